What follows belongs to an exercise in optimizing a design on an open flow for small area and a short achievable clock period; a production flow would make more cautious choices.
At most, simulation tests tie the RTL to the original design; equivalence was not proved.
Order is by start time. A run may have started before the one above it ended, and the first run may already hold edits.
Not every run is shown, and edits may drop behaviour that the tests do not exercise.
The RTL of run 1 was laid out without a check of its function.
Power figures rest on the tool's default switching activity, not on a simulated workload.

--- design/flow/config.mk ---
export PLATFORM = sky130hd
export DESIGN_NAME = ucsbece154b_victim_cache
export DESIGN_NICKNAME = ucsbece154b_victim_cache
export VERILOG_FILES = /design/flow/design.v
export SDC_FILE = /design/flow/constraint.sdc
export NUM_CORES = 4
export LEC_CHECK = 0
export CAP_MARGIN = 20
export CORE_MARGIN = 2
export CORE_UTILIZATION = 40
export SLEW_MARGIN = 20
--- design/flow/constraint.sdc ---
create_clock -name core_clock -period 28.0 [get_ports {clk_i}]
set_input_delay 5.6000 -clock core_clock [delete_from_list [all_inputs] [get_ports {clk_i}]]
set_output_delay 5.6000 -clock core_clock [all_outputs]
set_load 0.01 [all_outputs]
--- design/flow/design.v ---
module ucsbece154b_victim_cache #(
    parameter int unsigned ADDR_WIDTH = 56,
    parameter int unsigned LINE_WIDTH = 128,
    parameter int unsigned NR_ENTRIES = 8
) (
    input   logic                   clk_i,
    input   logic                   rst_ni,
    input   logic                   flush_i,
    input   logic                   en_i,
    input   logic [ADDR_WIDTH-1:0]  raddr_i,
    output  logic [LINE_WIDTH-1:0]  rdata_o,
    output  logic                   hit_o,
    input   logic                   we_i,
    input   logic [ADDR_WIDTH-1:0]  waddr_i,
    input   logic [LINE_WIDTH-1:0]  wdata_i
);
localparam OFFSET_WIDTH = LINE_WIDTH/32;  
localparam TAG_SIZE = ADDR_WIDTH - LINE_WIDTH/32;  
logic [TAG_SIZE-1:0] rtag, wtag;
assign rtag = raddr_i[OFFSET_WIDTH +: TAG_SIZE];  
assign wtag = waddr_i[OFFSET_WIDTH +: TAG_SIZE];
/*verilator lint_off UNUSED*/
wire unused = (|raddr_i[OFFSET_WIDTH-1:0])|(|waddr_i[OFFSET_WIDTH-1:0]);
/*verilator lint_on UNUSED*/
typedef logic [$clog2(NR_ENTRIES)-1:0] way_index_t;
logic [NR_ENTRIES-1:0][LINE_WIDTH-1:0] data_d, data_q;
logic [NR_ENTRIES-1:0][TAG_SIZE-1:0] tag_d, tag_q;
way_index_t [NR_ENTRIES-1:0] lrup_d, lrup_q;  
way_index_t [NR_ENTRIES-1:0] mrup_d, mrup_q;  
logic [NR_ENTRIES-1:0] valid_d, valid_q;
way_index_t lru_d, lru_q, mru_d, mru_q;
function automatic void lru_bump(input way_index_t way);
    if (way != mru_d) begin
        if (way == lru_d) lru_d = mrup_d[way];
        else mrup_d[lrup_d[way]] = mrup_d[way];
        lrup_d[mrup_d[way]] = lrup_d[way];
        lrup_d[way] = mru_d;
        mrup_d[mru_d] = way;
        mru_d = way;
    end
endfunction
always_comb begin
    rdata_o = 'x;
    hit_o = 1'b0;
    lru_d = lru_q;
    mru_d = mru_q;
    data_d = data_q;
    tag_d = tag_q;
    lrup_d = lrup_q;
    mrup_d = mrup_q;
    valid_d = valid_q;
    for (int i = 0; i < NR_ENTRIES; i++) begin
        if (!hit_o && en_i && valid_d[i] && (rtag==tag_d[i])) begin
            hit_o = '1;
            rdata_o = data_d[i];
            lru_bump(way_index_t'(i));
        end
    end
    if (en_i && we_i) begin
        data_d[lru_d] = wdata_i;
        tag_d[lru_d] = wtag;
        valid_d[lru_d] = '1;
        lru_bump(lru_d);
    end
    if (!rst_ni || flush_i || !en_i) begin
        for (int i = 0; i < NR_ENTRIES; i++) begin
            valid_d[i] = 1'b0;
            lrup_d[i] = way_index_t'(i-1);
            mrup_d[i] = way_index_t'(i+1);
        end
        lru_d = '0;
        mru_d = way_index_t'(NR_ENTRIES-1);
    end
end
always_ff @(posedge clk_i) begin
    data_q <= data_d;
    tag_q <= tag_d;
    lrup_q <= lrup_d;
    mrup_q <= mrup_d;
    valid_q <= valid_d;
    lru_q <= lru_d;
    mru_q <= mru_d;
end
endmodule
--- design/flow/run.sh ---
#!/bin/bash
# synth_recipe.tcl (not shown) runs the flow's synth.tcl, then flattens the netlist and writes it again
# the make line also repeats each setting of config.mk as NAME=value (left out here)
make -C /OpenROAD-flow-scripts/flow DESIGN_CONFIG=/design/flow/config.mk WORK_HOME=/design/flow/orfs CLKGATE_MAP_FILE= SYNTH_SCRIPT=/design/flow/synth_recipe.tcl finish
==> results of run 1 <==
==> cells by family (layout without fill, tap and decap cells) <==
kind of cell             Yosys count  count (layout)  share of synthesized area
AO/OA/AOI/OAI                   3500            3500                      0.259
AND/OR/NAND/NOR                 3343            3343                      0.158
flip-flops                      1502            1502                      0.463
buffers and inverters           1097            2211                     0.0449
XOR/XNOR                         406             406                     0.0381
multiplexers                     203             203                     0.0232
adder cells (fa/ha/maj)          110             110                     0.0144
other                              0              11                          0
==> cells in the final DEF (no fill, tap or decap), types with 29 or more instances in the layout <==
cell,netlist,final
nand2b_1,63,62
inv_1,143,142
a32o_1,520,520
xnor2_1,274,270
o211ai_1,38,38
clkinv_1,4,40
a22o_1,603,603
o22ai_1,72,72
a211oi_1,39,39
xor2_1,118,117
clkinv_2,1,33
and3_1,47,46
nor4_1,94,88
o221ai_1,73,73
clkdlybuf4s50_1,0,362
nor2b_1,77,77
nand4_1,158,158
o21ai_1,25,29
edfxtp_1,1440,1440
nor2_1,763,753
buf_4,7,1197
nor3_1,153,146
and2_1,45,44
o21ai_0,956,952
buf_12,0,162
a21oi_1,625,617
nand3_1,293,289
mux2_2,49,49
a221o_1,43,43
mux2i_1,140,138
a22oi_1,123,123
nand2_1,1468,1461
clkbuf_16,0,175
ha_1,109,107
dfxtp_1,62,62
or3_1,32,32
clkbuf_1,627,31
a31oi_1,70,68
==> per-layer routing <==
metal,vias to the layer above,part of all wire
met5,-,0.00094
met3,978,0.12
met2,6268,0.41
met1,48100,0.41
li1,40800,-
met4,54,0.053
==> flip-flops by register name (all words and copies together) (netlist names) <==
name / count
mru_q: 3
valid_q: 8
mrup_q: 24
lrup_q: 24
tag_q: 416
data_q: 1024
lru_q: 3
==> per-stage QoR <==
stage,hold WS (ns),std cells,setup slack (ns),util,area (um^2)
after floorplan,0.437,10200,3.74,-,96100
after global placement,0.501,14100,2.66,0.473,113000
after detailed placement,0.509,14100,2.53,0.473,113000
after CTS,0.525,14400,3.33,0.497,118000
after global routing,0.556,14400,2.10,0.497,119000
final,0.525,14500,2.75,0.497,119000
==> path summary, 6_finish.rpt <==
| kind | from | endpoint | slack, ns | cells after the start |
|---|---|---|---|---|
| min reg2reg | valid_q[4]$_SDFFE_PP0P_ | valid_q[4]$_SDFFE_PP0P_ | 0.52 | 2 |
| max | raddr_i[44] | tag_q[167]$_DFFE_PP_ | 2.75 | 73 |
| min | valid_q[4]$_SDFFE_PP0P_ | valid_q[4]$_SDFFE_PP0P_ | 0.52 | 2 |
| max reg2reg | tag_q[38]$_DFFE_PP_ | tag_q[167]$_DFFE_PP_ | 7.89 | 68 |
==> power breakdown <==
| group | internal, mW | switching [mW] |
|---|---|---|
| sequential | 2.57 | 0.0668 |
| clock | 1.30 | 1.06 |
| combinational | 0.271 | 0.454 |
==> critical path, delay by kind of cell <==
kind | cells | cell delay (ns)
xor+xnor | 1 | 0.83
fa+ha+maj | 9 | 2.35
mux | 5 | 1.69
buf+inv | 16 | 3.11
simple gates | 19 | 5.40
compound gates | 23 | 6.92
==> area by class of cell <==
cell class	count	area (um^2)
clock inverters	116	1280
repair buffers	1727	15900
clock buffers	209	4540
multi-input cells	7562	47700
well taps	3167	3960
diodes	11	27.5
fillers	22300	120000
flip-flops and latches	1502	44500
inverters	159	622
==> results_dict.tcl, run 1 <==
set metrics [dict create \
    status "finished clean" \
    fp.dieH_um 494 \
    yosysTopAreaCell "edfxtp_1" \
    clockRootBuffer "clkbuf_16" \
    synth_warnings 1 \
    ir_drop_mv 0.0581 \
    worstPathArrival_ns 26.00 \
    top_usage_layer "met2" \
    crit_type "in -> reg" \
    synth.net_count 10500 \
    synth-async-reset-ratio 0 \
    syn_avg_cell_area_um2 9.46 \
    grt_usage 0.401 \
    crit_required_ns 28.74 \
    nNetsFinal 11500 \
    grt_max_degree 181 \
    max_cap_viol_count 0 \
    fin_crit_ns 25.25 \
    cts_made_buffers 175 \
    skew_ns 0.102 \
    grtUsageMet1 0.561 \
    seq_area_frac_synth 0.463 \
    dr.pass1.iters 8 \
    crit_top_cell "ha_1" \
    finalPower_mw 5.73 \
    endpoint_kind "register" \
    synth_flop_cell "edfxtp_1" \
    worstMarginPinSlew_ns 1.33 \
    io-pin-count 374 \
    drc 0 \
    core_um2 238000 \
    synthTopCellsByCount "1,468 x nand2_1, 1,440 x edfxtp_1, 956 x o21ai_0" \
    port_buffers 365 \
    grt_antenna_before_repair 51 \
    cp_slowest_cell "xnor2_1" \
    yosysMostFrequentCell "nand2_1" \
    clockBufferDepth 3 \
    grt_pass1_vias 88300 \
    cts_sinks 1502 \
    ys_seq_elements 1502 \
    synth_area_um2 96100 \
    setup_violations 0 \
    rsz0062_at_grt "no" \
    std_cell_rows 179 \
    vias_per_cell 6.65 \
    synth.distinct_cells 135 \
    synth-edff-count 1440 \
    slowest_delay_ns 0.83 \
    start_util 0.403 \
    wl_um 508000 \
    finalHoldViolCount 0 \
    grt_overflow 0 \
    post-dp-hpwl_um 380000 \
    ant_nets 0 \
    routed-via-count 96100 \
    h-tree-depth 4 \
    finalCritPeriodShare 0.902 \
    drt_iter0_drc 15500 \
    wire_per_inst_um 35.1 \
    die_w_um 494 \
    synth_area_leaders "edfxtp_1 45%, nand2_1 5.7%, a22o_1 5.5%, a32o_1 5.4%, o21ai_0 5.0%" \
    tns_ns 0 \
    maxClockFrequency_mhz 39.6 \
    maxSlewHeadroom 0.111 \
    clk_pin_slew_ns 0.06 \
    place.gp.congestion 1.10 \
    drive_above_1_share 0.166 \
    hp-class "reg -> reg" \
    grt_use_met2 0.571 \
    grtUsageMet3 0.114 \
    clock_latency_ns 0.91 \
    die_area_um2 244000 \
    p_leak_nw 44.4 \
    cts_tree "built" \
    postSynthCellCount 10200 \
    cp_max_fo 17 \
    post_cts_resized 0 \
    powerDensity_nw_per_um2 48.3 \
    syn2layout_area_growth_pct 23.4 \
    synth.top_cell.area_share 0.450 \
    cts_setup_buffers 0 \
    grt_pass1_wl_um 700000 \
    start_kind "input port" \
    drv_slew 0 \
    holdBufCountCts 0 \
]
==> inputs of run 2 (changes only) <==
==> design/flow/design.v (replaced) <==
module ucsbece154b_victim_cache #(
    parameter int unsigned ADDR_WIDTH = 56,
    parameter int unsigned LINE_WIDTH = 128,
    parameter int unsigned NR_ENTRIES = 8
) (
    input   logic                   clk_i,
    input   logic                   rst_ni,
    input   logic                   flush_i,
    input   logic                   en_i,
    input   logic [ADDR_WIDTH-1:0]  raddr_i,
    output  logic [LINE_WIDTH-1:0]  rdata_o,
    output  logic                   hit_o,
    input   logic                   we_i,
    input   logic [ADDR_WIDTH-1:0]  waddr_i,
    input   logic [LINE_WIDTH-1:0]  wdata_i
);
localparam int OFFSET_WIDTH = LINE_WIDTH/32;
localparam int TAG_SIZE = ADDR_WIDTH - OFFSET_WIDTH;
localparam int N = NR_ENTRIES;
logic [TAG_SIZE-1:0] rtag, wtag;
assign rtag = raddr_i[OFFSET_WIDTH +: TAG_SIZE];
assign wtag = waddr_i[OFFSET_WIDTH +: TAG_SIZE];
/*verilator lint_off UNUSED*/
wire unused = (|raddr_i[OFFSET_WIDTH-1:0])|(|waddr_i[OFFSET_WIDTH-1:0]);
/*verilator lint_on UNUSED*/
logic [N-1:0][LINE_WIDTH-1:0] data_q;
logic [N-1:0][TAG_SIZE-1:0]   tag_q;
logic [N-1:0]                 valid_q;
logic [N-1:0][N-1:0]          older_q;
logic [N-1:0] match, sel;
always_comb begin
    for (int i = 0; i < N; i++)
        match[i] = valid_q[i] && (tag_q[i] == rtag);
    for (int i = 0; i < N; i++) begin
        sel[i] = match[i];
        for (int j = 0; j < i; j++)
            if (match[j]) sel[i] = 1'b0;
    end
end
assign hit_o = en_i && (|match);
always_comb begin
    rdata_o = '0;
    for (int i = 0; i < N; i++)
        rdata_o = rdata_o | ({LINE_WIDTH{sel[i]}} & data_q[i]);
end
logic [N-1:0][N-1:0] older1, older2;
logic [N-1:0] victim;
logic clear;
assign clear = !rst_ni || flush_i || !en_i;
always_comb begin
    older1 = older_q;
    for (int i = 0; i < N; i++)
        for (int j = i+1; j < N; j++) begin
            if (sel[i]) older1[i][j] = 1'b0;
            if (sel[j]) older1[i][j] = 1'b1;
        end
    for (int i = 0; i < N; i++) begin
        victim[i] = 1'b1;
        for (int j = 0; j < N; j++) begin
            if (j > i && !older1[i][j]) victim[i] = 1'b0;
            if (j < i && older1[j][i]) victim[i] = 1'b0;
        end
    end
    older2 = older1;
    if (we_i)
        for (int i = 0; i < N; i++)
            for (int j = i+1; j < N; j++) begin
                if (victim[i]) older2[i][j] = 1'b0;
                if (victim[j]) older2[i][j] = 1'b1;
            end
end
always_ff @(posedge clk_i) begin
    if (clear) begin
        valid_q <= '0;
        for (int i = 0; i < N; i++)
            for (int j = 0; j < N; j++)
                older_q[i][j] <= 1'b1;
    end else begin
        for (int i = 0; i < N; i++)
            if (we_i && victim[i]) valid_q[i] <= 1'b1;
        older_q <= older2;
    end
end
always_ff @(posedge clk_i) begin
    for (int i = 0; i < N; i++)
        if (we_i && victim[i]) begin
            data_q[i] <= wdata_i;
            tag_q[i] <= wtag;
        end
end
endmodule
==> results_dict.tcl, run 2 <==
set metrics [dict create \
    ant_nets 0 \
    start_kind "input port" \
    synth.net_count 3568 \
    synth-async-reset-ratio 0 \
    routed-via-count 31600 \
    ir_drop_mv 0.0570 \
    powerDensity_nw_per_um2 68.6 \
    postSynthCellCount 3323 \
    cts_setup_buffers 0 \
    finalHoldViolCount 0 \
    reg_top3 "data_q (1024), tag_q (416), older_q (28)" \
    synth_area_leaders "edfxtp_1 77%, xnor2_1 4.8%, a21oi_1 2.4%, nand3_1 2.4%, a222oi_1 2.3%" \
    drive_above_1_share 0.0731 \
    h-tree-depth 4 \
    finalPower_mw 4.55 \
    grt_overflow 0 \
    multiInputGateArea_um2 11000 \
    endpoint_kind "primary output" \
    yosysMostFrequentCell "edfxtp_1" \
    fillers 11700 \
    synth_area_um2 55800 \
    final_cell_mix "1,440 x edfxtp_1, 365 x clkdlybuf4s50_1, 305 x xnor2_1, 271 x a21oi_1, 267 x nand3_1" \
    crit_required_ns 22.40 \
    io-pin-count 374 \
    yosysTopAreaCell "edfxtp_1" \
    std_cell_rows 137 \
    syn2layout_area_growth_pct 18.8 \
    synth-edff-count 1440 \
    clockBufferDepth 3 \
    holdBufCountCts 0 \
    core_um2 139000 \
    final_common_cell "edfxtp_1" \
    grt_max_degree 178 \
    largest_reg_flops 1024 \
    vias_per_cell 5.54 \
    cts_sinks 1476 \
    max_cap_viol_count 0 \
    drc 0 \
    crit_type "in -> out" \
    die_w_um 378 \
    seq_area_um2 44000 \
    grt_usage 0.209 \
    cp_max_fo 53 \
    rsz0062_at_grt "no" \
    fin_crit_ns 17.64 \
    cts_tree "built" \
    cts_made_buffers 155 \
    synth_warnings 1 \
    ys_seq_elements 1476 \
    port_buffers 365 \
    top_register "data_q" \
    place.gp.congestion 0.816 \
    clock_latency_ns 0.78 \
    post_cts_resized 0 \
    status "finished clean" \
    hp-class "reg -> reg" \
    die_area_um2 143000 \
    clk_pin_slew_ns 0.06 \
    skew_ns 0.0258 \
    worstPathArrival_ns 12.04 \
    start_util 0.401 \
    synth_flop_cell "edfxtp_1" \
    syn_avg_cell_area_um2 16.8 \
    setup_violations 0 \
    drt_iter0_drc 3383 \
    post-dp-hpwl_um 83700 \
    maxClockFrequency_mhz 56.7 \
    dr.pass1.iters 9 \
    p_leak_nw 20.4 \
    synth.distinct_cells 60 \
    tns_ns 0 \
    grt_pass1_vias 29900 \
    seq_area_frac_synth 0.788 \
    grt_pass1_wl_um 215000 \
    wire_per_inst_um 26.6 \
    synthTopCellsByCount "1,440 x edfxtp_1, 305 x xnor2_1, 271 x a21oi_1" \
    grt_antenna_before_repair 20 \
    fp.dieH_um 378 \
    synth.top_cell.area_share 0.775 \
    clockRootBuffer "clkbuf_16" \
    worstMarginPinSlew_ns 1.35 \
    finalCritPeriodShare 0.630 \
    maxSlewHeadroom 0.0988 \
    nNetsFinal 3936 \
    drv_slew 0 \
    wl_um 152000 \
]
-- run 2: cell types whose count changed after synthesis, moves of 74 or more --
cell | previous run | this run
nand2_1 | 1468 | 142
o21ai_0 | 956 | 18
nor2_1 | 763 | 13
a22o_1 | 603 | 0
a32o_1 | 520 | 0
clkbuf_1 | 627 | 135
a21oi_1 | 625 | 271
buf_1 | 202 | 12
mux2i_1 | 140 | 0
nor3_1 | 153 | 19
inv_1 | 143 | 12
a222oi_1 | 7 | 128
ha_1 | 109 | 0
nor2b_1 | 77 | 3
-- run 2: worst paths after layout --
check	from	to	slack [ns]	cells past startpoint
setup / recovery	raddr_i[20]	rdata_o[65]	10.36	14
hold / removal	valid_q[0]$_SDFFE_PP0P_	valid_q[0]$_SDFFE_PP0P_	0.48	1
setup reg to reg	tag_q[112]$_DFFE_PP_	data_q[635]$_DFFE_PP_	20.17	13
hold reg to reg	valid_q[0]$_SDFFE_PP0P_	valid_q[0]$_SDFFE_PP0P_	0.48	1
-- run 2: final cells by class --
| type | count | share of cell area |
|---|---|---|
| Antenna cell | 6 | 0.000226 |
| Clock buffer | 208 | 0.0628 |
| Multi-Input combinational cell | 1629 | 0.166 |
| Sequential cell | 1476 | 0.663 |
| Inverter | 13 | 0.00119 |
| Timing Repair Buffer | 416 | 0.0620 |
| Clock inverter | 73 | 0.00893 |
| Tap cell | 1876 | 0.0354 |
-- run 2: layer usage --
| layer | global-route usage | share of wire |
|---|---|---|
| met5 | 0 | 0.0012 |
| met4 | 0.0596 | 0.021 |
| met3 | 0.0477 | 0.084 |
| met2 | 0.323 | 0.46 |
| met1 | 0.297 | 0.43 |
-- run 2: kinds of logic after synthesis --
| logic type | count (synthesis) | share of synthesized area |
|---|---|---|
| AOI/OAI and AO/OA | 600 | 0.0741 |
| xor gates and xnor gates | 415 | 0.0651 |
| buffers and inverters | 218 | 0.0161 |
| DFF | 1476 | 0.788 |
| and+or+nand+nor | 614 | 0.0570 |
-- run 2: power by group --
| group | internal, mW | switching, mW | total (mW) |
|---|---|---|---|
| registers | 2.45 | 0.00683 | 2.46 |
| clock network | 1.09 | 0.840 | 1.93 |
| logic | 0.0550 | 0.0958 | 0.151 |
-- run 2: through the flow --
step	instances	hold WS, ns	util	instance area, um^2	setup WS, ns
6_report	5697	0.476	0.477	66300	10.36
5_1_grt	5692	0.486	0.477	66300	10.25
4_1_cts	5691	0.473	0.477	66300	10.45
3_5_place_dp	5410	0.460	0.443	61500	10.52
3_3_place_gp	5410	0.446	0.443	61500	10.50
2_1_floorplan	3323	0.426	-	55800	2.34
-- run 2: worst max-delay path, cell delays in order --
cell and delay [ns]:
clkdlybuf4s50_1 0.88, xor2_1 0.35, nor4_1 0.80, nand4_1 0.27
nor4_4 0.30, buf_4 0.62, buf_4 0.75, or3_1 0.45
nor3_4 0.08, buf_4 0.26, buf_4 0.39, a22oi_1 0.32
nand3_1 0.19, clkdlybuf4s50_1 0.53
==> inputs of run 3 (changes only) <==
--- a/design/flow/config.mk
+++ b/design/flow/config.mk
@@ -7,5 +7,6 @@
 export LEC_CHECK = 0
 export CAP_MARGIN = 20
 export CORE_MARGIN = 2
-export CORE_UTILIZATION = 40
+export CORE_UTILIZATION = 65
+export CTS_BUF_LIST = sky130_fd_sc_hd__clkbuf_4
 export SLEW_MARGIN = 20
==> results_dict.tcl, run 3 <==
set metrics [dict create \
    setup_violations 0 \
    cts_tree "built" \
    skew_ns 0.0889 \
    postSynthCellCount 3323 \
    cts_setup_buffers 0 \
    fin_crit_ns 17.55 \
    nNetsFinal 4147 \
    post_cts_resized 0 \
    hold_end "valid_q[0]$_SDFFE_PP0P_" \
    finalHoldViolCount 0 \
    routed-via-count 33500 \
    placed_area_um2 60600 \
    vias_per_cell 6.33 \
    fillers 5183 \
    ant_nets 0 \
    synth.net_count 3568 \
    h-tree-depth 5 \
    reg_top3 "data_q (1024), tag_q (416), older_q (28)" \
    endpoint_kind "primary output" \
    clkPwrFrac 0.390 \
    drc 0 \
    start_kind "input port" \
    clockRootBuffer "clkbuf_4" \
    wl_um 146000 \
    rsz0062_at_grt "no" \
    seq_area_frac_synth 0.788 \
    maxClockFrequency_mhz 57.0 \
    hold_path_depth 1 \
    p_leak_nw 20.7 \
    tns_ns 0 \
    drive_above_1_share 0.144 \
    std_cell_rows 107 \
    reg2reg_slack_ns 19.82 \
    powerDensity_nw_per_um2 66.0 \
    port_buffers 365 \
    grt_pass1_wl_um 212000 \
    synth_area_leaders "edfxtp_1 77%, xnor2_1 4.8%, a21oi_1 2.4%, nand3_1 2.4%, a222oi_1 2.3%" \
    drt_iter0_drc 3932 \
    slowest_delay_ns 0.88 \
    yosysMostFrequentCell "edfxtp_1" \
    crit_family "simple AND/OR/NAND/NOR gates" \
    top_register "data_q" \
    place.gp.congestion 0.889 \
    cp_max_fo 55 \
    worstMarginPinSlew_ns 1.16 \
    max_cap_viol_count 0 \
    clk_pin_slew_ns 0.06 \
    final_common_cell "edfxtp_1" \
    synth_area_um2 55800 \
    post-place-cells 4677 \
    drv_slew 0 \
    worstPathArrival_ns 11.95 \
    grt_antenna_before_repair 24 \
    cp_cell_sequence "clkdlybuf4s50_1 -> xnor2_1 -> nand4_1 -> nor4_1 -> nand4_1 -> nor4b_2 -> nor2b_4 -> buf_4 -> a222oi_1 -> nand3_1 -> clkdlybuf4s50_1" \
    grt_overflow 0 \
    status "finished clean" \
    crit_type "in -> out" \
    hp-start "valid_q[0]$_SDFFE_PP0P_" \
    grt_max_degree 138 \
    rr_startpoint "tag_q[176]$_DFFE_PP_" \
    syn_avg_cell_area_um2 16.8 \
    synthTopCellsByCount "1,440 x edfxtp_1, 305 x xnor2_1, 271 x a21oi_1" \
    finalCritPeriodShare 0.627 \
    ys_seq_elements 1476 \
    die_w_um 297 \
    grt_usage 0.330 \
    design_area_um2 64800 \
    p_int_mw 3.37 \
    seqPwrFrac 0.575 \
    syn2layout_area_growth_pct 16.2 \
    yosysTopAreaCell "edfxtp_1" \
    clockBufferDepth 4 \
    core_um2 85100 \
    synth.top_cell.area_share 0.775 \
    hp-class "reg -> reg" \
    holdBufCountCts 0 \
    swShare 0.212 \
    dr.pass1.iters 7 \
    cp_slowest_cell "nor2b_4" \
    r2r-end "data_q[337]$_DFFE_PP_" \
    start_util 0.656 \
    largest_reg_flops 1024 \
    rr_worst_depth 13 \
    grt_pass1_vias 33800 \
    cts_made_buffers 367 \
    io-pin-count 374 \
    synth-edff-count 1440 \
    synth_flop_cell "edfxtp_1" \
    fp.dieH_um 297 \
    post-dp-hpwl_um 79900 \
    synth.distinct_cells 60 \
    crit_required_ns 22.40 \
    ir_drop_mv 0.0495 \
    clock_latency_ns 1.21 \
    synth_warnings 1 \
    synth-async-reset-ratio 0 \
    maxSlewHeadroom 0.227 \
    die_area_um2 88200 \
    worstPathBufferInverterCount 3 \
    cts_sinks 1476 \
    comb_power_share 0.035 \
    final_cell_mix "1,440 x edfxtp_1, 504 x clkbuf_4, 365 x clkdlybuf4s50_1, 305 x xnor2_1, 271 x a21oi_1" \
    wire_per_inst_um 27.7 \
    switchingPower_mw 0.907 \
    instances_no_fill 5286 \
]
-- run 3: cell counts after synthesis --
No cell type changed its count.
-- run 3: worst max-delay path by stage --
stage,cells after the start,end,slack [ns],startpoint
floorplan,9,data_q[384]$_DFFE_PP_,2.34,raddr_i[18]
global placement,11,rdata_o[124],10.58,raddr_i[24]
detailed placement,11,rdata_o[124],10.57,raddr_i[24]
CTS,11,rdata_o[124],10.54,raddr_i[24]
global route,11,rdata_o[44],10.29,raddr_i[36]
finish,11,rdata_o[124],10.45,raddr_i[36]
-- run 3: power by group through the flow --
stage | combinational (mW) | clock, mW | sequential (mW)
after global placement | 0.142 | 0 | 2.51
after global routing | 0.155 | 1.80 | 2.46
after CTS | 0.147 | 1.70 | 2.46
final | 0.148 | 1.67 | 2.46
after detailed placement | 0.146 | 0 | 2.51
after floorplan | 0.0564 | 0 | 2.51
-- run 3: routing by layer --
metal  vias to the layer above  track usage  wire length, um
met4                        26        0.122             3970
met5                         -            0              162
met3                       281        0.100            17100
met2                      2046        0.530            71700
li1                      14500            -                -
met1                     16600        0.432            53500
-- run 3: layout make-up --
cell class	instances	area, um^2	share of cell area
multi-input combinational	1629	11000	0.170
sequential	1476	44000	0.678
antenna	8	20.0	0.000309
inverter	13	78.8	0.00122
tap	1144	1430	0.0221
clock inverter	97	483	0.00745
clock buffer	504	3780	0.0584
timing repair buffer	415	4070	0.0627
-- run 3: logic make-up (layout without fill, tap and decap cells) --
| family | after synthesis | count (layout) | synth area share |
|---|---|---|---|
| DFF | 1476 | 1476 | 0.788 |
| other | 0 | 8 | 0 |
| xor gates and xnor gates | 415 | 415 | 0.0651 |
| buffers and inverters | 218 | 1029 | 0.0161 |
| AOI/OAI and AO/OA | 600 | 600 | 0.0741 |
| and+or+nand+nor | 614 | 614 | 0.0570 |
-- run 3: through the flow --
stage / util / hold WS (ns) / setup slack, ns / total power, mW
2_1_floorplan: - / 0.426 / 2.34 / 2.57
3_3_place_gp: 0.711 / 0.449 / 10.58 / 2.65
3_5_place_dp: 0.711 / 0.453 / 10.57 / 2.65
4_1_cts: 0.761 / 0.469 / 10.54 / 4.30
5_1_grt: 0.762 / 0.478 / 10.29 / 4.42
6_report: 0.762 / 0.471 / 10.45 / 4.28
==> inputs of run 4 (changes only) <==
==> design/flow/flow/run.sh (new file) <==
#!/bin/bash
# Layout flow: the standard synthesis unchanged, then the standard ORFS steps with
# small port buffers and timing repair that aims past the bare constraint.
set -euo pipefail
bash standard.sh synth > synth_make.log 2>&1
bash standard.sh \
  "BUFFER_PORTS_ARGS=-buffer_cell sky130_fd_sc_hd__buf_2" \
  SETUP_SLACK_MARGIN=14 \
  finish > layout_make.log 2>&1
==> design/flow/standard.sh (new file) <==
#!/bin/bash
# synth_recipe.tcl (not shown) runs the flow's synth.tcl, then flattens the netlist and writes it again
# the make line also repeats each setting of config.mk as NAME=value (left out here)
make -C /OpenROAD-flow-scripts/flow DESIGN_CONFIG=/design/flow/config.mk WORK_HOME=/design/flow/orfs CLKGATE_MAP_FILE= SYNTH_SCRIPT=/design/flow/synth_recipe.tcl "${@:-finish}"
removed: design/flow/run.sh
==> results_dict.tcl, run 4 <==
set metrics [dict create \
    topRoutingLayerUsed "met5" \
    clk_pin_slew_ns 0.06 \
    cts_tree "built" \
    seq_area_um2 44000 \
    setup_violations 0 \
    setup_slack_ns 13.71 \
    rsz0062_at_grt "yes" \
    nNetsFinal 4251 \
    placed_area_um2 58700 \
    routed-via-count 35000 \
    whs_ns 0.470 \
    ys_seq_elements 1476 \
    finalCritPeriodShare 0.510 \
    grt_usage 0.354 \
    syn_avg_cell_area_um2 16.8 \
    grt_pass1_wl_um 224000 \
    top_register "data_q" \
    status "finished clean" \
    start_kind "input port" \
    skew_ns 0.0883 \
    synth-edff-count 1440 \
    holdBufCountCts 0 \
    worst-path-stages 15 \
    tns_ns 0 \
    dr.pass1.iters 9 \
    worstPathArrival_ns 8.69 \
    fin_util 0.778 \
    worstPathBufferInverterCount 7 \
    wl_met3_um 20900 \
    reg_top3 "data_q (1024), tag_q (416), older_q (28)" \
    p_leak_nw 22.5 \
    yosysMostFrequentCell "edfxtp_1" \
    final_cell_mix "1,440 x edfxtp_1, 533 x clkbuf_4, 301 x buf_2, 271 x a21oi_1, 266 x xnor2_1" \
    maxSlewHeadroom 0.229 \
    cp_cell_sequence "buf_6 -> xnor2_1 -> nand4_1 -> nor4_4 -> nand4_1 -> buf_6 -> buf_12 -> nand4_1 -> nor4_4 -> clkbuf_16 -> buf_12 -> clkbuf_16 -> a222oi_1 -> nand3_1 -> buf_2" \
    seq_area_frac_synth 0.788 \
    clockRootBuffer "clkbuf_4" \
    final_common_cell "edfxtp_1" \
    crit_type "in -> out" \
    multiInputGateArea_um2 12000 \
    wire_per_inst_um 30.3 \
    fillers 4946 \
    synth-async-reset-ratio 0 \
    hp-start "valid_q[2]$_SDFFE_PP0P_" \
    grt_antenna_before_repair 26 \
    synth.distinct_cells 60 \
    drt_iter0_drc 4842 \
    powerDensity_nw_per_um2 64.9 \
    reg2reg_slack_ns 21.81 \
    clockBufferDepth 4 \
    postSynthCellCount 3323 \
    vias_per_cell 6.49 \
    crit_top_cell "nand4_1" \
    cts_sinks 1476 \
    finalPower_mw 4.30 \
    synth_flop_cell "edfxtp_1" \
    hp-class "reg -> reg" \
    synth_warnings 1 \
    hold_end "valid_q[2]$_SDFFE_PP0P_" \
    crit_family "simple AND/OR/NAND/NOR gates" \
    synth.net_count 3568 \
    port_buffers 365 \
    start_util 0.656 \
    fin_crit_ns 14.29 \
    core_um2 85100 \
    grt_overflow 0 \
    ir_drop_mv 0.0521 \
    cts_made_buffers 373 \
    switchingPower_mw 0.920 \
    max_cap_viol_count 0 \
    h-tree-depth 5 \
    wl_um 164000 \
    fp.dieH_um 297 \
    pre_cts_ws_ns 11.72 \
    slowest_delay_ns 0.43 \
    synth_area_um2 55800 \
    std_cell_rows 107 \
    place.gp.congestion 0.875 \
    cp_slowest_cell "nor4_4" \
    grt_pass1_vias 33800 \
    endpoint_kind "primary output" \
    post-place-cells 4670 \
    die_area_um2 88200 \
    wl_met2_um 78300 \
    clkPwrFrac 0.394 \
    syn2layout_area_growth_pct 18.8 \
    drv_slew 0 \
    rr_worst_depth 15 \
    synthTopCellsByCount "1,440 x edfxtp_1, 305 x xnor2_1, 271 x a21oi_1" \
    finalHoldViolCount 0 \
    design_area_um2 66300 \
    r2r-end "data_q[886]$_DFFE_PP_" \
    post-dp-hpwl_um 80100 \
    p_int_mw 3.38 \
    grt_max_degree 122 \
    cp_max_fo 11 \
    maxClockFrequency_mhz 70.0 \
    drive_above_1_share 0.273 \
    largest_reg_flops 1024 \
    rr_startpoint "tag_q[96]$_DFFE_PP_" \
    yosysTopAreaCell "edfxtp_1" \
    comb_power_share 0.034 \
    drc 0 \
    wirelength_met1_um 58600 \
    hold_path_depth 1 \
    synth_area_leaders "edfxtp_1 77%, xnor2_1 4.8%, a21oi_1 2.4%, nand3_1 2.4%, a222oi_1 2.3%" \
    ant_nets 0 \
    worstMarginPinSlew_ns 1.16 \
    die_w_um 297 \
    instances_no_fill 5394 \
    synth.top_cell.area_share 0.775 \
    io-pin-count 374 \
    clock_latency_ns 1.24 \
    seqPwrFrac 0.572 \
    crit_required_ns 22.40 \
    swShare 0.214 \
]
## run 4: cell counts after synthesis
Identical to the previous run, type by type.
## run 4: power by group through the flow
stage                     Combinational [mW]  Clock, mW  Sequential [mW]
final                                  0.146       1.69             2.46
after floorplan                       0.0566          0             2.51
after CTS                              0.141       1.70             2.46
after global placement                 0.125          0             2.51
after global routing                   0.153       1.82             2.46
after detailed placement               0.129          0             2.51
## run 4: what timing repair did
item,4_1_cts,5_1_grt
cloned,23,18
setup endpoints to repair,129,128
resized for setup,263,62
pin swaps,121,170
buffers inserted,51,13
## run 4: cell type report
cell class | instances | share of cell area
sequential | 1476 | 0.663
multi-input combinational | 1633 | 0.181
timing repair buffer | 509 | 0.0677
clock buffer | 533 | 0.0604
tap | 1144 | 0.0216
clock inverter | 71 | 0.00483
inverter | 13 | 0.00119
antenna | 15 | 0.000566
## run 4: layer usage
metal	global-route usage	vias to the layer above
met1	0.481	17400
met4	0.135	26
li1	-	14800
met5	0	-
met2	0.553	2483
met3	0.0973	372
## run 4: worst max path at each step
stage	start	to	slack (ns)
global placement	raddr_i[36]	rdata_o[52]	11.68
CTS	raddr_i[31]	rdata_o[22]	13.94
finish	raddr_i[26]	rdata_o[117]	13.71
global route	raddr_i[9]	rdata_o[117]	13.67
floorplan	raddr_i[18]	data_q[384]$_DFFE_PP_	14.22
detailed placement	raddr_i[22]	rdata_o[62]	11.72
## run 4: logic make-up (layout without fill, tap and decap cells)
| logic type | after synthesis | in the layout | synth area share |
|---|---|---|---|
| AND/OR/NAND/NOR | 614 | 618 | 0.0570 |
| AO/OA/AOI/OAI | 600 | 600 | 0.0741 |
| other | 0 | 15 | 0 |
| XOR/XNOR | 415 | 415 | 0.0651 |
| flip-flops | 1476 | 1476 | 0.788 |
| buffers and inverters | 218 | 1126 | 0.0161 |
==> inputs of run 5 (changes only) <==
==> design/flow/flow/run.sh (replaced) <==
#!/bin/bash
# Layout flow: the standard synthesis unchanged, then the standard ORFS steps with
# small port buffers, a clock tree of clkbuf_16 leaf clusters without dummy loads,
# and timing repair that aims past the bare constraint.
set -euo pipefail
bash standard.sh synth > synth_make.log 2>&1
bash standard.sh \
  "BUFFER_PORTS_ARGS=-buffer_cell sky130_fd_sc_hd__buf_1" \
  "CTS_ARGS=-sink_clustering_enable -repair_clock_nets -dont_use_dummy_load -sink_clustering_size 20 -sink_clustering_max_diameter 60 -buf_list sky130_fd_sc_hd__clkbuf_16" \
  SETUP_SLACK_MARGIN=13.5 \
  finish > layout_make.log 2>&1
--- a/design/flow/config.mk
+++ b/design/flow/config.mk
@@ -8,5 +8,4 @@
 export CAP_MARGIN = 20
 export CORE_MARGIN = 2
 export CORE_UTILIZATION = 65
-export CTS_BUF_LIST = sky130_fd_sc_hd__clkbuf_4
 export SLEW_MARGIN = 20
==> results_dict.tcl, run 5 <==
set metrics [dict create \
    status "finished clean" \
    hp-class "reg -> reg" \
    endpoint_kind "primary output" \
    crit_type "in -> out" \
    yosys.area_share.simple 0.0570 \
    yosys.area_share.adder 0 \
    synth_top_family_by_area "compound AO/OA/AOI/OAI gates" \
    final_common_cell "edfxtp_1" \
    synth.net_count 3568 \
    post-dp-hpwl_um 80000 \
    clk_pin_slew_ns 0.08 \
    final_cell_mix "1,440 x edfxtp_1, 328 x buf_1, 290 x xnor2_1, 271 x a21oi_1, 266 x nand3_1" \
    place.gp.congestion 0.867 \
    vias_per_cell 6.67 \
    synth_area_um2 55800 \
    drc 0 \
    p_leak_nw 19.3 \
    fp.dieH_um 297 \
    synth_warnings 1 \
    finalHoldViolCount 0 \
    finalCritPeriodShare 0.517 \
    drt_iter0_drc 4601 \
    grt_usage 0.334 \
    fin_util 0.734 \
    r2r-end "data_q[792]$_DFFE_PP_" \
    dr.pass1.iters 8 \
    slowest_delay_ns 0.61 \
    rsz0062_at_grt "yes" \
    synth_xor_area_frac 0.0651 \
    postSynthCellCount 3323 \
    cts_tree "built" \
    core_um2 85100 \
    maxClockFrequency_mhz 69.1 \
    worstMarginPinSlew_ns 1.06 \
    synth_mux_area_frac 0 \
    cp_max_fo 40 \
    crit_required_ns 22.40 \
    grt_max_degree 137 \
    drv_slew 0 \
    nNetsFinal 3945 \
    worstPathBufferInverterCount 5 \
    clockBufferDepth 3 \
    synth.top_cell.area_share 0.775 \
    ir_drop_mv 0.0658 \
    setup_violations 0 \
    cp_slowest_cell "nor4_1" \
    wl_um 150000 \
    yosysMostFrequentCell "edfxtp_1" \
    syn_avg_cell_area_um2 16.8 \
    reg2reg_slack_ns 21.09 \
    rr_startpoint "tag_q[10]$_DFFE_PP_" \
    reg_top3 "data_q (1024), tag_q (416), older_q (28)" \
    start_util 0.656 \
    holdBufCountCts 0 \
    grt_pass1_vias 31400 \
    ant_nets 0 \
    seq_area_frac_synth 0.788 \
    maxSlewHeadroom 0.291 \
    synth_area_leaders "edfxtp_1 77%, xnor2_1 4.8%, a21oi_1 2.4%, nand3_1 2.4%, a222oi_1 2.3%" \
    hp-start "valid_q[0]$_SDFFE_PP0P_" \
    hold_end "valid_q[0]$_SDFFE_PP0P_" \
    h-tree-depth 3 \
    worstPathArrival_ns 8.88 \
    synth-compound-area-share 0.0741 \
    synth_flop_cell "edfxtp_1" \
    io-pin-count 374 \
    clockRootBuffer "clkbuf_16" \
    cp_cell_sequence "clkbuf_4 -> xnor2_1 -> o2111ai_1 -> nor4_1 -> nand4_1 -> buf_4 -> nor4_4 -> bufbuf_16 -> clkbuf_16 -> a222oi_1 -> nand3_1 -> buf_1" \
    synth-async-reset-ratio 0 \
    wire_per_inst_um 30.9 \
    crit_path_start "raddr_i[53]" \
    die_area_um2 88200 \
    max_cap_viol_count 0 \
    top_register "data_q" \
    ys_seq_elements 1476 \
    syn2layout_area_growth_pct 12.0 \
    grt_overflow 0 \
    clock_latency_ns 0.69 \
    powerDensity_nw_per_um2 61.8 \
    grt_antenna_before_repair 25 \
    fin_crit_ns 14.48 \
    largest_reg_flops 1024 \
    cts_sinks 1476 \
    die_w_um 297 \
    skew_ns 0.0777 \
    rr_worst_depth 14 \
    port_buffers 365 \
    cts_made_buffers 97 \
    grt_pass1_wl_um 214000 \
    crit_family "buffers and inverters" \
    yosysTopAreaCell "edfxtp_1" \
    tns_ns 0 \
    synth-edff-count 1440 \
    synthTopCellsByCount "1,440 x edfxtp_1, 305 x xnor2_1, 271 x a21oi_1" \
    std_cell_rows 107 \
    routed-via-count 32400 \
    synth.distinct_cells 60 \
    hold_path_depth 1 \
    start_kind "input port" \
    drive_above_1_share 0.0887 \
]
## run 5: worst register-to-register path, cell delays in order, from the launching register on
cell and delay, ns:
edfxtp_1 0.39, xnor2_1 0.26, nand4_1 0.23, nor4_4 0.31, buf_6 0.20, buf_4 0.14, buf_4 0.16, and4_2 0.66
or4b_2 0.27, nor2_1 0.06, o21bai_1 0.63, nand4_1 0.63, inv_8 0.85, buf_4 0.82, buf_4 0.85
## run 5: per-stage QoR
stage                     hold slack, ns  cell area, um^2  total power [mW]  instances  setup slack [ns]
after detailed placement           0.454            58400              2.63       4691             10.77
final                              0.473            62500              3.86       4859             13.52
after global routing               0.501            62500              3.95       4852             13.46
after floorplan                    0.426            55800              2.57       3323             14.22
after global placement             0.448            58400              2.63       4691             10.86
after CTS                          0.467            62000              3.87       4826             13.50
## run 5: where the power goes
group,leakage [nW],total (mW),switching (mW),internal [mW]
sequential,13.3,2.46,0.00757,2.45
clock,1.20,1.27,0.657,0.611
combinational,4.79,0.135,0.0974,0.0376
## run 5: cells by family after synthesis
group,count (synthesis)
buf+inv,218
xor+xnor,415
flops,1476
simple gates,614
compound gates,600
## run 5: how the worst max path moves through the flow
| stage | to | slack [ns] | depth (start not counted) |
|---|---|---|---|
| after global placement | rdata_o[121] | 10.86 | 12 |
| after CTS | rdata_o[82] | 13.50 | 13 |
| after global routing | rdata_o[83] | 13.46 | 12 |
| after floorplan | data_q[384]$_DFFE_PP_ | 14.22 | 9 |
| after detailed placement | rdata_o[121] | 10.77 | 12 |
| final | rdata_o[83] | 13.52 | 12 |
## run 5: repair_timing
action / in CTS / in global routing
pin swaps: 21 / 19
gates cloned: 11 / 7
buffers inserted: 27 / 9
endpoints found under the setup margin: 129 / 111
resized for setup: 171 / 43
## run 5: cell type report
cell class,instances,area [um^2]
inverter,13,78.8
timing repair buffer,479,2950
antenna,17,42.5
tap,1144,1430
clock buffer,97,2430
fill,5310,22700
multi-input combinational,1633,11600
sequential,1476,44000
## run 5: routing by layer
| metal | up-vias | part of all wire | global-route usage |
|---|---|---|---|
| li1 | 13800 | - | - |
| met1 | 16400 | 0.37 | 0.470 |
| met2 | 1933 | 0.49 | 0.532 |
| met3 | 278 | 0.11 | 0.0688 |
| met4 | 26 | 0.030 | 0.109 |
| met5 | - | 0.0011 | 0 |
==> inputs of run 6 (changes only) <==
--- a/design/flow/design.v
+++ b/design/flow/design.v
@@ -38,11 +38,9 @@
     end
 end
 assign hit_o = en_i && (|match);
-always_comb begin
-    rdata_o = '0;
-    for (int i = 0; i < N; i++)
-        rdata_o = rdata_o | ({LINE_WIDTH{sel[i]}} & data_q[i]);
-end
+ucsbece154b_victim_cache_rmux #(.W(LINE_WIDTH), .N(N)) u_rmux (
+    .sel_i(sel), .data_i(data_q), .data_o(rdata_o)
+);
 logic [N-1:0][N-1:0] older1, older2;
 logic [N-1:0] victim;
 logic clear;
@@ -89,3 +87,17 @@
         end
 end
 endmodule
+module ucsbece154b_victim_cache_rmux #(
+    parameter int W = 128,
+    parameter int N = 8
+) (
+    input  logic [N-1:0]        sel_i,
+    input  logic [N-1:0][W-1:0] data_i,
+    output logic [W-1:0]        data_o
+);
+always_comb begin
+    data_o = '0;
+    for (int i = 0; i < N; i++)
+        data_o = data_o | ({W{sel_i[i]}} & data_i[i]);
+end
+endmodule
--- a/design/flow/config.mk
+++ b/design/flow/config.mk
@@ -9,3 +9,5 @@
 export CORE_MARGIN = 2
 export CORE_UTILIZATION = 65
 export SLEW_MARGIN = 20
+export SYNTH_HIERARCHICAL = 1
+export SYNTH_MINIMUM_KEEP_SIZE = 0
==> results_dict.tcl, run 6 <==
set metrics [dict create \
    start_kind "input port" \
    final_common_cell "edfxtp_1" \
    clkPwrFrac 0.326 \
    worstMarginPinSlew_ns 1.07 \
    grt_antenna_before_repair 19 \
    synth_warnings 8 \
    synth-async-reset-ratio 0 \
    clock_latency_ns 0.68 \
    clk_pin_slew_ns 0.07 \
    crit_path_start "raddr_i[52]" \
    fin_crit_ns 14.49 \
    drv_slew 0 \
    grt_overflow 0 \
    die_w_um 297 \
    start_util 0.655 \
    holdBufCountCts 0 \
    slowest_delay_ns 0.46 \
    h-tree-depth 3 \
    cts_sinks 1476 \
    seqPwrFrac 0.640 \
    endpoint_kind "primary output" \
    clockRootBuffer "clkbuf_16" \
    cp_cell_sequence "buf_1 -> buf_8 -> buf_4 -> xnor2_1 -> nand4_1 -> nor4_4 -> and4_4 -> nor4_4 -> nand2_4 -> bufinv_16 -> clkbuf_16 -> a22oi_1 -> nand4_1 -> buf_1" \
    swShare 0.197 \
    worstPathArrival_ns 8.89 \
    fillers 5264 \
    wl_um 143000 \
    instances_no_fill 4566 \
    maxClockFrequency_mhz 69.0 \
    synth.top_cell.area_share 0.776 \
    grt_pass1_vias 29300 \
    ys_seq_elements 1476 \
    syn2layout_area_growth_pct 9.72 \
    post-place-cells 4412 \
    grt_max_degree 113 \
    synth_flop_cell "edfxtp_1" \
    io-pin-count 374 \
    p_int_mw 3.09 \
    seq_area_um2 44000 \
    synth_area_um2 55700 \
    drive_above_1_share 0.0837 \
    multiInputGateArea_um2 10600 \
    maxSlewHeadroom 0.285 \
    place.gp.congestion 0.869 \
    seq_area_frac_synth 0.789 \
    ant_nets 0 \
    synth.net_count 3269 \
    synth.distinct_cells 59 \
    finalCritPeriodShare 0.517 \
    cp_slowest_cell "nor4_4" \
    synth_area_leaders "edfxtp_1 78%, a22oi_1 6.9%, xnor2_1 5.8%, nand4_1 2.5%, buf_6 1.9%" \
    crit_family "simple AND/OR/NAND/NOR gates" \
    comb_power_share 0.034 \
    die_area_um2 88100 \
    drt_iter0_drc 3821 \
    syn_avg_cell_area_um2 18.4 \
    p_leak_nw 18.4 \
    whs_ns 0.471 \
    max_cap_viol_count 0 \
    crit_required_ns 22.40 \
    reg_top3 "data_q (1024), tag_q (416), older_q (28)" \
    final_cell_mix "1,440 x edfxtp_1, 512 x a22oi_1, 357 x xnor2_1, 333 x buf_1, 226 x nand4_1" \
    finalHoldViolCount 0 \
    drc 0 \
    crit_type "in -> out" \
    routed-via-count 30500 \
    clockBufferDepth 3 \
    nNetsFinal 3652 \
    dr.pass1.iters 6 \
    vias_per_cell 6.68 \
    hp-start "valid_q[3]$_SDFFE_PP0P_" \
    cts_made_buffers 95 \
    cp_max_fo 36 \
    yosysMostFrequentCell "edfxtp_1" \
    core_um2 85000 \
    post-dp-hpwl_um 76400 \
    ir_drop_mv 0.0567 \
    synthTopCellsByCount "1,440 x edfxtp_1, 513 x a22oi_1, 366 x xnor2_1" \
    port_buffers 365 \
    grt_usage 0.320 \
    grt_pass1_wl_um 203000 \
    cts_tree "built" \
    yosysTopAreaCell "edfxtp_1" \
    top_register "data_q" \
    switchingPower_mw 0.758 \
    rr_startpoint "tag_q[195]$_DFFE_PP_" \
    status "finished clean" \
    tns_ns 0 \
    fp.dieH_um 297 \
    setup_violations 0 \
    postSynthCellCount 3024 \
    worstPathBufferInverterCount 6 \
    rsz0062_at_grt "yes" \
    hp-class "reg -> reg" \
    std_cell_rows 107 \
    powerDensity_nw_per_um2 62.9 \
    largest_reg_flops 1024 \
    skew_ns 0.0735 \
    synth-edff-count 1440 \
    wire_per_inst_um 31.2 \
]
run 6: layout make-up:
| class | count | share of cell area |
|---|---|---|
| Multi-Input combinational cell | 1359 | 0.173 |
| Clock buffer | 95 | 0.0389 |
| Inverter | 18 | 0.00397 |
| Antenna cell | 17 | 0.000696 |
| Timing Repair inverter | 7 | 0.00100 |
| Timing Repair Buffer | 450 | 0.0395 |
| Sequential cell | 1476 | 0.719 |
| Tap cell | 1144 | 0.0234 |
run 6: kinds of logic (layout without fill, tap and decap cells):
group,after synthesis,in the layout,share of synthesized area
buffers and inverters,190,570,0.0275
AO/OA/AOI/OAI,590,590,0.0792
AND/OR/NAND/NOR,352,353,0.0389
other,0,17,0
flip-flops,1476,1476,0.789
XOR/XNOR,416,416,0.0654
run 6: path summary, 6_finish.rpt:
path / endpoint / slack (ns) / cells past startpoint
worst max-delay path: rdata_o[13] / 13.51 / 14
worst min-delay path: valid_q[3]$_SDFFE_PP0P_ / 0.47 / 1
worst max register to register: data_q[540]$_DFFE_PP_ / 21.72 / 12
worst min register to register: valid_q[3]$_SDFFE_PP0P_ / 0.47 / 1
run 6: timing repair:
item                                   CTS  global route
pin swaps                               15            10
cloned                                  12             2
buffers inserted                        14            14
setup endpoints to repair              128           116
endpoints found under the hold margin    0             0
resized for setup                      153            13
run 6: power by group through the flow:
stage	registers [mW]	clock network (mW)	logic, mW
3_3_place_gp	2.51	0	0.121
4_1_cts	2.46	1.27	0.129
6_report	2.46	1.25	0.131
2_1_floorplan	2.51	0	0.0573
5_1_grt	2.46	1.34	0.139
3_5_place_dp	2.51	0	0.125
run 6: metal layers:
metal	share of wire	routed length (um)	vias up	global-route usage
li1	-	-	12900	-
met1	0.39	55500	15700	0.462
met2	0.49	69200	1589	0.509
met3	0.097	13800	229	0.0544
met4	0.028	4040	16	0.0960
met5	0.00069	99	-	0
run 6: through the flow:
step                       util  worst slack [ns]  power [mW]  instance area [um^2]
final                     0.719             13.51        3.84                 61100
after global routing      0.719             13.46        3.94                 61100
after CTS                 0.716             13.51        3.86                 60900
after detailed placement  0.677             11.25        2.63                 57600
after global placement    0.677             11.22        2.63                 57600
after floorplan               -             14.07        2.57                 55700
==> inputs of run 7 (changes only) <==
==> design/flow/flow/run.sh (replaced) <==
#!/bin/bash
# Layout flow: the standard synthesis unchanged, then the standard ORFS steps with
# small port buffers, a clock tree of clkbuf_8 leaf clusters without dummy loads,
# and timing repair that aims past the bare constraint.
set -euo pipefail
bash standard.sh synth > synth_make.log 2>&1
bash standard.sh \
  "BUFFER_PORTS_ARGS=-buffer_cell sky130_fd_sc_hd__buf_1" \
  "CTS_ARGS=-sink_clustering_enable -repair_clock_nets -dont_use_dummy_load -sink_clustering_size 16 -sink_clustering_max_diameter 40 -buf_list sky130_fd_sc_hd__clkbuf_8" \
  SETUP_SLACK_MARGIN=13.5 \
  finish > layout_make.log 2>&1
==> results_dict.tcl, run 7 <==
set metrics [dict create \
    pre_cts_ws_ns 11.25 \
    finalCritPeriodShare 0.515 \
    synth_area_um2 55700 \
    wire_per_inst_um 31.0 \
    seq_area_frac_synth 0.789 \
    cts_tree "built" \
    yosysMostFrequentCell "edfxtp_1" \
    skew_ns 0.0942 \
    clock_latency_ns 0.84 \
    postSynthCellCount 3024 \
    worstPathArrival_ns 8.83 \
    synth_area_leaders "edfxtp_1 78%, a22oi_1 6.9%, xnor2_1 5.8%, nand4_1 2.5%, buf_6 1.9%" \
    hp-class "reg -> reg" \
    start_kind "input port" \
    place.gp.congestion 0.869 \
    crit_required_ns 22.40 \
    crit_type "in -> out" \
    top_register "data_q" \
    cts_made_buffers 154 \
    port_buffers 365 \
    routed-via-count 30700 \
    grt_overflow 0 \
    setup_slack_ns 13.57 \
    post-place-cells 4412 \
    drc 0 \
    powerDensity_nw_per_um2 61.3 \
    setup_violations 0 \
    start_util 0.655 \
    post-dp-hpwl_um 76400 \
    finalHoldViolCount 0 \
    instances_no_fill 4625 \
    core_um2 85000 \
    r2r-end "data_q[548]$_DFFE_PP_" \
    fp.dieH_um 297 \
    io-pin-count 374 \
    rsz0062_at_grt "no" \
    grt_pass1_wl_um 204000 \
    cp_max_fo 68 \
    fin_crit_ns 14.43 \
    hold_end "valid_q[3]$_SDFFE_PP0P_" \
    h-tree-depth 4 \
    grt_pass1_vias 29600 \
    drv_slew 0 \
    maxClockFrequency_mhz 69.3 \
    ant_nets 0 \
    status "finished clean" \
    holdBufCountCts 0 \
    drive_above_1_share 0.102 \
    worstMarginPinSlew_ns 1.08 \
    fillers 5286 \
    ir_drop_mv 0.0598 \
    clk_pin_slew_ns 0.05 \
    wl_um 143000 \
    grtUsageMet1 0.462 \
    finalPower_mw 3.73 \
    maxSlewHeadroom 0.281 \
    clockBufferDepth 3 \
    synth_flop_cell "edfxtp_1" \
    top_usage_layer "met2" \
    drt_iter0_drc 3763 \
    ys_seq_elements 1476 \
    clockRootBuffer "clkbuf_8" \
    rr_startpoint "tag_q[346]$_DFFE_PP_" \
    grt_antenna_before_repair 18 \
    vias_per_cell 6.63 \
    whs_ns 0.465 \
    syn2layout_area_growth_pct 9.32 \
    hp-start "valid_q[3]$_SDFFE_PP0P_" \
    reg_top3 "data_q (1024), tag_q (416), older_q (28)" \
    nNetsFinal 3715 \
    synth.top_cell.area_share 0.776 \
    endpoint_kind "primary output" \
    die_w_um 297 \
    max_cap_viol_count 0 \
    tns_ns 0 \
    grtUsageMet3 0.0554 \
    cts_sinks 1476 \
    yosysTopAreaCell "edfxtp_1" \
    synth_warnings 8 \
    reg2reg_slack_ns 21.71 \
    p_leak_nw 18.4 \
    hold_path_depth 1 \
    synth.distinct_cells 59 \
    dr.pass1.iters 5 \
    grt_use_met2 0.513 \
    synth-async-reset-ratio 0 \
    final_cell_mix "1,440 x edfxtp_1, 509 x a22oi_1, 357 x xnor2_1, 331 x buf_1, 226 x nand4_1" \
    largest_reg_flops 1024 \
    std_cell_rows 107 \
    grt_usage 0.322 \
    rr_worst_depth 13 \
    synth-edff-count 1440 \
    final_common_cell "edfxtp_1" \
    grt_max_degree 113 \
    syn_avg_cell_area_um2 18.4 \
    die_area_um2 88100 \
    synthTopCellsByCount "1,440 x edfxtp_1, 513 x a22oi_1, 366 x xnor2_1" \
    synth.net_count 3269 \
]
## run 7: changes by cell type in the layout (fill, tap and decap cells not counted), sizes merged
cell	before	now
buf	439	438
bufbuf	5	3
bufinv	3	2
clkbuf	101	167
diode	17	13
inv	21	22
## run 7: repair_timing
| item | 4_1_cts | 5_1_grt |
|---|---|---|
| setup endpoints to repair | 128 | 106 |
| pin swaps | 15 | 12 |
| cloned | 11 | 4 |
| setup buffers | 14 | 17 |
| gates resized for setup | 155 | 26 |
## run 7: critical path: stages
cell	delay [ns]
clkbuf_4	0.20
xnor2_2	0.22
nand4_1	0.18
or4_4	0.60
or4_4	0.55
nand4_1	0.16
buf_4	0.16
nor3_4	0.06
bufbuf_16	0.36
a22oi_1	0.25
nand4_1	0.19
buf_1	0.18
## run 7: worst max path at each step
stage / start / endpoint / slack (ns)
6_report: raddr_i[51] / rdata_o[35] / 13.57
5_1_grt: raddr_i[51] / rdata_o[10] / 13.47
4_1_cts: raddr_i[42] / rdata_o[12] / 13.50
3_5_place_dp: raddr_i[30] / rdata_o[73] / 11.25
3_3_place_gp: raddr_i[30] / rdata_o[73] / 11.22
2_1_floorplan: raddr_i[30] / data_q[384]$_DFFE_PP_ / 14.07
## run 7: cell families after synthesis
group / count (synthesis) / share of synthesized area
xor gates and xnor gates: 416 / 0.0654
DFF: 1476 / 0.789
AOI/OAI and AO/OA: 590 / 0.0792
and+or+nand+nor: 352 / 0.0389
buffers and inverters: 190 / 0.0275
## run 7: cell type report
class	count	area, um^2	area share
flip-flops and latches	1476	44000	0.722
multi-input cells	1359	10600	0.174
repair buffers	454	2450	0.0403
clock buffers	154	2120	0.0348
well taps	1144	1430	0.0235
inverters	18	233	0.00382
repair inverters	7	61.3	0.00101
diodes	13	32.5	0.000534
## run 7: metal layers
layer / vias to the layer above / part of all wire
met5: - / 0.00060
met4: 14 / 0.027
met3: 230 / 0.094
met2: 1667 / 0.49
met1: 15700 / 0.39
li1: 13000 / -
## run 7: power breakdown
part | leakage [nW] | switching (mW) | internal [mW] | total (mW)
clock | 1.11 | 0.652 | 0.488 | 1.14
combinational | 3.94 | 0.0943 | 0.0369 | 0.131
sequential | 13.3 | 0.00787 | 2.45 | 2.46
## run 7: metrics by stage
stage	cell area, um^2	utilization
6_report	60900	0.717
3_5_place_dp	57600	0.677
5_1_grt	60900	0.716
4_1_cts	60600	0.713
2_1_floorplan	55700	-
3_3_place_gp	57600	0.677
==> inputs of run 8 (changes only) <==
==> design/flow/flow/run.sh (replaced) <==
#!/bin/bash
# Layout flow: the standard synthesis unchanged, then the standard ORFS steps with
# small port buffers, a clock tree of small clkbuf_4 leaf clusters without dummy
# loads, and timing repair that aims past the bare constraint.
set -euo pipefail
bash standard.sh synth > synth_make.log 2>&1
bash standard.sh \
  "BUFFER_PORTS_ARGS=-buffer_cell sky130_fd_sc_hd__buf_1" \
  "CTS_ARGS=-sink_clustering_enable -repair_clock_nets -dont_use_dummy_load -sink_clustering_size 10 -sink_clustering_max_diameter 35 -buf_list sky130_fd_sc_hd__clkbuf_4" \
  SETUP_SLACK_MARGIN=13.75 \
  finish > layout_make.log 2>&1
==> results_dict.tcl, run 8 <==
set metrics [dict create \
    synth_area_leaders "edfxtp_1 78%, a22oi_1 6.9%, xnor2_1 5.8%, nand4_1 2.5%, buf_6 1.9%" \
    routed-via-count 31400 \
    io-pin-count 374 \
    crit_type "in -> out" \
    max_cap_viol_count 0 \
    wire_per_inst_um 32.1 \
    ant_nets 0 \
    worstMarginPinSlew_ns 1.09 \
    largest_reg_flops 1024 \
    cts_sinks 1476 \
    nNetsFinal 3790 \
    die_area_um2 88100 \
    hold_path_depth 1 \
    finalCritPeriodShare 0.509 \
    top_register "data_q" \
    core_um2 85000 \
    p_leak_nw 18.6 \
    grt_pass1_wl_um 209000 \
    wl_um 151000 \
    synth_area_um2 55700 \
    status "finished clean" \
    yosysMostFrequentCell "edfxtp_1" \
    finalHoldViolCount 0 \
    powerDensity_nw_per_um2 57.9 \
    grt_usage 0.331 \
    start_util 0.655 \
    grt_max_degree 113 \
    cp_max_fo 9 \
    cts_tree "built" \
    vias_per_cell 6.68 \
    synth.distinct_cells 59 \
    multiInputGateArea_um2 10900 \
    reg_top3 "data_q (1024), tag_q (416), older_q (28)" \
    synth_warnings 8 \
    post-dp-hpwl_um 76400 \
    fin_crit_ns 14.25 \
    fillers 5327 \
    endpoint_kind "primary output" \
    rsz0062_at_grt "yes" \
    setup_violations 0 \
    rr_worst_depth 15 \
    whs_ns 0.469 \
    worstPathArrival_ns 8.65 \
    maxClockFrequency_mhz 70.2 \
    syn2layout_area_growth_pct 9.79 \
    skew_ns 0.131 \
    ir_drop_mv 0.0411 \
    clockRootBuffer "clkbuf_4" \
    setup_slack_ns 13.75 \
    synth_flop_cell "edfxtp_1" \
    tns_ns 0 \
    place.gp.congestion 0.869 \
    seq_area_um2 44000 \
    clockBufferDepth 3 \
    yosysTopAreaCell "edfxtp_1" \
    die_w_um 297 \
    fin_util 0.720 \
    final_common_cell "edfxtp_1" \
    h-tree-depth 4 \
    syn_avg_cell_area_um2 18.4 \
    drv_slew 0 \
    clk_pin_slew_ns 0.06 \
    port_buffers 365 \
    grt_antenna_before_repair 18 \
    pre_cts_ws_ns 11.25 \
    synth-edff-count 1440 \
    drt_iter0_drc 3812 \
    grt_overflow 0 \
    hp-class "reg -> reg" \
    drive_above_1_share 0.139 \
    std_cell_rows 107 \
    finalPower_mw 3.54 \
    ys_seq_elements 1476 \
    drc 0 \
    synth-async-reset-ratio 0 \
    dr.pass1.iters 8 \
    clock_latency_ns 1.15 \
    fp.dieH_um 297 \
    seq_area_frac_synth 0.789 \
    cts_made_buffers 189 \
    grt_pass1_vias 30300 \
    crit_required_ns 22.40 \
    synth.top_cell.area_share 0.776 \
    synth.net_count 3269 \
    final_cell_mix "1,440 x edfxtp_1, 473 x a22oi_1, 356 x xnor2_1, 308 x buf_1, 226 x nand4_1" \
    postSynthCellCount 3024 \
    synthTopCellsByCount "1,440 x edfxtp_1, 513 x a22oi_1, 366 x xnor2_1" \
    start_kind "input port" \
    maxSlewHeadroom 0.272 \
]
run 8: cell counts after synthesis:
Identical to the previous run, type by type.
run 8: cell type report:
cell class / instances / area share
antenna: 18 / 0.000736
clock buffer: 189 / 0.0232
inverter: 18 / 0.00348
multi-input combinational: 1359 / 0.177
sequential: 1476 / 0.719
tap: 1144 / 0.0234
timing repair buffer: 491 / 0.0513
timing repair inverter: 10 / 0.00178
run 8: routing by layer:
| metal | track usage | wire [um] | vias to the layer above |
|---|---|---|---|
| met3 | 0.0614 | 15100 | 270 |
| met5 | 0 | 107 | - |
| met1 | 0.471 | 58300 | 16100 |
| met4 | 0.106 | 4510 | 16 |
| met2 | 0.528 | 72900 | 1758 |
| li1 | - | - | 13300 |
run 8: critical path, stage by stage:
cell     delay [ns]
buf_1          0.08
buf_6          0.15
xnor2_4        0.17
nand4_1        0.18
or4_4          0.59
or4_4          0.55
nand4_1        0.16
buf_4          0.16
nor3_4         0.05
buf_6          0.17
buf_16         0.19
a22oi_1        0.18
nand4_1        0.19
buf_2          0.19
run 8: cell families after synthesis:
group	count (synthesis)	share of synthesized area
buffers and inverters	190	0.0275
flip-flops	1476	0.789
XOR/XNOR	416	0.0654
AO/OA/AOI/OAI	590	0.0792
AND/OR/NAND/NOR	352	0.0389
run 8: path summary, 6_finish.rpt:
path                                                end  slack [ns]                     from
worst min-delay path            valid_q[3]$_SDFFE_PP0P_        0.47  valid_q[3]$_SDFFE_PP0P_
worst min register to register  valid_q[3]$_SDFFE_PP0P_        0.47  valid_q[3]$_SDFFE_PP0P_
worst max-delay path                        rdata_o[35]       13.75               raddr_i[7]
worst max register to register    data_q[561]$_DFFE_PP_       21.70      tag_q[55]$_DFFE_PP_
run 8: stage by stage:
| step | cells | cell area [um^2] |
|---|---|---|
| 2_1_floorplan | 3024 | 55700 |
| 3_3_place_gp | 4412 | 57600 |
| 3_5_place_dp | 4412 | 57600 |
| 4_1_cts | 4656 | 60400 |
| 5_1_grt | 4695 | 61100 |
| 6_report | 4705 | 61200 |
run 8: where the power goes:
| group | internal [mW] | switching (mW) | leakage, nW | total (mW) |
|---|---|---|---|---|
| clock | 0.309 | 0.643 | 0.870 | 0.952 |
| combinational | 0.0380 | 0.0949 | 4.39 | 0.133 |
| sequential | 2.45 | 0.00783 | 13.3 | 2.46 |
| total | 2.80 | 0.746 | 18.6 | 3.54 |
run 8: timing repair:
action                                  CTS  global route
hold buffers                              0             0
setup buffers                            33            15
endpoints found under the setup margin  129           128
endpoints found under the hold margin     0             0
pin swaps                                23            24
cloned                                   22            16
resized for setup                       205            83
==> inputs of run 9 (changes only) <==
--- a/design/flow/design.v
+++ b/design/flow/design.v
@@ -27,17 +27,21 @@
 logic [N-1:0][TAG_SIZE-1:0]   tag_q;
 logic [N-1:0]                 valid_q;
 logic [N-1:0][N-1:0]          older_q;
-logic [N-1:0] match, sel;
+logic [N-1:0] match_n, match, sel;
+for (genvar g = 0; g < N; g++) begin : g_cmp
+    ucsbece154b_victim_cache_cmp u_cmp (
+        .valid_i(valid_q[g]), .tag_i(tag_q[g]), .rtag_i(rtag), .match_no(match_n[g])
+    );
+end
+assign match = ~match_n;
 always_comb begin
-    for (int i = 0; i < N; i++)
-        match[i] = valid_q[i] && (tag_q[i] == rtag);
     for (int i = 0; i < N; i++) begin
         sel[i] = match[i];
         for (int j = 0; j < i; j++)
             if (match[j]) sel[i] = 1'b0;
     end
 end
-assign hit_o = en_i && (|match);
+assign hit_o = en_i && !(&match_n);
 ucsbece154b_victim_cache_rmux #(.W(LINE_WIDTH), .N(N)) u_rmux (
     .sel_i(sel), .data_i(data_q), .data_o(rdata_o)
 );
@@ -101,3 +105,39 @@
         data_o = data_o | ({W{sel_i[i]}} & data_i[i]);
 end
 endmodule
+module ucsbece154b_victim_cache_cmp (
+    input  logic        valid_i,
+    input  logic [51:0] tag_i,
+    input  logic [51:0] rtag_i,
+    output logic        match_no
+);
+logic [12:0] ne;
+logic [3:0]  eq;
+for (genvar g = 0; g < 13; g++) begin : g_eq
+    ucsbece154b_victim_cache_ne4 u_ne (.a_i(tag_i[4*g +: 4]), .b_i(rtag_i[4*g +: 4]), .ne_o(ne[g]));
+end
+for (genvar g = 0; g < 3; g++) begin : g_nor
+    ucsbece154b_victim_cache_nor4 u_nor (.a_i(ne[4*g +: 4]), .y_o(eq[g]));
+end
+assign eq[3] = valid_i && !ne[12];
+ucsbece154b_victim_cache_nand4 u_nand (.a_i(eq), .y_o(match_no));
+endmodule
+module ucsbece154b_victim_cache_ne4 (
+    input  logic [3:0] a_i,
+    input  logic [3:0] b_i,
+    output logic       ne_o
+);
+assign ne_o = !(&(a_i ~^ b_i));
+endmodule
+module ucsbece154b_victim_cache_nor4 (
+    input  logic [3:0] a_i,
+    output logic       y_o
+);
+assign y_o = !(|a_i);
+endmodule
+module ucsbece154b_victim_cache_nand4 (
+    input  logic [3:0] a_i,
+    output logic       y_o
+);
+assign y_o = !(&a_i);
+endmodule
==> results_dict.tcl, run 9 <==
set metrics [dict create \
    placed_area_um2 57700 \
    grt_usage 0.301 \
    cts_made_buffers 194 \
    seq_area_um2 44000 \
    die_w_um 297 \
    nNetsFinal 3734 \
    ir_drop_mv 0.0397 \
    routed-via-count 30200 \
    wl_um 134000 \
    whs_ns 0.474 \
    reg_top3 "data_q (1024), tag_q (416), older_q (28)" \
    setup_violations 0 \
    synth_top_family_by_area "compound AO/OA/AOI/OAI gates" \
    yosys.area_share.adder 0 \
    die_area_um2 88100 \
    synth.net_count 3225 \
    io-pin-count 374 \
    fillers 5420 \
    grt_antenna_before_repair 32 \
    synth-compound-area-share 0.0804 \
    clockBufferDepth 3 \
    h-tree-depth 4 \
    holdBufCountCts 0 \
    cp_slowest_cell "nor4_4" \
    critPathCapture "rdata_o[60]" \
    core_um2 85000 \
    grt_pass1_vias 31200 \
    crit_type "in -> out" \
    drc 0 \
    std_cell_rows 107 \
    synth_mux_area_frac 0 \
    start_util 0.656 \
    yosys.area_share.simple 0.0431 \
    endpoint_kind "primary output" \
    finalCritPeriodShare 0.507 \
    place.gp.congestion 0.812 \
    worst-path-stages 12 \
    wire_per_inst_um 28.7 \
    maxClockFrequency_mhz 70.4 \
    reg2reg_slack_ns 21.69 \
    status "finished clean" \
    skew_ns 0.108 \
    finalHoldViolCount 0 \
    grt_max_degree 124 \
    crit_required_ns 22.40 \
    crit_path_start "raddr_i[24]" \
    ant_nets 0 \
    tns_ns 0 \
    synthTopCellsByCount "1,440 x edfxtp_1, 514 x a22oi_1, 416 x xnor2_1" \
    maxSlewHeadroom 0.286 \
    synth.top_cell.area_share 0.776 \
    r2r-end "tag_q[203]$_DFFE_PP_" \
    grt_pass1_wl_um 195000 \
    seq_area_frac_synth 0.789 \
    start_kind "input port" \
    drv_slew 0 \
    syn_avg_cell_area_um2 18.7 \
    rsz0062_at_grt "no" \
    design_area_um2 60200 \
    syn2layout_area_growth_pct 8.00 \
    worstMarginPinSlew_ns 1.07 \
    largest_reg_flops 1024 \
    max_cap_viol_count 0 \
    rr_startpoint "tag_q[403]$_DFFE_PP_" \
    synth_warnings 8 \
    p_leak_nw 18.0 \
    clock_latency_ns 1.12 \
    yosysMostFrequentCell "edfxtp_1" \
    hp-class "reg -> reg" \
    crit_family "simple AND/OR/NAND/NOR gates" \
    fin_crit_ns 14.20 \
    synth.distinct_cells 65 \
    worstPathArrival_ns 8.60 \
    clk_pin_slew_ns 0.06 \
    crit_top_cell "nand4_1" \
    postSynthCellCount 2980 \
    slowest_delay_ns 0.35 \
    dr.pass1.iters 7 \
    final_cell_mix "1,440 x edfxtp_1, 514 x a22oi_1, 414 x xnor2_1, 308 x buf_1, 241 x nand4_1" \
    final_common_cell "edfxtp_1" \
    worstPathBufferInverterCount 4 \
    powerDensity_nw_per_um2 58.5 \
    clockRootBuffer "clkbuf_4" \
    grt_overflow 0 \
    yosysTopAreaCell "edfxtp_1" \
    port_buffers 365 \
    synth_xor_area_frac 0.0654 \
    top_register "data_q" \
    ys_seq_elements 1476 \
    synth-edff-count 1440 \
    post-dp-hpwl_um 69700 \
    synth_area_um2 55700 \
    drive_above_1_share 0.111 \
    synth_flop_cell "edfxtp_1" \
    cp_cell_sequence "buf_2 -> xnor2_1 -> nand4_1 -> nor4_4 -> nand4_1 -> buf_6 -> and3_2 -> and2_4 -> buf_16 -> a22oi_1 -> nand4_1 -> buf_2" \
    cts_tree "built" \
    vias_per_cell 6.51 \
    fp.dieH_um 297 \
    cts_sinks 1476 \
    cp_max_fo 25 \
    synth-async-reset-ratio 0 \
    multiInputGateArea_um2 10800 \
    drt_iter0_drc 2797 \
    synth_area_leaders "edfxtp_1 78%, a22oi_1 6.9%, xnor2_1 6.5%, nand4_1 2.7%, buf_6 1.8%" \
    rr_worst_depth 13 \
]
## run 9: cell count changes after synthesis, moves of 9 or more
| cell | previous run | this run |
|---|---|---|
| nor4_2 | 3 | 24 |
| buf_2 | 64 | 24 |
| xnor2_1 | 366 | 416 |
| nor3_1 | 14 | 4 |
| xor2_1 | 50 | 0 |
| nand4_1 | 226 | 241 |
| nand2_1 | 17 | 8 |
| nor4_1 | 35 | 2 |
## run 9: report_power, final
group / internal (mW) / switching [mW] / total, mW
registers: 2.45 / 0.00778 / 2.46
clock network: 0.317 / 0.632 / 0.949
logic: 0.0353 / 0.0779 / 0.113
## run 9: logic make-up after synthesis
| kind of cell | count (synthesis) |
|---|---|
| XOR/XNOR | 416 |
| AND/OR/NAND/NOR | 348 |
| AO/OA/AOI/OAI | 603 |
| buffers and inverters | 137 |
| flip-flops | 1476 |
## run 9: through the flow
| stage | setup WS (ns) | utilization | total power [mW] | std cells |
|---|---|---|---|---|
| floorplan | 14.11 | - | 2.56 | 2980 |
| global placement | 11.82 | 0.679 | 2.61 | 4399 |
| detailed placement | 11.79 | 0.679 | 2.62 | 4400 |
| CTS | 13.73 | 0.703 | 3.55 | 4613 |
| global route | 13.75 | 0.708 | 3.64 | 4644 |
| finish | 13.80 | 0.708 | 3.52 | 4647 |
## run 9: metal layers
metal | vias to the layer above | share of wire | global-route usage
met5 | - | 0.0012 | 0
met4 | 28 | 0.034 | 0.118
met3 | 305 | 0.090 | 0.0723
met2 | 1411 | 0.49 | 0.497
met1 | 15300 | 0.38 | 0.391
li1 | 13200 | - | -
## run 9: what timing repair did
action                     4_1_cts  5_1_grt
gates cloned                     9        5
gates resized for setup        111       37
setup endpoints to repair      128      128
buffers inserted                10       12
pin swaps                       10       19
## run 9: final cells by class
type,instances,share of cell area
flip-flops and latches,1476,0.730
multi-input cells,1368,0.179
repair buffers,430,0.0390
clock buffers,194,0.0242
well taps,1144,0.0238
inverters,14,0.00270
repair inverters,5,0.000769
diodes,16,0.000665
## run 9: worst min-delay path by stage
stage,slack [ns],endpoint,from,cells past startpoint
floorplan,0.44,valid_q[1]$_SDFFE_PP0P_,valid_q[1]$_SDFFE_PP0P_,2
global placement,0.45,valid_q[4]$_SDFFE_PP0P_,valid_q[4]$_SDFFE_PP0P_,1
detailed placement,0.46,valid_q[4]$_SDFFE_PP0P_,valid_q[4]$_SDFFE_PP0P_,1
CTS,0.48,valid_q[2]$_SDFFE_PP0P_,valid_q[2]$_SDFFE_PP0P_,1
global route,0.48,valid_q[2]$_SDFFE_PP0P_,valid_q[2]$_SDFFE_PP0P_,1
finish,0.47,valid_q[2]$_SDFFE_PP0P_,valid_q[2]$_SDFFE_PP0P_,1
## run 9: worst register-to-register path, cell delays in order (launching register included)
cell and delay (ns):
edfxtp_1 0.38, xnor2_1 0.19, nand4_1 0.23, nor4_2 0.49, nand4_1 0.31, nand4b_1 0.34, nor2_4 0.21, buf_12 0.15
buf_8 0.37, a21oi_1 0.13, or4_1 0.69, inv_8 0.57, buf_4 0.84, buf_4 0.94
## run 9: modules after synthesis (local to each module, per instance), a selection
module                          area [um^2]  cells  times used
ucsbece154b_victim_cache_nand4         6.26      1           8
ucsbece154b_victim_cache_ne4           41.3      5         104
ucsbece154b_victim_cache              45200   1668           1
ucsbece154b_victim_cache_nor4          12.5      1          24
ucsbece154b_victim_cache_cmp           13.8      1           8
==> inputs of run 10 (changes only) <==
--- a/design/flow/design.v
+++ b/design/flow/design.v
@@ -34,13 +34,7 @@
     );
 end
 assign match = ~match_n;
-always_comb begin
-    for (int i = 0; i < N; i++) begin
-        sel[i] = match[i];
-        for (int j = 0; j < i; j++)
-            if (match[j]) sel[i] = 1'b0;
-    end
-end
+ucsbece154b_victim_cache_selgen #(.N(N)) u_sel (.match_ni(match_n), .sel_o(sel));
 assign hit_o = en_i && !(&match_n);
 ucsbece154b_victim_cache_rmux #(.W(LINE_WIDTH), .N(N)) u_rmux (
     .sel_i(sel), .data_i(data_q), .data_o(rdata_o)
@@ -141,3 +135,17 @@
 );
 assign y_o = !(&a_i);
 endmodule
+module ucsbece154b_victim_cache_selgen #(
+    parameter int N = 8
+) (
+    input  logic [N-1:0] match_ni,
+    output logic [N-1:0] sel_o
+);
+always_comb begin
+    for (int i = 0; i < N; i++) begin
+        sel_o[i] = !match_ni[i];
+        for (int j = 0; j < i; j++)
+            if (!match_ni[j]) sel_o[i] = 1'b0;
+    end
+end
+endmodule
--- a/design/flow/flow/run.sh
+++ b/design/flow/flow/run.sh
@@ -7,5 +7,5 @@
 bash standard.sh \
   "BUFFER_PORTS_ARGS=-buffer_cell sky130_fd_sc_hd__buf_1" \
   "CTS_ARGS=-sink_clustering_enable -repair_clock_nets -dont_use_dummy_load -sink_clustering_size 10 -sink_clustering_max_diameter 35 -buf_list sky130_fd_sc_hd__clkbuf_4" \
-  SETUP_SLACK_MARGIN=13.75 \
+  SETUP_SLACK_MARGIN=14.0 \
   finish > layout_make.log 2>&1
==> results_dict.tcl, run 10 <==
set metrics [dict create \
    status "finished clean" \
    core_um2 84900 \
    die_area_um2 87700 \
    synth_warnings 9 \
    drt_iter0_drc 2313 \
    std_cell_rows 107 \
    synthTopCellsByCount "1,440 x edfxtp_1, 512 x a22oi_1, 416 x xnor2_1" \
    rsz0062_at_grt "yes" \
    clockRootBuffer "clkbuf_4" \
    post-place-cells 4375 \
    tns_ns 0 \
    yosysMostFrequentCell "edfxtp_1" \
    place.gp.congestion 0.810 \
    synth-async-reset-ratio 0 \
    synth_flop_cell "edfxtp_1" \
    synth_area_leaders "edfxtp_1 78%, a22oi_1 6.9%, xnor2_1 6.6%, nand4_1 2.7%, buf_6 1.8%" \
    fin_util 0.710 \
    setup_violations 0 \
    grt_pass1_vias 29700 \
    seq_area_frac_synth 0.792 \
    nNetsFinal 3713 \
    grt_overflow 0 \
    clk_pin_slew_ns 0.07 \
    whs_ns 0.472 \
    grt_antenna_before_repair 30 \
    placed_area_um2 57500 \
    synth-edff-count 1440 \
    clockBufferDepth 3 \
    die_w_um 296 \
    drc 0 \
    worstMarginPinSlew_ns 1.14 \
    pre_cts_ws_ns 12.44 \
    final_cell_mix "1,440 x edfxtp_1, 483 x a22oi_1, 414 x xnor2_1, 292 x buf_1, 243 x nand4_1" \
    cts_made_buffers 195 \
    vias_per_cell 6.43 \
    maxSlewHeadroom 0.237 \
    io-pin-count 374 \
    synth.net_count 3201 \
    crit_type "in -> out" \
    finalHoldViolCount 0 \
    cts_sinks 1476 \
    max_cap_viol_count 0 \
    routed-via-count 29800 \
    yosysTopAreaCell "edfxtp_1" \
    slowest_delay_ns 0.45 \
    largest_reg_flops 1024 \
    fp.dieH_um 296 \
    start_kind "input port" \
    cts_tree "built" \
    clock_latency_ns 1.15 \
    synth.distinct_cells 51 \
    p_leak_nw 17.9 \
    syn_avg_cell_area_um2 18.8 \
    syn2layout_area_growth_pct 8.57 \
    drv_slew 0 \
    crit_top_cell "nand4_1" \
    setup_slack_ns 14.03 \
    finalPower_mw 3.52 \
    maxClockFrequency_mhz 71.6 \
    grt_pass1_wl_um 190000 \
    holdBufCountCts 0 \
    port_buffers 365 \
    ant_nets 0 \
    hp-class "reg -> reg" \
    skew_ns 0.116 \
    fin_crit_ns 13.97 \
    synth.top_cell.area_share 0.779 \
    cp_slowest_cell "nor4_4" \
    final_common_cell "edfxtp_1" \
    start_util 0.654 \
    finalCritPeriodShare 0.499 \
    synth_area_um2 55500 \
    cp_cell_sequence "buf_2 -> xnor2_1 -> nand4_1 -> nor4_4 -> nand4_1 -> buf_4 -> nor3b_4 -> buf_12 -> buf_12 -> a22oi_1 -> nand4_1 -> buf_1" \
    postSynthCellCount 2956 \
    powerDensity_nw_per_um2 58.5 \
    top_register "data_q" \
    instances_no_fill 4639 \
    drive_above_1_share 0.122 \
    dr.pass1.iters 5 \
    post-dp-hpwl_um 66400 \
    worstPathArrival_ns 8.37 \
    wire_per_inst_um 28.9 \
    grt_max_degree 135 \
    crit_required_ns 22.40 \
    h-tree-depth 4 \
    design_area_um2 60200 \
    cp_max_fo 58 \
    endpoint_kind "primary output" \
    reg_top3 "data_q (1024), tag_q (416), older_q (28)" \
    wl_um 134000 \
    grt_usage 0.300 \
    ys_seq_elements 1476 \
    ir_drop_mv 0.0394 \
]
## run 10: cell types whose count changed in the layout (fill, tap and decap cells not counted), moves of 12 or more
cell      previous run  this run
a22oi_1            514       483
a22oi_2              0        29
clkbuf_2             7        31
buf_1              308       292
nor2b_1              6        20
diode_2             16        29
nor2_1              14        27
a21oi_1             17         5
buf_2               41        29
## run 10: layout make-up
cell class | count | area [um^2]
Antenna cell | 29 | 72.6
Sequential cell | 1476 | 44000
Tap cell | 1144 | 1430
Inverter | 9 | 72.6
Timing Repair inverter | 2 | 20.0
Clock buffer | 195 | 1460
Multi-Input combinational cell | 1353 | 10700
Fill cell | 5523 | 24600
Timing Repair Buffer | 431 | 2480
## run 10: logic make-up (layout without fill, tap and decap cells)
group | after synthesis | after routing | synth area share
other | 0 | 29 | 0
flip-flops | 1476 | 1476 | 0.792
XOR/XNOR | 416 | 416 | 0.0657
buffers and inverters | 128 | 637 | 0.0214
AO/OA/AOI/OAI | 576 | 576 | 0.0768
AND/OR/NAND/NOR | 360 | 361 | 0.0438
## run 10: what timing repair did
item,CTS,global route
gates cloned,12,7
buffers inserted,19,2
gates resized for setup,97,86
pin swaps,11,9
setup endpoints to repair,128,128
## run 10: path summary, 6_finish.rpt
check	from	end	slack (ns)	depth (start not counted)
setup / recovery	raddr_i[26]	rdata_o[35]	14.03	12
hold / removal	valid_q[6]$_SDFFE_PP0P_	valid_q[6]$_SDFFE_PP0P_	0.47	1
setup reg to reg	tag_q[89]$_DFFE_PP_	data_q[24]$_DFFE_PP_	22.18	13
hold reg to reg	valid_q[6]$_SDFFE_PP0P_	valid_q[6]$_SDFFE_PP0P_	0.47	1
## run 10: Yosys stat by module (local to each module, per instance), excerpt
module / area (um^2) / cells / times used / flip-flops and latches
ucsbece154b_victim_cache_nor4: 12.5 / 1 / 24 / 0
ucsbece154b_victim_cache_nand4: 6.26 / 1 / 8 / 0
ucsbece154b_victim_cache_cmp: 13.8 / 1 / 8 / 0
ucsbece154b_victim_cache: 44900 / 1632 / 1 / 1476
ucsbece154b_victim_cache_ne4: 41.3 / 5 / 104 / 0
## run 10: critical path: cells and delay by family
kind / cells / cell delay [ns]
and+or+nand+nor: 5 / 1.14
buffers and inverters: 5 / 1.22
xor gates and xnor gates: 1 / 0.16
AOI/OAI and AO/OA: 1 / 0.13
## run 10: per-layer routing
metal | GRT usage | up-vias | wire length, um
li1 | - | 13100 | -
met1 | 0.401 | 15100 | 51400
met2 | 0.483 | 1327 | 64700
met3 | 0.0749 | 288 | 12900
met4 | 0.110 | 24 | 4810
met5 | 0 | - | 155
## run 10: where the power goes
part	internal, mW	total, mW	switching, mW
combinational	0.0356	0.114	0.0787
sequential	2.45	2.46	0.00771
clock	0.318	0.949	0.631
==> inputs of run 11 (changes only) <==
--- a/design/flow/design.v
+++ b/design/flow/design.v
@@ -36,8 +36,20 @@
 assign match = ~match_n;
 ucsbece154b_victim_cache_selgen #(.N(N)) u_sel (.match_ni(match_n), .sel_o(sel));
 assign hit_o = en_i && !(&match_n);
-ucsbece154b_victim_cache_rmux #(.W(LINE_WIDTH), .N(N)) u_rmux (
-    .sel_i(sel), .data_i(data_q), .data_o(rdata_o)
+localparam int H = LINE_WIDTH/2;
+logic [N-1:0] sel_hi;
+logic [N-1:0][H-1:0] data_lo, data_hi;
+always_comb
+    for (int i = 0; i < N; i++) begin
+        data_lo[i] = data_q[i][H-1:0];
+        data_hi[i] = data_q[i][LINE_WIDTH-1:H];
+    end
+ucsbece154b_victim_cache_selgen #(.N(N)) u_sel_hi (.match_ni(match_n), .sel_o(sel_hi));
+ucsbece154b_victim_cache_rmux #(.W(H), .N(N)) u_rmux_lo (
+    .sel_i(sel), .data_i(data_lo), .data_o(rdata_o[H-1:0])
+);
+ucsbece154b_victim_cache_rmux #(.W(H), .N(N)) u_rmux_hi (
+    .sel_i(sel_hi), .data_i(data_hi), .data_o(rdata_o[LINE_WIDTH-1:H])
 );
 logic [N-1:0][N-1:0] older1, older2;
 logic [N-1:0] victim;
==> results_dict.tcl, run 11 <==
set metrics [dict create \
    endpoint_kind "primary output" \
    multiInputGateArea_um2 10800 \
    powerDensity_nw_per_um2 58.0 \
    die_w_um 297 \
    crit_type "in -> out" \
    crit_required_ns 22.40 \
    drv_slew 0 \
    drc 0 \
    crit_top_cell "nand4_1" \
    maxClockFrequency_mhz 71.6 \
    core_um2 85000 \
    grt_usage 0.291 \
    finalHoldViolCount 0 \
    place.gp.congestion 0.818 \
    port_buffers 365 \
    final_cell_mix "1,440 x edfxtp_1, 503 x a22oi_1, 408 x xnor2_1, 285 x buf_1, 243 x nand4_1" \
    std_cell_rows 107 \
    synthTopCellsByCount "1,440 x edfxtp_1, 512 x a22oi_1, 416 x xnor2_1" \
    fin_crit_ns 13.96 \
    finalCritPeriodShare 0.499 \
    instances_no_fill 4656 \
    setup_violations 0 \
    largest_reg_flops 1024 \
    post-place-cells 4399 \
    seq_area_frac_synth 0.790 \
    skew_ns 0.104 \
    die_area_um2 88000 \
    slowest_delay_ns 0.41 \
    io-pin-count 374 \
    synth_warnings 9 \
    syn2layout_area_growth_pct 8.77 \
    rsz0062_at_grt "yes" \
    wire_per_inst_um 28.4 \
    ir_drop_mv 0.0424 \
    tns_ns 0 \
    clockBufferDepth 3 \
    clk_pin_slew_ns 0.07 \
    reg_top3 "data_q (1024), tag_q (416), older_q (28)" \
    hp-class "reg -> reg" \
    yosysTopAreaCell "edfxtp_1" \
    synth.net_count 3213 \
    seq_area_um2 44000 \
    cts_made_buffers 191 \
    worstPathArrival_ns 8.36 \
    fillers 5497 \
    whs_ns 0.481 \
    top_register "data_q" \
    drive_above_1_share 0.125 \
    synth_flop_cell "edfxtp_1" \
    h-tree-depth 4 \
    synth_area_leaders "edfxtp_1 78%, a22oi_1 6.9%, xnor2_1 6.5%, nand4_1 2.7%, buf_6 2.0%" \
    clock_latency_ns 1.12 \
    maxSlewHeadroom 0.258 \
    ys_seq_elements 1476 \
    synth.top_cell.area_share 0.777 \
    finalPower_mw 3.51 \
    placed_area_um2 57700 \
    syn_avg_cell_area_um2 18.8 \
    yosysMostFrequentCell "edfxtp_1" \
    worstMarginPinSlew_ns 1.11 \
    start_util 0.655 \
    routed-via-count 30000 \
    reg2reg_slack_ns 22.10 \
    grt_pass1_wl_um 186000 \
    final_common_cell "edfxtp_1" \
    clockRootBuffer "clkbuf_4" \
    wl_um 132000 \
    design_area_um2 60500 \
    vias_per_cell 6.43 \
    p_leak_nw 18.1 \
    synth_area_um2 55700 \
    post-dp-hpwl_um 68700 \
    grt_overflow 0 \
    cts_sinks 1476 \
    status "finished clean" \
    max_cap_viol_count 0 \
    synth-async-reset-ratio 0 \
    grt_pass1_vias 30000 \
    cp_max_fo 32 \
    start_kind "input port" \
    cp_cell_sequence "clkbuf_4 -> xnor2_1 -> nand4_1 -> nor4_4 -> nand4_1 -> buf_4 -> inv_6 -> buf_16 -> nor3b_4 -> buf_12 -> clkbuf_16 -> a22oi_1 -> nand4_1 -> buf_1" \
    ant_nets 0 \
    drt_iter0_drc 2542 \
    synth-edff-count 1440 \
    postSynthCellCount 2968 \
    cp_slowest_cell "nor4_4" \
    grt_antenna_before_repair 26 \
    grt_max_degree 124 \
    fp.dieH_um 297 \
    cts_tree "built" \
    dr.pass1.iters 5 \
    nNetsFinal 3738 \
    synth.distinct_cells 51 \
]
[run 11: metal layers]
layer	vias to the layer above	share of wire	track usage	routed length, um
li1	13100	-	-	-
met1	15200	0.39	0.390	51900
met2	1319	0.49	0.473	64700
met3	258	0.092	0.0737	12100
met4	28	0.025	0.100	3350
met5	-	0.0012	0	161
[run 11: worst paths after layout]
path	start	to	cells after the start
max reg2reg	tag_q[354]$_DFFE_PP_	data_q[903]$_DFFE_PP_	12
min reg2reg	valid_q[7]$_SDFFE_PP0P_	valid_q[7]$_SDFFE_PP0P_	1
min	valid_q[7]$_SDFFE_PP0P_	valid_q[7]$_SDFFE_PP0P_	1
max	raddr_i[43]	rdata_o[83]	14
[run 11: logic make-up (layout without fill, tap and decap cells)]
logic type      count (synthesis)  count (layout)  share of synthesized area
compound gates                576             576                     0.0766
xor+xnor                      416             416                     0.0655
buf+inv                       129             650                     0.0231
flops                        1476            1476                      0.790
other cells                     0              21                          0
simple gates                  371             373                     0.0450
[run 11: metrics by stage]
stage / worst slack (ns) / utilization
floorplan: 14.21 / -
global placement: 12.42 / 0.679
detailed placement: 12.40 / 0.679
CTS: 14.00 / 0.703
global route: 13.94 / 0.712
finish: 14.04 / 0.712
[run 11: layout make-up]
type	instances	share of cell area
diodes	21	0.000868
inverters	10	0.00128
well taps	1144	0.0236
clock buffers	191	0.0237
multi-input cells	1365	0.179
repair buffers	449	0.0455
flip-flops and latches	1476	0.726
[run 11: power breakdown]
group,total (mW),switching [mW],internal [mW],leakage (nW)
clock network,0.942,0.629,0.312,0.879
logic,0.114,0.0784,0.0357,3.90
registers,2.46,0.00771,2.45,13.3
[run 11: worst max-delay path, delay by kind of cell]
family,cells,cell delay [ns]
buf+inv,7,1.27
simple gates,5,1.03
compound gates,1,0.21
xor+xnor,1,0.20
[run 11: per-module statistics from Yosys (local to each module, per instance), a selection]
module | cell area, um^2 | flip-flops and latches | copies in the design
ucsbece154b_victim_cache_nand4 | 6.26 | 0 | 8
ucsbece154b_victim_cache | 44900 | 1476 | 1
ucsbece154b_victim_cache_ne4 | 41.3 | 0 | 104
ucsbece154b_victim_cache_cmp | 13.8 | 0 | 8
ucsbece154b_victim_cache_nor4 | 12.5 | 0 | 24
[run 11: repair_timing]
item | 4_1_cts | 5_1_grt
buffers inserted | 18 | 8
resized for setup | 125 | 100
hold endpoints to repair | 0 | 0
gates cloned | 4 | 14
pin swaps | 14 | 20
endpoints found under the setup margin | 128 | 122
hold buffers | 0 | 0
==> inputs of run 12 (changes only) <==
--- a/design/flow/design.v
+++ b/design/flow/design.v
@@ -36,20 +36,8 @@
 assign match = ~match_n;
 ucsbece154b_victim_cache_selgen #(.N(N)) u_sel (.match_ni(match_n), .sel_o(sel));
 assign hit_o = en_i && !(&match_n);
-localparam int H = LINE_WIDTH/2;
-logic [N-1:0] sel_hi;
-logic [N-1:0][H-1:0] data_lo, data_hi;
-always_comb
-    for (int i = 0; i < N; i++) begin
-        data_lo[i] = data_q[i][H-1:0];
-        data_hi[i] = data_q[i][LINE_WIDTH-1:H];
-    end
-ucsbece154b_victim_cache_selgen #(.N(N)) u_sel_hi (.match_ni(match_n), .sel_o(sel_hi));
-ucsbece154b_victim_cache_rmux #(.W(H), .N(N)) u_rmux_lo (
-    .sel_i(sel), .data_i(data_lo), .data_o(rdata_o[H-1:0])
-);
-ucsbece154b_victim_cache_rmux #(.W(H), .N(N)) u_rmux_hi (
-    .sel_i(sel_hi), .data_i(data_hi), .data_o(rdata_o[LINE_WIDTH-1:H])
+ucsbece154b_victim_cache_rmux #(.W(LINE_WIDTH), .N(N)) u_rmux (
+    .sel_i(sel), .data_i(data_q), .data_o(rdata_o)
 );
 logic [N-1:0][N-1:0] older1, older2;
 logic [N-1:0] victim;
--- a/design/flow/flow/run.sh
+++ b/design/flow/flow/run.sh
@@ -6,6 +6,6 @@
 bash standard.sh synth > synth_make.log 2>&1
 bash standard.sh \
   "BUFFER_PORTS_ARGS=-buffer_cell sky130_fd_sc_hd__buf_1" \
-  "CTS_ARGS=-sink_clustering_enable -repair_clock_nets -dont_use_dummy_load -sink_clustering_size 10 -sink_clustering_max_diameter 35 -buf_list sky130_fd_sc_hd__clkbuf_4" \
+  "CTS_ARGS=-sink_clustering_enable -repair_clock_nets -dont_use_dummy_load -sink_clustering_size 10 -sink_clustering_max_diameter 60 -buf_list sky130_fd_sc_hd__clkbuf_4" \
   SETUP_SLACK_MARGIN=14.0 \
   finish > layout_make.log 2>&1
==> results_dict.tcl, run 12 <==
set metrics [dict create \
    final_cell_mix "1,440 x edfxtp_1, 469 x a22oi_1, 416 x xnor2_1, 287 x buf_1, 243 x nand4_1" \
    clkPwrFrac 0.259 \
    vias_per_cell 6.49 \
    holdBufCountCts 0 \
    synth_flop_cell "edfxtp_1" \
    syn2layout_area_growth_pct 8.23 \
    ys_seq_elements 1476 \
    tns_ns 0 \
    pre_cts_ws_ns 12.44 \
    finalPower_mw 3.47 \
    crit_top_cell "nand4_1" \
    maxSlewHeadroom 0.288 \
    setup_slack_ns 13.96 \
    finalHoldViolCount 0 \
    yosysMostFrequentCell "edfxtp_1" \
    p_leak_nw 17.8 \
    synth-edff-count 1440 \
    routed-via-count 29900 \
    cp_max_fo 34 \
    maxClockFrequency_mhz 71.2 \
    finalCritPeriodShare 0.501 \
    grt_overflow 0 \
    cts_tree "built" \
    clockRootBuffer "clkbuf_4" \
    syn_avg_cell_area_um2 18.8 \
    cts_made_buffers 165 \
    crit_type "in -> out" \
    hp-start "valid_q[6]$_SDFFE_PP0P_" \
    ant_nets 0 \
    grt_antenna_before_repair 27 \
    core_um2 84900 \
    io-pin-count 374 \
    drc 0 \
    die_area_um2 87700 \
    reg_top3 "data_q (1024), tag_q (416), older_q (28)" \
    place.gp.congestion 0.810 \
    synth_area_um2 55500 \
    p_int_mw 2.76 \
    worstMarginPinSlew_ns 1.07 \
    wl_um 135000 \
    hp-class "reg -> reg" \
    top_register "data_q" \
    synth_warnings 9 \
    nNetsFinal 3684 \
    grt_usage 0.297 \
    dr.pass1.iters 5 \
    placed_area_um2 57500 \
    crit_path_start "raddr_i[41]" \
    final_common_cell "edfxtp_1" \
    largest_reg_flops 1024 \
    comb_power_share 0.033 \
    clockBufferDepth 3 \
    clock_latency_ns 1.11 \
    clk_pin_slew_ns 0.11 \
    drt_iter0_drc 2437 \
    synth-async-reset-ratio 0 \
    grt_max_degree 135 \
    seq_area_frac_synth 0.792 \
    ir_drop_mv 0.0490 \
    setup_violations 0 \
    switchingPower_mw 0.713 \
    rr_startpoint "tag_q[136]$_DFFE_PP_" \
    slowest_delay_ns 0.45 \
    die_w_um 296 \
    crit_family "simple AND/OR/NAND/NOR gates" \
    skew_ns 0.0880 \
    wire_per_inst_um 29.4 \
    yosysTopAreaCell "edfxtp_1" \
    grt_pass1_vias 29400 \
    synth_area_leaders "edfxtp_1 78%, a22oi_1 6.9%, xnor2_1 6.6%, nand4_1 2.7%, buf_6 1.8%" \
    drv_slew 0 \
    synth.top_cell.area_share 0.779 \
    postSynthCellCount 2956 \
    start_util 0.654 \
    worstPathBufferInverterCount 3 \
    h-tree-depth 4 \
    fp.dieH_um 296 \
    endpoint_kind "primary output" \
    cts_sinks 1476 \
    start_kind "input port" \
    crit_required_ns 22.40 \
    post-dp-hpwl_um 66400 \
    drive_above_1_share 0.120 \
    port_buffers 365 \
    seqPwrFrac 0.709 \
    std_cell_rows 107 \
    status "finished clean" \
    synthTopCellsByCount "1,440 x edfxtp_1, 512 x a22oi_1, 416 x xnor2_1" \
    rsz0062_at_grt "yes" \
    fin_crit_ns 14.04 \
    synth.net_count 3201 \
    max_cap_viol_count 0 \
    synth.distinct_cells 51 \
    grt_pass1_wl_um 188000 \
    design_area_um2 60100 \
    swShare 0.205 \
    worstPathArrival_ns 8.44 \
    cp_slowest_cell "nor4_4" \
    powerDensity_nw_per_um2 57.8 \
    cp_cell_sequence "buf_2 -> xnor2_1 -> nand4_1 -> nor4_4 -> nand4_1 -> nand4b_1 -> nor2_4 -> clkbuf_16 -> a22oi_1 -> nand4_1 -> buf_1" \
]
## run 12: cell types whose count changed after synthesis
cell,before,now
buf_2,1,21
buf_4,13,4
buf_6,100,89
inv_1,7,6
nand2_1,5,4
nand3_1,2,1
nand4_2,2,1
nand4b_1,3,2
nor2_1,35,31
nor3_2,3,2
nor3b_1,2,1
nor3b_2,2,1
## run 12: kinds of logic (layout without fill, tap and decap cells)
kind of cell,Yosys count,after routing,synth area share
flops,1476,1476,0.792
compound gates,576,576,0.0768
xor+xnor,416,416,0.0657
simple gates,360,361,0.0438
buf+inv,128,608,0.0214
other cells,0,19,0
## run 12: final timing paths
path	to	slack, ns	cells after the start
worst max-delay path	rdata_o[4]	13.96	11
worst min-delay path	valid_q[6]$_SDFFE_PP0P_	0.48	1
worst min register to register	valid_q[6]$_SDFFE_PP0P_	0.48	1
worst max register to register	data_q[34]$_DFFE_PP_	22.10	14
## run 12: per-module statistics from Yosys (local to each module, per instance), a selection
| module | area (um^2) | cells | times used |
|---|---|---|---|
| ucsbece154b_victim_cache_nand4 | 6.26 | 1 | 8 |
| ucsbece154b_victim_cache_cmp | 13.8 | 1 | 8 |
| ucsbece154b_victim_cache_nor4 | 12.5 | 1 | 24 |
| ucsbece154b_victim_cache_ne4 | 41.3 | 5 | 104 |
| ucsbece154b_victim_cache | 44900 | 1632 | 1 |
## run 12: worst register-to-register path, cell delays in order, from the launching register on
cell and delay (ns):
edfxtp_1 0.42, xnor2_1 0.17, nand4_1 0.31, nor4_4 0.45, nand4_1 0.13, buf_4 0.20, nor3b_4 0.21, buf_4 0.25
buf_6 0.34, nand2_1 0.10, o22ai_1 0.24, o2111ai_1 0.35, inv_8 0.75, buf_4 0.93, buf_4 0.68
## run 12: through the flow
step	util	instances	hold WS, ns
floorplan	-	2956	0.441
global placement	0.678	4375	0.447
detailed placement	0.678	4375	0.458
CTS	0.700	4565	0.484
global route	0.707	4594	0.505
finish	0.708	4600	0.483
## run 12: power groups by stage
stage	sequential (mW)	combinational (mW)	clock, mW
after floorplan	2.51	0.0463	0
after global placement	2.51	0.106	0
after detailed placement	2.51	0.111	0
after CTS	2.46	0.114	0.920
after global routing	2.46	0.124	0.995
final	2.46	0.114	0.898
## run 12: area by class of cell
class	instances	area (um^2)
diodes	19	47.5
clock buffers	165	1240
fillers	5536	24800
inverters	9	72.6
multi-input cells	1353	10800
flip-flops and latches	1476	44000
well taps	1144	1430
repair buffers	432	2480
repair inverters	2	25.0
## run 12: layer usage
layer  vias up  global-route usage  part of all wire
met5         -                   0            0.0015
met4        30              0.0993             0.028
met3       242              0.0729             0.097
met2      1353               0.480              0.49
met1     15200               0.401              0.39
li1      13000                   -                 -
## run 12: repair_timing
item / in CTS / in global routing
endpoints found under the setup margin: 128 / 128
buffers inserted: 16 / 4
pin swaps: 13 / 9
gates resized for setup: 79 / 109
cloned: 9 / 12

==> port drivers added, routing unchanged <==
No port has a modelled driver above. Below, the same layouts with a new extraction and two added sets of constraints. Step 1 assumes that a clkbuf_16 drives the clock port and a buf_2 every other input. Step 2 moves the port delays by t, midway between the first and last clock arrival at a register: inputs arrive t later, outputs are due t later. That takes back most of the time a late clock gives input paths. a / b / c = ideal ports / drivers / drivers and shift; a / b = the first two.
run | t, ns | slack for setup (ns) | hold slack, ns | worst register clock-pin slew, ns | worst slew at a driven data input, ns
run 1 | 0.960 | 2.747 / 2.826 / 1.866 | 0.525 / 0.525 / 0.525 | 0.07 / 0.07 | 0.16
run 2 | 0.843 | 10.359 / 10.325 / 10.325 | 0.476 / 0.476 / 0.476 | 0.06 / 0.06 | 0.17
run 3 | 1.238 | 10.447 / 10.422 / 10.422 | 0.471 / 0.471 / 0.471 | 0.08 / 0.08 | 0.14
run 4 | 1.262 | 13.706 / 13.655 / 13.655 | 0.470 / 0.470 / 0.470 | 0.09 / 0.09 | 0.16
run 5 | 0.720 | 13.523 / 13.421 / 13.421 | 0.473 / 0.473 / 0.473 | 0.09 / 0.09 | 0.14
run 6 | 0.714 | 13.513 / 13.491 / 13.491 | 0.471 / 0.471 / 0.471 | 0.08 / 0.08 | 0.15
run 7 | 0.858 | 13.566 / 13.536 / 13.536 | 0.465 / 0.465 / 0.465 | 0.09 / 0.09 | 0.14
run 8 | 1.154 | 13.749 / 13.713 / 13.713 | 0.469 / 0.469 / 0.469 | 0.11 / 0.11 | 0.15
run 9 | 1.137 | 13.801 / 13.720 / 13.720 | 0.474 / 0.474 / 0.474 | 0.11 / 0.11 | 0.14
run 10 | 1.163 | 14.030 / 14.005 / 14.005 | 0.472 / 0.472 / 0.472 | 0.11 / 0.11 | 0.15
run 11 | 1.128 | 14.037 / 14.002 / 14.002 | 0.481 / 0.481 / 0.481 | 0.11 / 0.11 | 0.17
run 12 | 1.130 | 13.963 / 13.940 / 13.940 | 0.483 / 0.483 / 0.483 | 0.12 / 0.12 | 0.14
After both steps setup and hold are still met in every run listed. The setup slack of run 1, which loses most, moves by +0.079 ns with the drivers and by -0.881 ns with both steps.
